This is an optimization exercise on Yosys and OpenROAD, whose aim is small area, not a production implementation.
In this exercise RTL edits were held to simulation tests only and were not proved equivalent to the original.
The runs stand in the order in which they began. Some may have run side by side, so a run need not build on the results above it, and the first need not be the original design.
Some runs may be left out. An edit can pass the tests and still lose a function that they never use.
Power is estimated from default activity; no workload was simulated.

[flow/config.mk]
export PLATFORM = sky130hd
export DESIGN_NAME = axi_stream_insert_header
export DESIGN_NICKNAME = axi_stream_insert_header
export VERILOG_FILES = /design/flow/design.v
export SDC_FILE = /design/flow/constraint.sdc
export NUM_CORES = 4
export LEC_CHECK = 0
export CAP_MARGIN = 20
export CORE_MARGIN = 2
export CORE_UTILIZATION = 25
export SLEW_MARGIN = 20
[flow/constraint.sdc]
create_clock -name core_clock -period 5.0 [get_ports {clk}]
set_input_delay 1.0000 -clock core_clock [delete_from_list [all_inputs] [get_ports {clk}]]
set_output_delay 1.0000 -clock core_clock [all_outputs]
set_load 0.01 [all_outputs]
[flow/design.v]
`timescale 1ns/1ps
module axi_stream_insert_header #(
parameter DATA_WD = 256,
parameter DATA_BYTE_WD = DATA_WD / 8,
parameter BYTE_CNT_WD = $clog2(DATA_BYTE_WD)
) (
input clk,
input rst_n,
input valid_in,
input [DATA_WD-1 : 0] data_in,
input [DATA_BYTE_WD-1 : 0] keep_in,
input last_in,
output ready_in,
output valid_out,
output [DATA_WD-1 : 0] data_out,
output [DATA_BYTE_WD-1 : 0] keep_out,
output last_out,
input ready_out,
input valid_insert,
input [DATA_WD-1 : 0] data_insert,
input [DATA_BYTE_WD-1 : 0] keep_insert,
input [BYTE_CNT_WD-1 : 0] byte_insert_cnt,
output ready_insert
);
reg [BYTE_CNT_WD-1 : 0] byte_insert_cnt_r;
reg valid_in_r;
reg ready_in_r;
reg valid_s;
reg valid_s_r;
wire valid_s1;
reg [(DATA_WD << 1)-1:0] data_r;
reg [(DATA_BYTE_WD << 1)-1:0] keep_r;
reg valid_out_r;
reg [DATA_WD-1:0] data_out_r;
reg [DATA_BYTE_WD-1:0] keep_out_r;
reg last_out_r;
assign ready_in = ready_out;
assign ready_insert = ready_out;
always @(posedge clk, negedge rst_n) begin
    if(!rst_n)
    valid_in_r <= 1'b0;
	else 
	valid_in_r <= valid_in;
end
always @(posedge clk, negedge rst_n) begin
    if(!rst_n)
    ready_in_r <= 1'b0;
	else 
	ready_in_r <= ready_in;
end
always @(posedge clk, negedge rst_n) begin
    if(!rst_n)
	byte_insert_cnt_r <= {(BYTE_CNT_WD){1'b0}};
	else if(!valid_s & valid_insert & valid_in & ready_in & ready_insert)
	byte_insert_cnt_r <= byte_insert_cnt;
end
always @(posedge clk, negedge rst_n) begin
    if(!rst_n)
    valid_s <= 1'b0;
    else if(last_in & valid_in & ready_in)
    valid_s <= 1'b0;
    else if(valid_insert & valid_in & ready_insert & ready_in)
    valid_s <= 1'b1;
end
always @(posedge clk, negedge rst_n) begin
    if(!rst_n)
    valid_s_r <= 1'b0;
	else 
	valid_s_r <= valid_s;
end
assign valid_s1 = valid_s | valid_s_r;
always @(posedge clk, negedge rst_n) begin
    if(!rst_n)begin
        data_r <= {(DATA_WD << 1){1'b0}};
        keep_r <= {(DATA_BYTE_WD << 1){1'b0}};
    end
    else if(!valid_s & valid_insert & valid_in & ready_in & ready_insert)begin
        data_r <= {data_insert, data_in};
        keep_r <= {keep_insert, keep_in};
    end
    else if(valid_s & valid_in & ready_in)begin
        data_r <= {data_r[DATA_WD-1:0], data_in};
        keep_r <= {keep_r[DATA_BYTE_WD-1:0], keep_in};
    end
end
always @(posedge clk, negedge rst_n) begin
    if(!rst_n)
    last_out_r <= 1'b0;
    else if(last_in & valid_in & ready_in & !keep_r[byte_insert_cnt_r])
    last_out_r <= 1'b1;
	else if(!valid_s1 & keep_r[byte_insert_cnt_r] & ready_in_r)
	last_out_r <= 1'b1;
    else
    last_out_r <= 1'b0;
end
assign last_out = last_out_r;
always @(posedge clk, negedge rst_n) begin
	if(!rst_n)begin
		data_out_r <= {DATA_WD{1'b0}};
		keep_out_r <= {DATA_BYTE_WD{1'b0}};
   end
   else if(valid_s1 & valid_in_r & ready_in_r)begin
        data_out_r <= data_r >> ((byte_insert_cnt_r + 1) << 3);
        keep_out_r <= keep_r >> (byte_insert_cnt_r + 1);
   end
   else if(!valid_s1 & keep_r[byte_insert_cnt_r] & ready_in_r)begin
		data_out_r <= data_r << ((DATA_BYTE_WD-1-byte_insert_cnt_r) << 3);
		keep_out_r <= keep_r << (DATA_BYTE_WD-1-byte_insert_cnt_r);
	end
end
assign data_out = data_out_r;
assign keep_out = keep_out_r;
always @(posedge clk, negedge rst_n) begin
	if(!rst_n)
	valid_out_r <= 1'b0;
	else if(valid_s1 & valid_in_r & ready_in_r)
	valid_out_r <= 1'b1;
	else if(!valid_s1 & keep_r[byte_insert_cnt_r] & ready_in_r)
	valid_out_r <= 1'b1;
	else
	valid_out_r <= 1'b0;
end
assign valid_out = valid_out_r;
endmodule
[flow/run.sh]
#!/bin/bash
# synth_recipe.tcl (not shown) runs the flow's synth.tcl, then flattens the netlist and writes it again
# the make line also repeats each setting of config.mk as NAME=value (left out here)
make -C /OpenROAD-flow-scripts/flow DESIGN_CONFIG=/design/flow/config.mk WORK_HOME=/design/flow/orfs CLKGATE_MAP_FILE= SYNTH_SCRIPT=/design/flow/synth_recipe.tcl finish
==> results of run 1 <==
cell type report:
class / instances / share of cell area
clock inverter: 48 / 0.00609
antenna: 60 / 0.00163
tap: 3781 / 0.0514
inverter: 22 / 0.00117
multi-input combinational: 5218 / 0.514
clock buffer: 146 / 0.0334
timing repair buffer: 1476 / 0.154
sequential: 875 / 0.238
kinds of logic (layout without fill, tap and decap cells):
family,count (synthesis),count (layout),share of synthesized area
and+or+nand+nor,1158,1158,0.0775
DFF,875,875,0.302
buffers and inverters,770,1692,0.0488
muxes,2065,2065,0.386
other,0,60,0
AOI/OAI and AO/OA,1995,1995,0.186
state kept, by name, indices dropped and copies added (netlist names):
| signal | cells |
|---|---|
| data_r | 512 |
| data_out_r | 256 |
| keep_r | 64 |
| keep_out_r | 32 |
| byte_insert_cnt_r | 5 |
| last_out_r | 1 |
| ready_in_r | 1 |
| valid_in_r | 1 |
| valid_out_r | 1 |
| valid_s | 1 |
| valid_s_r | 1 |
power by group:
part / leakage [nW] / switching (mW) / internal [mW]
registers: 10.5 / 6.96 / 9.42
clock network: 1.77 / 3.61 / 4.74
logic: 23.2 / 22.2 / 14.3
total: 35.5 / 32.8 / 28.5
stage by stage:
step | power (mW) | setup WS, ns | cell area (um^2) | instances
detailed placement | 50.4 | 0.694 | 88300 | 11400
finish | 61.2 | 0.476 | 92100 | 11600
global route | 61.6 | 0.559 | 92000 | 11600
global placement | 50.3 | 0.449 | 88300 | 11400
CTS | 58.8 | 0.694 | 91900 | 11600
floorplan | 29.0 | 2.23 | 72500 | 6863
path summary, 6_finish.rpt:
check	slack (ns)	startpoint	cells past startpoint	to
max in group asynchronous	3.38	rst_n	2	byte_insert_cnt_r[4]
min in group core_clock	0.51	data_out_r[53]	1	data_out_r[53]
setup reg to reg	0.48	byte_insert_cnt_r[0]	8	data_out_r[233]
hold reg to reg	0.51	data_out_r[53]	1	data_out_r[53]
setup / recovery	0.48	byte_insert_cnt_r[0]	8	data_out_r[233]
hold / removal	0.06	rst_n	1	data_r[105]
synth_stat cells (13+ instances only):
library cell / count / area, um^2
and2_1: 28 / 175
nor2b_1: 299 / 1870
mux2_2: 881 / 9920
clkbuf_1: 426 / 1600
nor3_1: 75 / 375
o2bb2ai_1: 22 / 193
buf_2: 149 / 746
a221o_1: 16 / 160
mux4_2: 496 / 11200
a22o_1: 35 / 307
a21oi_1: 129 / 646
o211ai_1: 120 / 901
a222oi_1: 13 / 130
o22ai_1: 124 / 776
buf_6: 36 / 405
nand2_1: 342 / 1280
a2111oi_0: 16 / 140
inv_1: 18 / 67.6
dfrtp_1: 875 / 21900
buf_1: 86 / 323
nand3_1: 40 / 200
a211o_1: 31 / 272
nand2b_1: 22 / 138
or2_2: 23 / 144
a22oi_1: 395 / 2970
o221ai_1: 54 / 473
o21ai_0: 457 / 2290
buf_4: 51 / 383
a221oi_1: 50 / 438
o22a_1: 23 / 201
a211oi_1: 35 / 263
a31oi_1: 323 / 2020
nor2_1: 269 / 1010
a32oi_1: 18 / 158
mux2i_1: 678 / 6790
a2bb2oi_1: 38 / 333
routing by layer:
| layer | wire length (um) | vias to the layer above |
|---|---|---|
| li1 | - | 28900 |
| met3 | 84000 | 791 |
| met5 | 795 | - |
| met1 | 253000 | 39600 |
| met4 | 31400 | 52 |
| met2 | 215000 | 6011 |
layout by cell type (no fill, tap or decap), drive strengths merged, types with 29 or more instances in the layout:
cell type      Yosys  final
and2              32     32
a22oi            395    395
nor2b            299    299
mux4             496    496
buf              322    600
o221ai            54     54
a2bb2oi           38     38
o22ai            124    124
inv               22     29
nand2            342    342
dfrtp            875    875
a221oi            50     50
mux2             891    891
a22o              35     35
a31oi            323    323
nand3             40     40
o211ai           120    120
a21oi            129    129
o21ai            460    460
a211o             31     31
nor2             270    270
clkbuf           426    146
diode              0     60
mux2i            678    678
a211oi            35     35
nor3              76     76
clkdlybuf4s50      0    876
critical path, cell delays in order (launching register included):
cell     delay, ns
dfrtp_4       0.89
buf_12        0.47
mux4_2        0.63
mux2_2        0.33
o21ai_0       0.90
buf_4         0.26
o22ai_1       0.07
nor3_1        0.50
mux2i_1       0.16
==> summary.txt, run 1 <==
Syn Inst Count about 6900; status timing/DRC/antenna clean; pin count of the biggest net entering global routing 198; met1 Resource Use GR 0.539; Worst setup SP type register; Worst EP required approximately 5.7 ns; CP Max Fanout 63; routed via count 75300; first-pass GRT wire length 744 mm; met2 Resource Use GR 0.483; clock skew around 0.069 ns; final setup fails 0; area delta synth->final 27.0%; clock sinks 875; Total Wirelength about 600 mm; maximum vdd drop 371 uV; Die Ht 543 um; crit path DAT 5.21 ns; Routed Antenna Nets 0; f_max 221 MHz; FF+latch area 21900 um^2; Yosys warnings 1; number of synthesized flops with an enable pin 0; Post-DP HPWL around 470 mm; multi-input logic area 47400 um^2; initial cell density of the core 0.252; syn avg cell area 10.6 um^2; total gr overflow 0; # Post-CTS Setup Buffers 0; DR pass1 iterations 7; number of distinct library cells after synthesis 75; Final GP Congestion approximately 1.1; die width 543 um; CTS tree done; # DRC 0; Max-Cap Viols 0; synthesized area 72500 um^2; Slew headroom 0.101; Core ar. between 200000 and 300000 um^2; Final TNS setup 0 ns; initial antenna violation count 118; cts hold-fix bufs 0; clock transition at the registers of the reported paths 0.06 ns; grt peak-use layer met1; Top FF cell, synth dfrtp_1; sequential area share after synthesis 0.302; Final period util 0.905; asr flop ratio synth 1.00; final hold viol count 0; critical path class reg -> reg; cell row count about 200; Seq cells post-synth 875; Max clock buf depth 4; nets 8289; TritonCTS Buffers 109; WL/cell 50.2 um; initial drt markers 13200; clk root buf clkbuf_16; CTS H-tree depth 3; Slew Viols, Final 0; die area 295000 um^2; fillers between 20000 and 30000; leakage approximately 36 nW; worst hold slack approximately 0.06 ns; Syn Nets 7450; Tightest Pin Transition approximately 1.3 ns; Pwr per Cell Area 665 nW/um^2; hold crit path type in -> async; number of global-route vias before repair 69000; routing usage on met3 0.179; Crit. End Element register; layout cells sized above 1 0.288; CTS resizes 0; min cycle time layout 4.52 ns; final core utilization 0.319; top-level port count 879; unrepaired setup endpoints after global routing no; Skew-Pair Late Insertion Delay 0.90 ns; Vias/cell 6.48; All-Layer GR Usage 0.383; Port Buffers 878
==> run 2: changes to the inputs <==
==> flow/design.v (replaced) <==
`timescale 1ns/1ps
module axi_stream_insert_header #(
parameter DATA_WD = 256,
parameter DATA_BYTE_WD = DATA_WD / 8,
parameter BYTE_CNT_WD = $clog2(DATA_BYTE_WD)
) (
input clk,
input rst_n,
input valid_in,
input [DATA_WD-1 : 0] data_in,
input [DATA_BYTE_WD-1 : 0] keep_in,
input last_in,
output ready_in,
output valid_out,
output [DATA_WD-1 : 0] data_out,
output [DATA_BYTE_WD-1 : 0] keep_out,
output last_out,
input ready_out,
input valid_insert,
input [DATA_WD-1 : 0] data_insert,
input [DATA_BYTE_WD-1 : 0] keep_insert,
input [BYTE_CNT_WD-1 : 0] byte_insert_cnt,
output ready_insert
);
localparam LW = 9;
localparam NB = DATA_BYTE_WD;
assign ready_in = ready_out;
assign ready_insert = ready_out;
reg valid_s;        
reg valid_s_r;      
reg kflag;          
reg valid_out_r;
reg [BYTE_CNT_WD-1:0] cnt_r;
reg acc_r;          
reg rdy_r;          
reg last_out_r;
reg [NB*LW-1:0] hi_r;
reg [NB*LW-1:0] lo_r;
reg [NB*LW-1:0] out_r;
wire acc = valid_in & ready_out;
wire hdr = ~valid_s & valid_insert & acc;
wire en  = acc & (valid_s | valid_insert);
wire mode = valid_s | valid_s_r;
wire [NB*LW-1:0] in_l, ins_l;
genvar g;
generate for (g = 0; g < NB; g = g + 1) begin : pk
    assign in_l[g*LW +: LW]  = {keep_in[g], data_in[g*8 +: 8]};
    assign ins_l[g*LW +: LW] = {keep_insert[g], data_insert[g*8 +: 8]};
end endgenerate
wire [BYTE_CNT_WD-1:0] ksel = valid_s ? cnt_r : byte_insert_cnt;
always @(posedge clk, negedge rst_n) begin
    if (!rst_n) begin
        valid_s <= 1'b0;
        valid_s_r <= 1'b0;
        kflag <= 1'b0;
        valid_out_r <= 1'b0;
    end else begin
        if (last_in & acc)
            valid_s <= 1'b0;
        else if (valid_insert & acc)
            valid_s <= 1'b1;
        valid_s_r <= valid_s;
        if (en)
            kflag <= keep_in[ksel];
        valid_out_r <= rdy_r & (mode ? acc_r : kflag);
    end
end
always @(posedge clk) begin
    acc_r <= acc;
    rdy_r <= ready_out;
    if (hdr)
        cnt_r <= byte_insert_cnt;
    last_out_r <= (last_in & acc & ~kflag) | (~mode & kflag & rdy_r);
    if (en) begin
        hi_r <= valid_s ? lo_r : ins_l;
        lo_r <= in_l;
    end
end
wire [NB*LW-1:0] eh = mode ? hi_r : lo_r;
wire [NB*LW-1:0] el = mode ? lo_r : {NB*LW{1'b0}};
wire [2*NB*LW-1:0] e = {eh, el};
wire [(2*NB-1)*LW-1:0] s0 = e[2*NB*LW-1:LW];            
wire [(NB+15)*LW-1:0] s1 = cnt_r[4] ? s0[(NB+31)*LW-1:16*LW] : s0[(NB+15)*LW-1:0];
wire [(NB+7)*LW-1:0]  s2 = cnt_r[3] ? s1[(NB+15)*LW-1:8*LW]  : s1[(NB+7)*LW-1:0];
wire [(NB+3)*LW-1:0]  s3 = cnt_r[2] ? s2[(NB+7)*LW-1:4*LW]   : s2[(NB+3)*LW-1:0];
wire [(NB+1)*LW-1:0]  s4 = cnt_r[1] ? s3[(NB+3)*LW-1:2*LW]   : s3[(NB+1)*LW-1:0];
wire [NB*LW-1:0]      s5 = cnt_r[0] ? s4[(NB+1)*LW-1:1*LW]   : s4[NB*LW-1:0];
always @(posedge clk)
    out_r <= s5;
generate for (g = 0; g < NB; g = g + 1) begin : upk
    assign data_out[g*8 +: 8] = out_r[g*LW +: 8];
    assign keep_out[g] = out_r[g*LW + 8];
end endgenerate
assign valid_out = valid_out_r;
assign last_out = last_out_r;
endmodule
==> summary.txt, run 2 <==
CTS resizes 0 (unchanged); initial drt markers 7894 (was 13200); DR pass1 iterations 7 (unchanged); cts hold-fix bufs 0 (unchanged); status timing/DRC/antenna clean (unchanged); wire length on met3 41.8 mm (was 84.0 mm); Syn Inst Count 4520 (was 6863); nets 6023 (was 8289); CTS tree done (unchanged); synth cell count leaders 641 x mux2i_1, 581 x edfxtp_1, 432 x nand2_1 (was 881 x mux2_2, 875 x dfrtp_1, 678 x mux2i_1); # DRC 0 (unchanged); Logic pwr share 0.303 (was 0.596); Seq cells post-synth 876 (was 875); Final period util 0.936 (was 0.905); share of total power in sequential cells 0.367 (was 0.268); All-Layer GR Usage 0.333 (was 0.383); Total Wirelength 361 mm (was 584 mm); pin count of the biggest net entering global routing 126 (was 198); f_max 214 MHz (was 221 MHz); clock transition at the registers of the reported paths 0.07 ns (was 0.06 ns); unrepaired setup endpoints after global routing no (unchanged); routed via count 49100 (was 75300); cell row count 166 (was 197); maximum vdd drop 283 uV (was 371 uV); slowest CP cell o21ai_0 (unchanged); final setup fails 0 (unchanged); initial cell density of the core 0.251 (was 0.252); Slew Viols, Final 0 (unchanged); sequential area share after synthesis 0.456 (was 0.302); clock sinks 876 (was 875); first-pass GRT wire length 465 mm (was 744 mm); Yosys warnings 1 (unchanged); number of global-route vias before repair 46700 (was 69000); layout cells sized above 1 0.198 (was 0.288); CP Max Fanout 35 (was 63); Crit path largest cell delay 0.88 ns (was 0.90 ns); Max Used Layer met5 (unchanged); leakage 24.6 nW (was 35.5 nW); biggest regs hi_r: 288 flops, lo_r: 288 flops, out_r: 288 flops (was data_r: 512 flops, data_out_r: 256 flops, keep_r: 64 flops); Slew headroom 0.0516 (was 0.101); Area contributors post-synth edfxtp_1 34%, mux2i_1 13%, dfxtp_1 11% (was dfrtp_1 30%, mux4_2 15%, mux2_2 14%); design area 68100 um^2 (was 92100 um^2); Switching Power 8.91 mW (was 32.8 mW); hold crit path type reg -> reg (was in -> async); syn avg cell area 11.3 um^2 (was 10.6 um^2); Post-DP HPWL 293 mm (was 474 mm); CTS H-tree depth 3 (unchanged); area delta synth->final 33.0% (was 27.0%); number of distinct library cells after synthesis 61 (was 75); Skew-Pair Late Insertion Delay 0.82 ns (was 0.90 ns); Clk pwr share 0.329 (was 0.136); clock skew 0.0504 ns (was 0.0694 ns); met1 WL 145 mm (was 253 mm); Routed Antenna Nets 0 (unchanged); clk root buf clkbuf_16 (unchanged); total gr overflow 0 (unchanged); TritonCTS Buffers 105 (was 109); Top FF cell, synth edfxtp_1 (was dfrtp_1); Pwr per Cell Area 363 nW/um^2 (was 665 nW/um^2); fillers 20500 (was 29300); die area 209000 um^2 (was 295000 um^2); synthesized area 51200 um^2 (was 72500 um^2); Syn Nets 5107 (was 7450); Max clock buf depth 3 (was 4); Tightest Pin Transition 1.42 ns (was 1.34 ns); share of the synthesized area in the top cell type 0.341 (was 0.302); crit path DAT 5.30 ns (was 5.21 ns); sw frac 0.360 (was 0.535); r2r setup slk 0.32 ns (was 0.48 ns); Final TNS setup 0 ns (unchanged); asr flop ratio synth 0.00457 (was 1.00); most common cell after layout, fill and taps aside clkdlybuf4s50_1 (was mux2_2); min cycle time layout 4.68 ns (was 4.52 ns); Placement Cell Area 64500 um^2 (was 88300 um^2); initial antenna violation count 82 (was 118); top-level port count 879 (unchanged); Port Buffers 878 (unchanged); Top cell by count, worst path mux2i_1; number of synthesized flops with an enable pin 581 (was 0); Pint 15.8 mW (was 28.5 mW); final core utilization 0.334 (was 0.319); Core ar. 204000 um^2 (was 288000 um^2); Synth area leader edfxtp_1 (was dfrtp_1); final hold viol count 0 (unchanged); count leader, synth mux2i_1 (was mux2_2); Vias/cell 5.97 (was 6.48); Final GP Congestion 1.11 (was 1.09); Die Ht 457 um (was 543 um); WL/cell 43.9 um (was 50.2 um); crit-path cells nor2_4 > buf_4 > mux2i_4 > mux2i_1 > o21ai_0 > mux2i_1 > mux2i_1 (was buf_12 > mux4_2 > mux2_2 > o21ai_0 > buf_4 > o22ai_1 > nor3_1 > mux2i_1); total power draw 24.8 mW (was 61.2 mW); met2 wire length 149 mm (was 215 mm); critical path class reg -> reg (unchanged); Crit. End Element register (unchanged); die width 457 um (was 543 um); Worst EP required 5.62 ns (was 5.69 ns); # Post-CTS Setup Buffers 0 (unchanged); most frequent cells in the layout 878 x clkdlybuf4s50_1, 627 x mux2i_1, 581 x edfxtp_1 (was 881 x mux2_2, 876 x clkdlybuf4s50_1, 869 x dfrtp_1); Worst setup SP type register (unchanged); Max-Cap Viols 0 (unchanged)
[run 2: cell count changes in the layout (fill, tap and decap cells not counted), sizes merged, moves of 291 or more]
cell / before / now
dfrtp: 875 / 4
edfxtp: 0 / 581
mux2: 891 / 320
mux4: 496 / 174
a31oi: 323 / 18
dfxtp: 0 / 291
[run 2: layout make-up]
type | instances | area (um^2) | area share
multi-input combinational | 3229 | 26000 | 0.382
sequential | 876 | 23400 | 0.343
timing repair buffer | 1214 | 11700 | 0.172
tap | 2688 | 3360 | 0.0494
clock buffer | 132 | 2820 | 0.0414
clock inverter | 65 | 764 | 0.0112
inverter | 10 | 55.1 | 0.000808
antenna | 17 | 42.5 | 0.000625
[run 2: critical path: cells and delay by family (launching register included)]
family / cells / cell delay, ns
AO/OA/AOI/OAI: 1 / 0.88
AND/OR/NAND/NOR: 1 / 0.46
buffers and inverters: 1 / 0.64
flip-flops: 1 / 0.71
multiplexers: 4 / 1.74
[run 2: per-stage QoR]
step	setup WS (ns)	hold WS [ns]	instances
after floorplan	-0.872	0.424	4520
after detailed placement	0.633	0.531	8016
after global routing	0.407	0.522	8216
final	0.319	0.538	8231
after CTS	0.590	0.496	8213
after global placement	0.166	0.546	8014
[run 2: routing by layer]
metal / global-route usage / up-vias
met5: 0 / -
met3: 0.116 / 835
met1: 0.432 / 24800
met4: 0.193 / 60
met2: 0.477 / 3869
li1: - / 19500
[run 2: final timing paths]
path	startpoint	cells past startpoint	to
hold reg to reg	rdy_r	1	valid_out_r
setup reg to reg	valid_s	7	out_r[81]
hold / removal	rdy_r	1	valid_out_r
setup / recovery	valid_s	7	out_r[81]
min in group asynchronous	rst_n	1	valid_s
max in group asynchronous	rst_n	1	valid_s
[run 2: power by group through the flow]
stage | logic, mW | registers [mW] | clock network (mW)
finish | 7.51 | 9.09 | 8.15
global route | 7.53 | 9.11 | 8.50
CTS | 7.18 | 9.07 | 8.27
detailed placement | 7.16 | 9.23 | 0
global placement | 7.17 | 9.23 | 0
floorplan | 3.10 | 8.93 | 0
[run 2: logic make-up (layout without fill, tap and decap cells)]
| family | count (synthesis) | count (layout) | synth area share |
|---|---|---|---|
| AOI/OAI and AO/OA | 1226 | 1226 | 0.156 |
| buffers and inverters | 415 | 1421 | 0.0401 |
| DFF | 876 | 876 | 0.456 |
| muxes | 1153 | 1153 | 0.280 |
| other | 0 | 17 | 0 |
| and+or+nand+nor | 850 | 850 | 0.0685 |
==> run 3: changes to the inputs <==
==> flow/design.v (replaced) <==
`timescale 1ns/1ps
module axi_stream_insert_header #(
parameter DATA_WD = 256,
parameter DATA_BYTE_WD = DATA_WD / 8,
parameter BYTE_CNT_WD = $clog2(DATA_BYTE_WD)
) (
input clk,
input rst_n,
input valid_in,
input [DATA_WD-1 : 0] data_in,
input [DATA_BYTE_WD-1 : 0] keep_in,
input last_in,
output ready_in,
output valid_out,
output [DATA_WD-1 : 0] data_out,
output [DATA_BYTE_WD-1 : 0] keep_out,
output last_out,
input ready_out,
input valid_insert,
input [DATA_WD-1 : 0] data_insert,
input [DATA_BYTE_WD-1 : 0] keep_insert,
input [BYTE_CNT_WD-1 : 0] byte_insert_cnt,
output ready_insert
);
localparam LW = 9;
localparam NB = DATA_BYTE_WD;
localparam W  = NB * LW;
assign ready_in = ready_out;
assign ready_insert = ready_out;
reg valid_s;        
reg mode_r;         
reg kflag;          
reg valid_out_r;
reg [BYTE_CNT_WD-1:0] cnt_r;    
reg [BYTE_CNT_WD-1:0] cnt_n;    
reg acc_r;          
reg rdy_r;          
reg last_out_r;
reg [W-1:0] hi_n;   
reg [W-1:0] lo_n;   
reg [W-1:0] out_r;
wire acc = valid_in & ready_out;
wire hdr = ~valid_s & valid_insert & acc;       
wire en  = acc & (valid_s | valid_insert);      
wire vs_next = (last_in & acc) ? 1'b0 : (valid_insert & acc) ? 1'b1 : valid_s;
wire [W-1:0] in_l, ins_l;
genvar g;
generate for (g = 0; g < NB; g = g + 1) begin : pk
    assign in_l[g*LW +: LW]  = {keep_in[g], data_in[g*8 +: 8]};
    assign ins_l[g*LW +: LW] = {keep_insert[g], data_insert[g*8 +: 8]};
end endgenerate
wire ld      = en | (~valid_s & mode_r);    
wire ld_hold = ~ld;
wire hi_in   = hdr & last_in;               
wire hi_ins  = hdr & ~last_in;              
wire hi_lo   = ld & ~hdr;                   
wire lo_in   = ld & (valid_s | hi_ins);
wire [BYTE_CNT_WD-1:0] ksel = valid_s ? cnt_r : byte_insert_cnt;
always @(posedge clk, negedge rst_n) begin
    if (!rst_n) begin
        valid_s <= 1'b0;
        mode_r <= 1'b0;
        kflag <= 1'b0;
        valid_out_r <= 1'b0;
    end else begin
        valid_s <= vs_next;
        mode_r <= vs_next | valid_s;
        if (en)
            kflag <= keep_in[ksel];
        valid_out_r <= rdy_r & (mode_r ? acc_r : kflag);
    end
end
always @(posedge clk) begin
    acc_r <= acc;
    rdy_r <= ready_out;
    if (hdr) begin
        cnt_r <= byte_insert_cnt;
        cnt_n <= ~byte_insert_cnt;
    end
    last_out_r <= (last_in & acc & ~kflag) | (~mode_r & kflag & rdy_r);
    lo_n <= ~((~lo_n & {W{ld_hold}}) | (in_l & {W{lo_in}}));
    hi_n <= ~((in_l & {W{hi_in}}) | (ins_l & {W{hi_ins}}) |
              (~hi_n & {W{ld_hold}}) | (~lo_n & {W{hi_lo}}));
end
wire [(2*NB-1)*LW-1:0] st [0:BYTE_CNT_WD];
assign st[0] = {hi_n, lo_n[W-1:LW]};
genvar k;
generate for (k = BYTE_CNT_WD-1; k >= 0; k = k - 1) begin : sh
    localparam I = BYTE_CNT_WD-1-k;        
    localparam N = (NB + (1 << k) - 1) * LW;    
    assign st[I+1][N-1:0] = ~((st[I][N + (1 << k)*LW - 1 : (1 << k)*LW] | {N{cnt_n[k]}}) &
                              (st[I][N-1:0]                             | {N{cnt_r[k]}}));
    if (N < (2*NB-1)*LW) begin : pad
        assign st[I+1][(2*NB-1)*LW-1:N] = {((2*NB-1)*LW-N){1'b0}};
    end
end endgenerate
wire [W-1:0] win = (BYTE_CNT_WD % 2) ? st[BYTE_CNT_WD][W-1:0] : ~st[BYTE_CNT_WD][W-1:0];
always @(posedge clk)
    out_r <= win;
generate for (g = 0; g < NB; g = g + 1) begin : upk
    assign data_out[g*8 +: 8] = out_r[g*LW +: 8];
    assign keep_out[g] = out_r[g*LW + 8];
end endgenerate
assign valid_out = valid_out_r;
assign last_out = last_out_r;
endmodule
--- a/flow/config.mk
+++ b/flow/config.mk
@@ -8,4 +8,5 @@
 export CAP_MARGIN = 20
 export CORE_MARGIN = 2
 export CORE_UTILIZATION = 25
+export CTS_BUF_LIST = sky130_fd_sc_hd__clkbuf_4 sky130_fd_sc_hd__clkbuf_8
 export SLEW_MARGIN = 20
==> summary.txt, run 3 <==
number of global-route vias before repair 45000 (was 46700); f_max 249 MHz (was 214 MHz); maximum vdd drop 300 uV (was 283 uV); DP Cell Count 7726 (was 8016); initial drt markers 6625 (was 7894); number of synthesized flops with an enable pin 10 (was 581); top-level port count 879 (unchanged); TritonCTS Buffers 161 (was 105); biggest regs hi_n: 288 flops, lo_n: 288 flops, out_r: 288 flops (was hi_r: 288 flops, lo_r: 288 flops, out_r: 288 flops); Slew Viols, Final 0 (unchanged); Crit. End Element register (unchanged); FF-to-FF Start cnt_r[4] (was valid_s); nets 6287 (was 6023); Skew-Pair Late Insertion Delay 0.96 ns (was 0.82 ns); crit path DAT 4.80 ns (was 5.30 ns); worst hold slack 0.284 ns (was 0.538 ns); initial antenna violation count 41 (was 82); pin count of the biggest net entering global routing 213 (was 126); Syn Nets 5603 (was 5107); # DRC 0 (unchanged); Synth area leader dfxtp_1 (was edfxtp_1); count leader, synth o22ai_1 (was mux2i_1); Final TNS setup 0 ns (unchanged); Routed Antenna Nets 0 (unchanged); most frequent cells in the layout 1962 x o22ai_1, 891 x nor2_1, 877 x clkdlybuf4s50_1 (was 878 x clkdlybuf4s50_1, 627 x mux2i_1, 581 x edfxtp_1); Tightest Pin Transition 1.27 ns (was 1.42 ns); CTS resizes 0 (unchanged); # Post-CTS Setup Buffers 0 (unchanged); asr flop ratio synth 0.00454 (was 0.00457); design area 56200 um^2 (was 68100 um^2); clock sinks 881 (was 876); Placement Cell Area 52600 um^2 (was 64500 um^2); slowest CP cell o22ai_1 (was o21ai_0); Final period util 0.805 (was 0.936); FF-to-FF path depth 6 (was 7); final hold viol count 0 (unchanged); sequential area share after synthesis 0.428 (was 0.456); Die Ht 412 um (was 457 um); clock skew 0.0719 ns (was 0.0504 ns); Final GP Congestion 1.09 (was 1.11); number of distinct library cells after synthesis 40 (was 61); WL/cell 36.4 um (was 43.9 um); Top FF cell, synth dfxtp_1 (was edfxtp_1); share of the synthesized area in the top cell type 0.418 (was 0.341); Vias/cell 6.05 (was 5.97); Seq cells post-synth 881 (was 876); Worst EP required 5.78 ns (was 5.62 ns); Post-DP HPWL 235 mm (was 293 mm); syn avg cell area 8.28 um^2 (was 11.3 um^2); crit-path cells buf_12 > o22ai_1 > o22ai_1 > o22ai_1 > o22ai_1 > o22ai_1 (was nor2_4 > buf_4 > mux2i_4 > mux2i_1 > o21ai_0 > mux2i_1 > mux2i_1); most common cell after layout, fill and taps aside o22ai_1 (was clkdlybuf4s50_1); routed via count 48500 (was 49100); min cycle time layout 4.02 ns (was 4.68 ns); Yosys warnings 1 (unchanged); unrepaired setup endpoints after global routing no (unchanged); Crit path largest cell delay 0.98 ns (was 0.88 ns); Port Buffers 878 (unchanged); initial cell density of the core 0.252 (was 0.251); CTS tree done (unchanged); Max-Cap Viols 0 (unchanged); CP Max Fanout 85 (was 35); synthesized area 41500 um^2 (was 51200 um^2); Syn Inst Count 5016 (was 4520); final setup fails 0 (unchanged); Slew headroom 0.152 (was 0.0516); non-filler instance count after layout 8026 (was 8231); CTS H-tree depth 4 (was 3); Area contributors post-synth dfxtp_1 42%, o22ai_1 30%, nor2_1 8.1% (was edfxtp_1 34%, mux2i_1 13%, dfxtp_1 11%); layout cells sized above 1 0.0930 (was 0.198); clk root buf clkbuf_8 (was clkbuf_16); r2r setup slk 0.98 ns (was 0.32 ns); DR pass1 iterations 10 (was 7); cell row count 149 (was 166); die width 412 um (was 457 um); total gr overflow 0 (unchanged); cts hold-fix bufs 0 (unchanged); first-pass GRT wire length 382 mm (was 465 mm); synth cell count leaders 1965 x o22ai_1, 891 x nor2_1, 867 x dfxtp_1 (was 641 x mux2i_1, 581 x edfxtp_1, 432 x nand2_1); die area 169000 um^2 (was 209000 um^2); Core ar. 165000 um^2 (was 204000 um^2); Top cell by count, worst path o22ai_1 (was mux2i_1); status timing/DRC/antenna clean (unchanged); Pwr per Cell Area 488 nW/um^2 (was 363 nW/um^2); clock transition at the registers of the reported paths 0.06 ns (was 0.07 ns); critical path class reg -> reg (unchanged); area delta synth->final 35.2% (was 33.0%); reg2reg end out_r[244] (was out_r[81]); All-Layer GR Usage 0.328 (was 0.333); hold crit path type in -> async (was reg -> reg); Worst setup SP type register (unchanged); Max clock buf depth 3 (unchanged); Total Wirelength 292 mm (was 361 mm); leakage 20.3 nW (was 24.6 nW)
## run 3: how the worst max path moves through the flow
stage | startpoint | end | slack, ns | depth (start not counted)
floorplan | valid_in | cnt_n[0] | 2.48 | 8
global placement | ready_out | hi_n[5] | 1.27 | 8
CTS | cnt_r[4] | out_r[62] | 1.40 | 6
finish | cnt_r[4] | out_r[244] | 0.98 | 6
global route | cnt_r[4] | out_r[73] | 1.13 | 6
detailed placement | ready_out | hi_n[77] | 1.24 | 8
## run 3: layout make-up
| cell class | count | area (um^2) |
|---|---|---|
| Antenna cell | 20 | 50.0 |
| Clock buffer | 240 | 3000 |
| Clock inverter | 40 | 498 |
| Fill cell | 17300 | 109000 |
| Inverter | 12 | 45.0 |
| Multi-Input combinational cell | 3517 | 20900 |
| Sequential cell | 881 | 17800 |
| Tap cell | 2189 | 2740 |
| Timing Repair Buffer | 1127 | 11100 |
## run 3: logic make-up after synthesis
| family | count (synthesis) | share of synthesized area |
|---|---|---|
| AOI/OAI and AO/OA | 2302 | 0.347 |
| buffers and inverters | 618 | 0.0700 |
| DFF | 881 | 0.428 |
| muxes | 291 | 0.0703 |
| and+or+nand+nor | 924 | 0.0848 |
## run 3: layer usage
metal	wire, um	GRT usage	up-vias
met5	145	0.00848	-
met4	25700	0.242	22
met3	30300	0.107	747
met2	125000	0.496	3158
met1	111000	0.386	23500
li1	-	-	21100
## run 3: power breakdown
| part | internal [mW] | leakage (nW) | switching [mW] |
|---|---|---|---|
| Clock | 4.24 | 1.84 | 3.38 |
| Sequential | 8.75 | 7.39 | 1.70 |
| Combinational | 3.34 | 11.0 | 6.00 |
## run 3: worst max-delay path, delay by kind of cell (launching register included)
family	cells	cell delay [ns]
compound gates	5	2.53
flops	1	0.83
buf+inv	1	0.41
## run 3: through the flow
| step | utilization | setup WS [ns] | total power, mW |
|---|---|---|---|
| after floorplan | - | 2.48 | 14.1 |
| after global placement | 0.319 | 1.27 | 19.4 |
| after detailed placement | 0.319 | 1.24 | 19.5 |
| after CTS | 0.340 | 1.40 | 27.0 |
| after global routing | 0.340 | 1.13 | 28.1 |
| final | 0.340 | 0.977 | 27.4 |
==> run 4: changes to the inputs <==
--- a/flow/design.v
+++ b/flow/design.v
@@ -55,6 +55,11 @@
 wire hi_ins  = hdr & ~last_in;              
 wire hi_lo   = ld & ~hdr;                   
 wire lo_in   = ld & (valid_s | hi_ins);
+wire [W-1:0] hi_d, lo_d;
+axi_stream_insert_header_load #(.W(W)) u_load (
+    .hi_n(hi_n), .lo_n(lo_n), .in_l(in_l), .ins_l(ins_l),
+    .hold_n(ld), .hi_in(hi_in), .hi_ins(hi_ins), .hold(ld_hold), .hi_lo_n(~hi_lo), .lo_in(lo_in),
+    .hi_d(hi_d), .lo_d(lo_d));
 wire [BYTE_CNT_WD-1:0] ksel = valid_s ? cnt_r : byte_insert_cnt;
 always @(posedge clk, negedge rst_n) begin
     if (!rst_n) begin
@@ -78,9 +83,8 @@
         cnt_n <= ~byte_insert_cnt;
     end
     last_out_r <= (last_in & acc & ~kflag) | (~mode_r & kflag & rdy_r);
-    lo_n <= ~((~lo_n & {W{ld_hold}}) | (in_l & {W{lo_in}}));
-    hi_n <= ~((in_l & {W{hi_in}}) | (ins_l & {W{hi_ins}}) |
-              (~hi_n & {W{ld_hold}}) | (~lo_n & {W{hi_lo}}));
+    lo_n <= lo_d;
+    hi_n <= hi_d;
 end
 wire [(2*NB-1)*LW-1:0] st [0:BYTE_CNT_WD];
 assign st[0] = {hi_n, lo_n[W-1:LW]};
@@ -104,3 +108,36 @@
 assign valid_out = valid_out_r;
 assign last_out = last_out_r;
 endmodule
+module axi_stream_insert_header_load #(
+parameter W = 288
+) (
+input [W-1:0] hi_n,
+input [W-1:0] lo_n,
+input [W-1:0] in_l,
+input [W-1:0] ins_l,
+input hold,
+input hold_n,
+input hi_in,
+input hi_ins,
+input hi_lo_n,
+input lo_in,
+output [W-1:0] hi_d,
+output [W-1:0] lo_d
+);
+wire [W-1:0] keep_hi = ~((hi_n | {W{hold_n}}) & (lo_n | {W{hi_lo_n}}));
+axi_stream_insert_header_sel #(.W(W)) u_sel (
+    .in_l(in_l), .ins_l(ins_l), .hi_in(hi_in), .hi_ins(hi_ins), .keep_hi(keep_hi), .hi_d(hi_d));
+assign lo_d = ~((~lo_n & ~{W{hold_n}}) | (in_l & {W{lo_in}}));
+endmodule
+module axi_stream_insert_header_sel #(
+parameter W = 288
+) (
+input [W-1:0] in_l,
+input [W-1:0] ins_l,
+input hi_in,
+input hi_ins,
+input [W-1:0] keep_hi,
+output [W-1:0] hi_d
+);
+assign hi_d = ~((in_l & {W{hi_in}}) | (ins_l & {W{hi_ins}}) | keep_hi);
+endmodule
==> flow/flow/run.sh (new file) <==
#!/bin/bash
# The standard layout (standard.sh), with two changes to how the layout
# is made: the port buffers use the smallest buffer cell, and clock tree
# synthesis adds no dummy loads and builds the tree from clkbuf_4/clkbuf_8.
set -euo pipefail
bash standard.sh \
  "BUFFER_PORTS_ARGS=-buffer_cell sky130_fd_sc_hd__buf_1" \
  "CTS_ARGS=-sink_clustering_enable -repair_clock_nets -dont_use_dummy_load -buf_list {sky130_fd_sc_hd__clkbuf_4 sky130_fd_sc_hd__clkbuf_8}" \
  finish > standard_flow.log 2>&1
==> flow/standard.sh (new file) <==
#!/bin/bash
# synth_recipe.tcl (not shown) runs the flow's synth.tcl, then flattens the netlist and writes it again
# the make line also repeats each setting of config.mk as NAME=value (left out here)
make -C /OpenROAD-flow-scripts/flow DESIGN_CONFIG=/design/flow/config.mk WORK_HOME=/design/flow/orfs CLKGATE_MAP_FILE= SYNTH_SCRIPT=/design/flow/synth_recipe.tcl "${@:-finish}"
--- a/flow/config.mk
+++ b/flow/config.mk
@@ -7,6 +7,6 @@
 export LEC_CHECK = 0
 export CAP_MARGIN = 20
 export CORE_MARGIN = 2
-export CORE_UTILIZATION = 25
-export CTS_BUF_LIST = sky130_fd_sc_hd__clkbuf_4 sky130_fd_sc_hd__clkbuf_8
+export CORE_UTILIZATION = 45
 export SLEW_MARGIN = 20
+export SYNTH_HIERARCHICAL = 1
removed: flow/run.sh
==> summary.txt, run 4 <==
initial antenna violation count 47 (was 41); Worst EP required 5.68 ns (was 5.78 ns); critical path class reg -> reg (unchanged); biggest regs hi_n: 288 flops, lo_n: 288 flops, out_r: 288 flops (unchanged); All-Layer GR Usage 0.486 (was 0.328); Port Buffers 878 (unchanged); Syn Inst Count 4122 (was 5016); Switching Power 9.21 mW (was 11.1 mW); DR pass1 iterations 7 (was 10); most frequent cells in the layout 1965 x o22ai_1, 878 x buf_1, 867 x dfxtp_1 (was 1962 x o22ai_1, 891 x nor2_1, 877 x clkdlybuf4s50_1); nets 5303 (was 6287); Min-Delay Path Depth 2; cell row count 107 (was 149); syn avg cell area 9.47 um^2 (was 8.28 um^2); status timing/DRC/antenna clean (unchanged); FF-to-FF path depth 7 (was 6); Syn Nets 4709 (was 5603); Final GP Congestion 1.09 (about the same); Yosys warnings 7 (was 1); CTS tree done (unchanged); clk root buf clkbuf_8 (unchanged); WL/cell 39.1 um (was 36.4 um); Worst setup SP type register (unchanged); final hold viol count 0 (unchanged); number of global-route vias before repair 38900 (was 45000); f_max 247 MHz (was 249 MHz); Final period util 0.811 (was 0.805); Max clock buf depth 3 (unchanged); Pint 14.2 mW (was 16.3 mW); total gr overflow 0 (unchanged); first-pass GRT wire length 306 mm (was 382 mm); most common cell after layout, fill and taps aside o22ai_1 (unchanged); crit path DAT 4.73 ns (was 4.80 ns); # DRC 0 (unchanged); Routed Antenna Nets 0 (unchanged); die width 298 um (was 412 um); synthesized area 39000 um^2 (was 41500 um^2); Post-DP HPWL 180 mm (was 235 mm); area delta synth->final 13.8% (was 35.2%); Tightest Pin Transition 1.31 ns (was 1.27 ns); min cycle time layout 4.05 ns (was 4.02 ns); Final TNS setup 0 ns (unchanged); clock sinks 881 (unchanged); TritonCTS Buffers 147 (was 161); Die Ht 298 um (was 412 um); Total Wirelength 230 mm (was 292 mm); hold crit path type in -> reg (was in -> async); initial cell density of the core 0.456 (was 0.252); routed via count 44700 (was 48500); # Post-CTS Setup Buffers 0 (unchanged); die area 89100 um^2 (was 169000 um^2); Slew headroom 0.125 (was 0.152); total power draw 23.4 mW (was 27.4 mW); maximum vdd drop 365 uV (was 300 uV); Core ar. 85500 um^2 (was 165000 um^2); CTS resizes 0 (unchanged); unrepaired setup endpoints after global routing no (unchanged); leakage 14.7 nW (was 20.3 nW); share of total power in sequential cells 0.435 (was 0.381); pin count of the biggest net entering global routing 214 (was 213); top-level port count 879 (unchanged); CP Max Fanout 45 (was 85); Clk pwr share 0.226 (was 0.278); Pwr per Cell Area 527 nW/um^2 (was 488 nW/um^2); initial drt markers 7796 (was 6625); CTS H-tree depth 4 (unchanged); Crit. End Element register (unchanged); Max-Cap Viols 0 (unchanged); final setup fails 0 (unchanged); clock transition at the registers of the reported paths 0.06 ns (about the same); layout cells sized above 1 0.0679 (was 0.0930); Logic pwr share 0.339 (was 0.341); Slew Viols, Final 0 (unchanged); clock skew 0.104 ns (was 0.0719 ns); Vias/cell 7.59 (was 6.05); sw frac 0.394 (was 0.404); fillers 8331 (was 17300); Skew-Pair Late Insertion Delay 0.89 ns (was 0.96 ns)
run 4: cell count changes in the layout (fill, tap and decap cells not counted), sizes merged, moves of 288 or more:
| cell | delta |
|---|---|
| clkdlybuf4s50 | -877 |
| nor2 | -867 |
| buf | +768 |
| a2bb2oi | +289 |
| a221oi | +288 |
| mux2i | -288 |
run 4: layout make-up:
class,instances,area [um^2],share of cell area
multi-input cells,2655,18200,0.409
flip-flops and latches,881,17800,0.400
repair buffers,1019,4900,0.110
clock buffers,147,2020,0.0456
well taps,1144,1430,0.0322
diodes,30,75.1,0.00169
inverters,12,45.0,0.00101
run 4: timing repair:
item                                    4_1_cts  5_1_grt
endpoints found under the setup margin        0        0
endpoints found under the hold margin         4        0
hold buffers                                  1        0
run 4: power by group through the flow:
stage / clock network (mW) / registers, mW / logic (mW)
final: 5.29 / 10.2 / 7.92
after detailed placement: 0 / 10.2 / 7.42
after floorplan: 0 / 9.91 / 4.34
after global placement: 0 / 10.2 / 7.37
after global routing: 5.55 / 10.3 / 7.99
after CTS: 5.27 / 10.1 / 7.45
run 4: per-stage QoR:
stage | worst slack, ns | instance area (um^2) | instances | hold WS, ns | utilization
floorplan | 2.39 | 39000 | 4122 | 0.443 | -
global placement | 1.40 | 42300 | 5709 | 0.463 | 0.494
detailed placement | 1.31 | 42300 | 5709 | 0.466 | 0.494
CTS | 1.51 | 44300 | 5857 | 0.267 | 0.518
global route | 1.04 | 44400 | 5875 | 0.301 | 0.519
finish | 0.945 | 44400 | 5888 | 0.296 | 0.519
run 4: worst max-delay path, stage by stage (launching register included):
cell and delay [ns]:
edfxtp_1 0.90, buf_12 0.33, buf_4 0.26, o22ai_1 0.24
o22ai_1 1.06, o22ai_1 0.46, o22ai_1 0.45, o22ai_1 0.15
run 4: layer usage:
metal	share of wire	track usage	wire (um)	vias to the layer above
met5	0.0014	0.0101	322	-
met3	0.13	0.160	30300	711
met1	0.38	0.627	87400	21600
met2	0.41	0.680	93600	3647
li1	-	-	-	18700
met4	0.081	0.342	18700	34
run 4: path summary, 6_finish.rpt:
| path | start | endpoint | slack (ns) |
|---|---|---|---|
| worst max register to register | cnt_r[4] | out_r[54] | 0.95 |
| worst min register to register | lo_n[0] | lo_n[0] | 0.48 |
| max in group asynchronous | rst_n | valid_out_r | 4.21 |
| worst max-delay path | cnt_r[4] | out_r[54] | 0.95 |
| min in group asynchronous | rst_n | kflag | 0.54 |
| worst min-delay path | data_insert[39] | hi_n[43] | 0.30 |
==> run 5: changes to the inputs <==
==> flow/flow/run.sh (replaced) <==
#!/bin/bash
# The standard layout (standard.sh), with two changes to how the layout
# is made: the port buffers use the smallest buffer cell, and clock tree
# synthesis adds no dummy loads, clusters up to 16 registers per leaf buffer
# and builds the tree from clkbuf_4/clkbuf_8.
set -euo pipefail
bash standard.sh \
  "BUFFER_PORTS_ARGS=-buffer_cell sky130_fd_sc_hd__buf_1" \
  "CTS_ARGS=-sink_clustering_enable -repair_clock_nets -dont_use_dummy_load -sink_clustering_size 16 -sink_clustering_max_diameter 100 -buf_list {sky130_fd_sc_hd__clkbuf_4 sky130_fd_sc_hd__clkbuf_8}" \
  finish > standard_flow.log 2>&1
--- a/flow/config.mk
+++ b/flow/config.mk
@@ -5,8 +5,8 @@
 export SDC_FILE = /design/flow/constraint.sdc
 export NUM_CORES = 4
 export LEC_CHECK = 0
-export CAP_MARGIN = 20
+export CAP_MARGIN = 35
 export CORE_MARGIN = 2
 export CORE_UTILIZATION = 45
-export SLEW_MARGIN = 20
+export SLEW_MARGIN = 25
 export SYNTH_HIERARCHICAL = 1
==> summary.txt, run 5 <==
number of global-route vias before repair 38200 (was 38900); cell row count 107 (unchanged); slowest CP cell edfxtp_1 (was o22ai_1); Crit path largest cell delay 0.91 ns (was 1.06 ns); maximum vdd drop 285 uV (was 365 uV); Worst EP required 5.53 ns (was 5.68 ns); Total Wirelength 230 mm (about the same); leakage 14.2 nW (was 14.7 nW); most common cell after layout, fill and taps aside o22ai_1 (unchanged); Max Used Layer met5 (unchanged); CTS tree done (unchanged); first-pass GRT wire length 305 mm (was 306 mm); Final GP Congestion 1.09 (unchanged); Final TNS setup 0 ns (unchanged); Slew headroom 0.252 (was 0.125); Post-DP HPWL 180 mm (about the same); r2r setup slk 1.14 ns (was 0.95 ns); total power draw 21.7 mW (was 23.4 mW); total gr overflow 0 (unchanged); status timing/DRC/antenna clean (unchanged); Top cell by count, worst path o22ai_1 (unchanged); design area 43400 um^2 (was 44400 um^2); Slew Viols, Final 0 (unchanged); clock transition at the registers of the reported paths 0.11 ns (was 0.06 ns); Vias/cell 7.67 (was 7.59); FF-to-FF Start cnt_r[4] (unchanged); Routed Antenna Nets 0 (unchanged); Setup crit end out_r[127] (was out_r[54]); CP Max Fanout 45 (unchanged); clk root buf clkbuf_8 (unchanged); WL/cell 39.6 um (was 39.1 um); final hold viol count 0 (unchanged); Final period util 0.772 (was 0.811); Syn Inst Count 4122 (unchanged); fillers 8324 (was 8331); top-level port count 879 (unchanged); Worst setup SP type register (unchanged); Die Ht 298 um (unchanged); met1 WL 88.4 mm (was 87.4 mm); crit path DAT 4.39 ns (was 4.73 ns); met2 wire length 94.7 mm (was 93.6 mm); synthesized area 39000 um^2 (unchanged); CTS H-tree depth 3 (was 4); Critical Path Source cnt_r[4] (unchanged); syn avg cell area 9.47 um^2 (unchanged); reg2reg end out_r[127] (was out_r[54]); cts hold-fix bufs 0 (was 1); Port Buffers 878 (unchanged); # Post-CTS Setup Buffers 0 (unchanged); Skew-Pair Late Insertion Delay 0.76 ns (was 0.89 ns); most frequent cells in the layout 1964 x o22ai_1, 878 x buf_1, 867 x dfxtp_1 (was 1965 x o22ai_1, 878 x buf_1, 867 x dfxtp_1); min cycle time layout 3.86 ns (was 4.05 ns); Yosys warnings 7 (unchanged); Pwr per Cell Area 500 nW/um^2 (was 527 nW/um^2); initial cell density of the core 0.456 (unchanged); critical path class reg -> reg (unchanged); All-Layer GR Usage 0.483 (was 0.486); initial antenna violation count 47 (unchanged); area delta synth->final 11.2% (was 13.8%); die area 89100 um^2 (unchanged); hold crit path type in -> async (was in -> reg); pin count of the biggest net entering global routing 214 (unchanged); nets 5231 (was 5303); final setup fails 0 (unchanged); FF-to-FF path depth 7 (unchanged); Placement Cell Area 42300 um^2 (about the same); initial drt markers 7559 (was 7796); post-route setup slack 1.14 ns (was 0.945 ns); Syn Nets 4709 (unchanged); Core ar. 85500 um^2 (unchanged); f_max 259 MHz (was 247 MHz); DR pass1 iterations 7 (unchanged); clock sinks 881 (unchanged); Tightest Pin Transition 1.12 ns (was 1.31 ns); TritonCTS Buffers 66 (was 147); unrepaired setup endpoints after global routing no (unchanged); clock skew 0.0876 ns (was 0.104 ns); layout cells sized above 1 0.0539 (was 0.0679); Max clock buf depth 3 (unchanged); wire length on met3 28.9 mm (was 30.3 mm); Max-Cap Viols 0 (unchanged); Crit. End Element register (unchanged); CTS resizes 0 (unchanged); die width 298 um (unchanged); # DRC 0 (unchanged); biggest regs hi_n: 288 flops, lo_n: 288 flops, out_r: 288 flops (unchanged); crit-path cells buf_12 > buf_4 > o22ai_1 > o22ai_1 > o22ai_1 > o22ai_1 > o22ai_1 (unchanged); pre-CTS setup slack 1.32 ns (was 1.31 ns); routed via count 44600 (was 44700)
-- run 5: worst min path at each step --
stage             endpoint  slack [ns]  depth (start not counted)
6_report       valid_out_r        0.08                          1
5_1_grt        valid_out_r        0.08                          1
2_1_floorplan  valid_out_r        0.44                          1
3_5_place_dp       lo_n[0]        0.47                          1
4_1_cts        valid_out_r        0.05                          1
3_3_place_gp       lo_n[8]        0.46                          1
-- run 5: area by class of cell --
cell class | instances | area [um^2] | share of cell area
Tap cell | 1144 | 1430 | 0.0330
Antenna cell | 26 | 65.1 | 0.00150
Inverter | 12 | 45.0 | 0.00104
Clock buffer | 66 | 908 | 0.0209
Timing Repair Buffer | 1028 | 4990 | 0.115
Multi-Input combinational cell | 2655 | 18200 | 0.419
Sequential cell | 881 | 17800 | 0.409
-- run 5: routing by layer --
| layer | global-route usage | up-vias |
|---|---|---|
| li1 | - | 18500 |
| met5 | 0 | - |
| met4 | 0.300 | 26 |
| met1 | 0.634 | 21800 |
| met3 | 0.146 | 611 |
| met2 | 0.691 | 3698 |
-- run 5: metrics by stage --
step	utilization	instances	hold slack, ns
after floorplan	-	4122	0.443
after global placement	0.494	5709	0.463
after detailed placement	0.495	5714	0.466
after CTS	0.505	5780	0.0543
after global routing	0.506	5794	0.0845
final	0.507	5812	0.0835
-- run 5: worst max-delay path: cells and delay by family (launching register included) --
| family | cells | cell delay (ns) |
|---|---|---|
| AOI/OAI and AO/OA | 5 | 2.14 |
| DFF | 1 | 0.91 |
| buffers and inverters | 2 | 0.59 |
-- run 5: power breakdown --
group / switching (mW) / internal (mW)
sequential: 1.40 / 8.76
combinational: 5.12 / 2.84
clock: 2.37 / 1.19
==> run 6: changes to the inputs <==
==> flow/flow/run.sh (replaced) <==
#!/bin/bash
# The standard layout (standard.sh), with two changes to how the layout
# is made: the port buffers use the smallest buffer cell, and clock tree
# synthesis adds no dummy loads, clusters up to 12 registers per leaf buffer
# and builds the tree from clkbuf_4/clkbuf_8.
set -euo pipefail
bash standard.sh \
  "BUFFER_PORTS_ARGS=-buffer_cell sky130_fd_sc_hd__buf_1" \
  "CTS_ARGS=-sink_clustering_enable -repair_clock_nets -dont_use_dummy_load -sink_clustering_size 12 -sink_clustering_max_diameter 80 -buf_list {sky130_fd_sc_hd__clkbuf_4 sky130_fd_sc_hd__clkbuf_8}" \
  finish > standard_flow.log 2>&1
--- a/flow/config.mk
+++ b/flow/config.mk
@@ -5,7 +5,7 @@
 export SDC_FILE = /design/flow/constraint.sdc
 export NUM_CORES = 4
 export LEC_CHECK = 0
-export CAP_MARGIN = 35
+export CAP_MARGIN = 30
 export CORE_MARGIN = 2
 export CORE_UTILIZATION = 45
 export SLEW_MARGIN = 25
==> summary.txt, run 6 <==
Worst setup SP type register (unchanged); Slew headroom 0.166 (was 0.252); clk root buf clkbuf_8 (unchanged); met1 Resource Use GR 0.623 (was 0.634); non-filler instance count after layout 5832 (was 5812); post-route setup slack 1.08 ns (was 1.14 ns); die area 89100 um^2 (unchanged); Skew-Pair Late Insertion Delay 0.78 ns (was 0.76 ns); Max clock buf depth 3 (unchanged); CP Max Fanout 45 (unchanged); synthesized area 39000 um^2 (unchanged); Pwr per Cell Area 506 nW/um^2 (was 500 nW/um^2); most common cell after layout, fill and taps aside o22ai_1 (unchanged); maximum vdd drop 264 uV (was 285 uV); critical path class reg -> reg (unchanged); worst hold slack 0.113 ns (was 0.0835 ns); Top cell by count, worst path o22ai_1 (unchanged); Port Buffers 878 (unchanged); grt peak-use layer met2 (unchanged); Die Ht 298 um (unchanged); CTS tree done (unchanged); unrepaired setup endpoints after global routing no (unchanged); Total Wirelength 230 mm (about the same); top-level port count 879 (unchanged); die width 298 um (unchanged); Worst EP required 5.55 ns (was 5.53 ns); All-Layer GR Usage 0.484 (was 0.483); Slew Viols, Final 0 (unchanged); min cycle time layout 3.92 ns (was 3.86 ns); pre-CTS setup slack 1.31 ns (was 1.32 ns); total gr overflow 0 (unchanged); initial cell density of the core 0.456 (unchanged); pin count of the biggest net entering global routing 214 (unchanged); crit path DAT 4.47 ns (was 4.39 ns); # DRC 0 (unchanged); area delta synth->final 11.9% (was 11.2%); Syn Inst Count 4122 (unchanged); Vias/cell 7.68 (was 7.67); CTS H-tree depth 3 (unchanged); # Post-CTS Setup Buffers 0 (unchanged); first-pass GRT wire length 305 mm (about the same); cell row count 107 (unchanged); DP Cell Count 5711 (was 5714); f_max 255 MHz (was 259 MHz); FF-to-FF path depth 7 (unchanged); hold crit path type in -> async (unchanged); Final period util 0.784 (was 0.772); Tightest Pin Transition 1.25 ns (was 1.12 ns); TritonCTS Buffers 86 (was 66); Yosys warnings 7 (unchanged); met2 Resource Use GR 0.686 (was 0.691); Syn Nets 4709 (unchanged); nets 5247 (was 5231); syn avg cell area 9.47 um^2 (unchanged); status timing/DRC/antenna clean (unchanged); most frequent cells in the layout 1961 x o22ai_1, 878 x buf_1, 867 x dfxtp_1 (was 1964 x o22ai_1, 878 x buf_1, 867 x dfxtp_1); clock skew 0.0993 ns (was 0.0876 ns); slowest CP cell o22ai_1 (was edfxtp_1); final setup fails 0 (unchanged); Final TNS setup 0 ns (unchanged); DR pass1 iterations 6 (was 7); Max-Cap Viols 0 (unchanged); WL/cell 39.5 um (was 39.6 um); clock sinks 881 (unchanged); leakage 14.3 nW (was 14.2 nW); layout cells sized above 1 0.0578 (was 0.0539); clock transition at the registers of the reported paths 0.09 ns (was 0.11 ns); routing usage on met3 0.161 (was 0.146); Crit path largest cell delay 1.02 ns (was 0.91 ns); Post-DP HPWL 180 mm (about the same); FF-to-FF Start cnt_r[4] (unchanged); crit-path cells buf_12 > buf_4 > o22ai_1 > o22ai_1 > o22ai_1 > o22ai_1 > o22ai_1 (unchanged); initial antenna violation count 56 (was 47); routed via count 44800 (was 44600); cts hold-fix bufs 0 (unchanged); Final GP Congestion 1.09 (unchanged); Crit. End Element register (unchanged); CTS resizes 0 (unchanged); initial drt markers 7611 (was 7559); Critical Path Source cnt_r[4] (unchanged); Core ar. 85500 um^2 (unchanged); number of global-route vias before repair 38400 (was 38200); biggest regs hi_n: 288 flops, lo_n: 288 flops, out_r: 288 flops (unchanged); final hold viol count 0 (unchanged); Routed Antenna Nets 0 (unchanged)
## run 6: path summary, 6_finish.rpt
| kind | slack [ns] | end |
|---|---|---|
| setup / recovery | 1.08 | out_r[127] |
| hold / removal | 0.11 | valid_out_r |
| max in group asynchronous | 4.64 | mode_r |
| min in group core_clock | 0.41 | hi_n[160] |
| setup reg to reg | 1.08 | out_r[127] |
| hold reg to reg | 0.48 | lo_n[6] |
## run 6: metrics by stage
step	total power, mW	util	cell area [um^2]
final	22.1	0.510	43600
after global routing	22.5	0.510	43600
after CTS	21.5	0.508	43500
after detailed placement	17.7	0.495	42300
after global placement	17.6	0.494	42300
after floorplan	14.2	-	39000
## run 6: layout make-up
type | count | area (um^2)
clock buffer | 86 | 1180
fill | 8306 | 41900
inverter | 12 | 45.0
sequential | 881 | 17800
timing repair buffer | 1024 | 4960
antenna | 30 | 75.1
multi-input combinational | 2655 | 18200
tap | 1144 | 1430
## run 6: power by group
group          internal (mW)  leakage, nW  switching [mW]  total, mW
Clock                   1.53        0.619            2.45       3.98
Combinational           2.84         6.31            5.14       7.97
Sequential              8.76         7.39            1.39       10.2
Total                   13.1         14.3            8.98       22.1
## run 6: per-layer routing
| metal | vias up | share of wire |
|---|---|---|
| met5 | - | 0.0010 |
| met2 | 3780 | 0.41 |
| met3 | 689 | 0.14 |
| met1 | 21700 | 0.38 |
| li1 | 18600 | - |
| met4 | 36 | 0.081 |
## run 6: worst max-delay path, delay by kind of cell (launching register included)
kind | cells | cell delay, ns
AOI/OAI and AO/OA | 5 | 2.23
buffers and inverters | 2 | 0.59
DFF | 1 | 0.88
==> run 7: changes to the inputs <==
==> flow/run.sh (new file) <==
#!/bin/bash
# synth_recipe.tcl (not shown) runs the flow's synth.tcl, then flattens the netlist and writes it again
# the make line also repeats each setting of config.mk as NAME=value (left out here)
make -C /OpenROAD-flow-scripts/flow DESIGN_CONFIG=/design/flow/config.mk WORK_HOME=/design/flow/orfs CLKGATE_MAP_FILE= SYNTH_SCRIPT=/design/flow/synth_recipe.tcl finish
--- a/flow/config.mk
+++ b/flow/config.mk
@@ -8,5 +8,8 @@
 export CAP_MARGIN = 30
 export CORE_MARGIN = 2
 export CORE_UTILIZATION = 45
+export CTS_BUF_LIST = sky130_fd_sc_hd__clkbuf_4 sky130_fd_sc_hd__clkbuf_8
+export CTS_CLUSTER_DIAMETER = 80
+export CTS_CLUSTER_SIZE = 12
 export SLEW_MARGIN = 25
 export SYNTH_HIERARCHICAL = 1
removed: flow/flow/run.sh
removed: flow/standard.sh
==> summary.txt, run 7 <==
status timing/DRC/antenna clean (unchanged); Routed Antenna Nets 0 (unchanged); total gr overflow 0 (unchanged); initial antenna violation count 38 (was 56); die area 89100 um^2 (unchanged); crit-path cells buf_12 > o22ai_1 > o22ai_1 > o22ai_1 > o22ai_1 > o22ai_1 (was buf_12 > buf_4 > o22ai_1 > o22ai_1 > o22ai_1 > o22ai_1 > o22ai_1); DR pass1 iterations 10 (was 6); total power draw 23.1 mW (was 22.1 mW); Final GP Congestion 1.11 (was 1.09); # DRC 0 (unchanged); die width 298 um (unchanged); Slew Viols, Final 0 (unchanged); top-level port count 879 (unchanged); post-route setup slack 1.01 ns (was 1.08 ns); Syn Nets 4709 (unchanged); worst hold slack 0.440 ns (was 0.113 ns); unrepaired setup endpoints after global routing no (unchanged); CTS H-tree depth 3 (unchanged); final setup fails 0 (unchanged); CP Max Fanout 118 (was 45); CTS resizes 0 (unchanged); TritonCTS Buffers 84 (was 86); initial cell density of the core 0.456 (unchanged); design area 49200 um^2 (was 43600 um^2); number of global-route vias before repair 39800 (was 38400); crit path DAT 4.51 ns (was 4.47 ns); maximum vdd drop 243 uV (was 264 uV); hold crit path type in -> async (unchanged); synthesized area 39000 um^2 (unchanged); clock sinks 881 (unchanged); family with the most delay on the worst path compound AO/OA/AOI/OAI gates (unchanged); Final period util 0.798 (was 0.784); routed via count 45100 (was 44800); Crit path largest cell delay 1.04 ns (was 1.02 ns); cell row count 107 (unchanged); min cycle time layout 3.99 ns (was 3.92 ns); clock skew 0.0562 ns (was 0.0993 ns); Critical Path Source cnt_n[4] (was cnt_r[4]); Placement Cell Area 47700 um^2 (was 42300 um^2); cts hold-fix bufs 0 (unchanged); WL/cell 39.8 um (was 39.5 um); first-pass GRT wire length 312 mm (was 305 mm); Port Buffers 878 (unchanged); area delta synth->final 26.0% (was 11.9%); syn avg cell area 9.47 um^2 (unchanged); Top cell by count, worst path o22ai_1 (unchanged); nets 5244 (was 5247); clock transition at the registers of the reported paths 0.10 ns (was 0.09 ns); Die Ht 298 um (unchanged); Core ar. 85500 um^2 (unchanged); Post-DP HPWL 181 mm (was 180 mm); most frequent cells in the layout 1962 x o22ai_1, 878 x clkdlybuf4s50_1, 867 x dfxtp_1 (was 1961 x o22ai_1, 878 x buf_1, 867 x dfxtp_1); Skew-Pair Late Insertion Delay 0.77 ns (was 0.78 ns); CP Buf/Inv Count 1 (was 2); pin count of the biggest net entering global routing 257 (was 214); Syn Inst Count 4122 (unchanged); Final TNS setup 0 ns (unchanged); layout cells sized above 1 0.0600 (was 0.0578); initial drt markers 8753 (was 7611); leakage 16.7 nW (was 14.3 nW); Vias/cell 7.72 (was 7.68); Pwr per Cell Area 469 nW/um^2 (was 506 nW/um^2); Max clock buf depth 3 (unchanged); f_max 251 MHz (was 255 MHz); All-Layer GR Usage 0.493 (was 0.484); critical path class reg -> reg (unchanged); Worst EP required 5.52 ns (was 5.55 ns); biggest regs hi_n: 288 flops, lo_n: 288 flops, out_r: 288 flops (unchanged); # Post-CTS Setup Buffers 0 (unchanged); Tightest Pin Transition 1.18 ns (was 1.25 ns); FF-to-FF Start cnt_n[4] (was cnt_r[4]); pre-CTS setup slack 0.973 ns (was 1.31 ns); slowest CP cell edfxtp_1 (was o22ai_1); Max-Cap Viols 0 (unchanged); Yosys warnings 7 (unchanged); Slew headroom 0.215 (was 0.166); r2r setup slk 1.01 ns (was 1.08 ns); CTS tree done (unchanged); final hold viol count 0 (unchanged); Worst setup SP type register (unchanged); clk root buf clkbuf_8 (unchanged); Crit. End Element register (unchanged); Total Wirelength 233 mm (was 230 mm); most common cell after layout, fill and taps aside o22ai_1 (unchanged)
## run 7: final timing paths
path | endpoint | cells after the start
worst max-delay path | out_r[225] | 6
worst min-delay path | mode_r | 1
worst max register to register | out_r[225] | 6
worst min register to register | lo_n[5] | 1
max in group asynchronous | kflag | 1
min in group core_clock | lo_n[5] | 1
## run 7: where the power goes
part / leakage, nW / total (mW) / internal (mW) / switching [mW]
logic: 8.63 / 8.75 / 3.51 / 5.24
clock network: 0.681 / 4.16 / 1.64 / 2.53
registers: 7.39 / 10.2 / 8.76 / 1.41
## run 7: layout make-up
type	instances	area, um^2
repair buffers	1023	10400
diodes	30	75.1
well taps	1144	1430
inverters	12	45.0
fillers	7552	36400
clock buffers	90	1200
clock inverters	9	115
flip-flops and latches	881	17800
multi-input cells	2655	18200
## run 7: routing by layer
layer / vias up / wire [um] / GRT usage
met5: - / 92 / 0
met4: 14 / 20500 / 0.347
met3: 840 / 32100 / 0.160
met2: 4116 / 94600 / 0.701
met1: 21600 / 85400 / 0.629
li1: 18500 / - / -
## run 7: stage by stage
step / std cells / utilization
floorplan: 4122 / -
global placement: 5712 / 0.558
detailed placement: 5712 / 0.558
CTS: 5811 / 0.573
global route: 5820 / 0.574
finish: 5844 / 0.575
## run 7: worst register-to-register path, stage by stage (launching register included)
cell and delay, ns:
edfxtp_1 1.04, buf_12 0.47, o22ai_1 0.33, o22ai_1 0.84, o22ai_1 0.34, o22ai_1 0.46, o22ai_1 0.26
==> run 8: changes to the inputs <==
==> flow/design.v (replaced) <==
`timescale 1ns/1ps
module axi_stream_insert_header #(
parameter DATA_WD = 256,
parameter DATA_BYTE_WD = DATA_WD / 8,
parameter BYTE_CNT_WD = $clog2(DATA_BYTE_WD)
) (
input clk,
input rst_n,
input valid_in,
input [DATA_WD-1 : 0] data_in,
input [DATA_BYTE_WD-1 : 0] keep_in,
input last_in,
output ready_in,
output valid_out,
output [DATA_WD-1 : 0] data_out,
output [DATA_BYTE_WD-1 : 0] keep_out,
output last_out,
input ready_out,
input valid_insert,
input [DATA_WD-1 : 0] data_insert,
input [DATA_BYTE_WD-1 : 0] keep_insert,
input [BYTE_CNT_WD-1 : 0] byte_insert_cnt,
output ready_insert
);
localparam LW = 9;
localparam NB = DATA_BYTE_WD;
localparam W  = NB * LW;
assign ready_in = ready_out;
assign ready_insert = ready_out;
reg valid_s;        
reg mode_r;         
reg kflag;          
reg valid_out_r;
reg [BYTE_CNT_WD-1:0] cnt_r;    
reg [BYTE_CNT_WD-1:0] cnt_n;    
reg acc_r;          
reg rdy_r;          
reg last_out_r;
reg [W-1:0] m_n;    
reg [W-1:0] l_n;    
reg [W-1:0] out_r;
wire acc = valid_in & ready_out;
wire hdr = ~valid_s & valid_insert & acc;       
wire en  = acc & (valid_s | valid_insert);      
wire vs_next = (last_in & acc) ? 1'b0 : (valid_insert & acc) ? 1'b1 : valid_s;
wire [W-1:0] in_l, ins_l;
genvar g;
generate for (g = 0; g < NB; g = g + 1) begin : pk
    assign in_l[g*LW +: LW]  = {keep_in[g], data_in[g*8 +: 8]};
    assign ins_l[g*LW +: LW] = {keep_insert[g], data_insert[g*8 +: 8]};
end endgenerate
wire shift  = valid_s & acc;                    
wire hdr_mb = hdr & ~last_in;                   
wire hdr_1b = hdr & last_in;                    
wire ended  = ~valid_s & mode_r & ~hdr;         
wire m_ld   = shift | hdr | ended;
wire [BYTE_CNT_WD-1:0] cnt_ld = hdr ? byte_insert_cnt : cnt_r;
wire [NB-1:0] sel_l_n, sel_ins, sel_in;
generate for (g = 0; g < NB; g = g + 1) begin : ls
    wire low = (g <= cnt_ld);
    assign sel_l_n[g] = ~(low & (shift | ended));
    assign sel_ins[g] = low & hdr_mb;
    assign sel_in[g]  = low ? hdr_1b : (shift | hdr_mb);
end endgenerate
wire [W-1:0] m_d, l_d;
axi_stream_insert_header_load #(.NB(NB), .LW(LW)) u_load (
    .m_n(m_n), .l_n(l_n), .in_l(in_l), .ins_l(ins_l),
    .m_ld(m_ld), .l_ld(en), .l_hold_n(en),
    .sel_l_n(sel_l_n), .sel_ins(sel_ins), .sel_in(sel_in),
    .m_d(m_d), .l_d(l_d));
wire [BYTE_CNT_WD-1:0] ksel = valid_s ? cnt_r : byte_insert_cnt;
always @(posedge clk, negedge rst_n) begin
    if (!rst_n) begin
        valid_s <= 1'b0;
        mode_r <= 1'b0;
        kflag <= 1'b0;
        valid_out_r <= 1'b0;
    end else begin
        valid_s <= vs_next;
        mode_r <= vs_next | valid_s;
        if (en)
            kflag <= keep_in[ksel];
        valid_out_r <= rdy_r & (mode_r ? acc_r : kflag);
    end
end
always @(posedge clk) begin
    acc_r <= acc;
    rdy_r <= ready_out;
    if (hdr) begin
        cnt_r <= byte_insert_cnt;
        cnt_n <= ~byte_insert_cnt;
    end
    last_out_r <= (last_in & acc & ~kflag) | (~mode_r & kflag & rdy_r);
    m_n <= m_d;
    l_n <= l_d;
end
wire [W-1:0] st [0:BYTE_CNT_WD];
assign st[0] = {m_n[LW-1:0], m_n[W-1:LW]};
genvar k;
generate for (k = BYTE_CNT_WD-1; k >= 0; k = k - 1) begin : rot
    localparam I = BYTE_CNT_WD-1-k;
    localparam S = (1 << k) * LW;
    wire [W-1:0] r = {st[I][S-1:0], st[I][W-1:S]};
    assign st[I+1] = ~((r | {W{cnt_n[k]}}) & (st[I] | {W{cnt_r[k]}}));
end endgenerate
wire [W-1:0] win = (BYTE_CNT_WD % 2) ? st[BYTE_CNT_WD] : ~st[BYTE_CNT_WD];
always @(posedge clk)
    out_r <= win;
generate for (g = 0; g < NB; g = g + 1) begin : upk
    assign data_out[g*8 +: 8] = out_r[g*LW +: 8];
    assign keep_out[g] = out_r[g*LW + 8];
end endgenerate
assign valid_out = valid_out_r;
assign last_out = last_out_r;
endmodule
module axi_stream_insert_header_load #(
parameter NB = 32,
parameter LW = 9
) (
input [NB*LW-1:0] m_n,
input [NB*LW-1:0] l_n,
input [NB*LW-1:0] in_l,
input [NB*LW-1:0] ins_l,
input m_ld,
input l_ld,
input l_hold_n,
input [NB-1:0] sel_l_n,
input [NB-1:0] sel_ins,
input [NB-1:0] sel_in,
output [NB*LW-1:0] m_d,
output [NB*LW-1:0] l_d
);
localparam W = NB * LW;
wire [W-1:0] sel_l_n_w;
genvar g;
generate for (g = 0; g < NB; g = g + 1) begin : lx
    assign sel_l_n_w[g*LW +: LW] = {LW{sel_l_n[g]}};
end endgenerate
wire [W-1:0] keep_m = ~((m_n | {W{m_ld}}) & (l_n | sel_l_n_w));
axi_stream_insert_header_sel #(.NB(NB), .LW(LW)) u_sel (
    .a(in_l), .sa(sel_in), .b(ins_l), .sb(sel_ins), .c(keep_m), .y(m_d));
assign l_d = ~((~l_n & ~{W{l_hold_n}}) | (in_l & {W{l_ld}}));
endmodule
module axi_stream_insert_header_sel #(
parameter NB = 32,
parameter LW = 9
) (
input [NB*LW-1:0] a,
input [NB-1:0] sa,
input [NB*LW-1:0] b,
input [NB-1:0] sb,
input [NB*LW-1:0] c,
output [NB*LW-1:0] y
);
genvar g;
generate for (g = 0; g < NB; g = g + 1) begin : ln
    assign y[g*LW +: LW] = ~((a[g*LW +: LW] & {LW{sa[g]}}) | (b[g*LW +: LW] & {LW{sb[g]}}) | c[g*LW +: LW]);
end endgenerate
endmodule
==> flow/flow/run.sh (new file) <==
#!/bin/bash
# The standard layout (standard.sh), with two changes to how the layout
# is made: the port buffers use the smallest buffer cell, and clock tree
# synthesis adds no dummy loads, clusters up to 16 registers per leaf buffer
# and builds the tree from clkbuf_4/clkbuf_8.
set -euo pipefail
bash standard.sh \
  "BUFFER_PORTS_ARGS=-buffer_cell sky130_fd_sc_hd__buf_1" \
  "CTS_ARGS=-sink_clustering_enable -repair_clock_nets -dont_use_dummy_load -sink_clustering_size 16 -sink_clustering_max_diameter 100 -buf_list {sky130_fd_sc_hd__clkbuf_4 sky130_fd_sc_hd__clkbuf_8}" \
  finish > standard_flow.log 2>&1
==> flow/standard.sh (new file) <==
#!/bin/bash
# synth_recipe.tcl (not shown) runs the flow's synth.tcl, then flattens the netlist and writes it again
# the make line also repeats each setting of config.mk as NAME=value (left out here)
make -C /OpenROAD-flow-scripts/flow DESIGN_CONFIG=/design/flow/config.mk WORK_HOME=/design/flow/orfs CLKGATE_MAP_FILE= SYNTH_SCRIPT=/design/flow/synth_recipe.tcl "${@:-finish}"
==> flow/config.mk (replaced) <==
export PLATFORM = sky130hd
export DESIGN_NAME = axi_stream_insert_header
export DESIGN_NICKNAME = axi_stream_insert_header
export VERILOG_FILES = /design/flow/design.v
export SDC_FILE = /design/flow/constraint.sdc
export NUM_CORES = 4
export LEC_CHECK = 0
export CAP_MARGIN = 35
export CORE_MARGIN = 2
export CORE_UTILIZATION = 45
export SLEW_MARGIN = 25
export SYNTH_HIERARCHICAL = 1
removed: flow/run.sh
==> summary.txt, run 8 <==
status timing/DRC/antenna clean (unchanged); final setup fails 0 (unchanged); number of global-route vias before repair 37000 (was 39800); CTS tree done (unchanged); pre-CTS setup slack 0.742 ns (was 0.973 ns); share of the synthesized area in the top cell type 0.458; Final GP Congestion 1.15 (was 1.11); CTS H-tree depth 3 (unchanged); asr flop ratio synth 0.00454; die width 295 um (was 298 um); CP Max Fanout 86 (was 118); Core ar. 83700 um^2 (was 85500 um^2); cell row count 106 (was 107); clock transition at the registers of the reported paths 0.11 ns (was 0.10 ns); Pwr per Cell Area 701 nW/um^2 (was 469 nW/um^2); # Post-CTS Setup Buffers 0 (unchanged); All-Layer GR Usage 0.472 (was 0.493); clock sinks 881 (unchanged); sequential area share after synthesis 0.465; crit path DAT 4.20 ns (was 4.51 ns); initial cell density of the core 0.455 (was 0.456); clock skew 0.101 ns (was 0.0562 ns); biggest regs l_n: 288 flops, m_n: 288 flops, out_r: 288 flops (was hi_n: 288 flops, lo_n: 288 flops, out_r: 288 flops); syn avg cell area 9.49 um^2 (was 9.47 um^2); min cycle time layout 3.67 ns (was 3.99 ns); top-level port count 879 (unchanged); Area contributors post-synth dfxtp_1 46%, o22ai_1 29%, a221oi_1 6.6%; Slew headroom 0.296 (was 0.215); clk root buf clkbuf_8 (unchanged); Final TNS setup 0 ns (unchanged); Yosys warnings 7 (unchanged); TritonCTS Buffers 66 (was 84); Crit path largest cell delay 0.72 ns (was 1.04 ns); Final period util 0.734 (was 0.798); synthesized area 38100 um^2 (was 39000 um^2); Tightest Pin Transition 1.06 ns (was 1.18 ns); final hold viol count 0 (unchanged); Synth area leader dfxtp_1; routed via count 42300 (was 45100); area delta synth->final 10.7% (was 26.0%); first-pass GRT wire length 288 mm (was 312 mm); pin count of the biggest net entering global routing 266 (was 257); Total Wirelength 217 mm (was 233 mm); most frequent cells in the layout 1735 x o22ai_1, 878 x buf_1, 867 x dfxtp_1 (was 1962 x o22ai_1, 878 x clkdlybuf4s50_1, 867 x dfxtp_1); f_max 273 MHz (was 251 MHz); initial antenna violation count 29 (was 38); # DRC 0 (unchanged); nets 5118 (was 5244); hold crit path type in -> async (unchanged); Seq cells post-synth ~880; Max-Cap Viols 0 (unchanged); post-route setup slack 1.33 ns (was 1.01 ns); maximum vdd drop 337 uV (was 243 uV); slowest CP cell edfxtp_1 (unchanged); die area 87000 um^2 (was 89100 um^2); Crit. End Element register (unchanged); crit-path cells buf_12 > o22ai_1 > o22ai_1 > o22ai_1 > o22ai_1 > o22ai_1 (unchanged); Vias/cell 7.45 (was 7.72); Top cell by count, worst path o22ai_1 (unchanged); Post-DP HPWL 175 mm (was 181 mm); synth cell count leaders 1735 x o22ai_1, 872 x dfxtp_1, 289 x a221oi_1; Syn Inst Count 4013 (was 4122); Port Buffers 878 (unchanged); count leader, synth o22ai_1; Skew-Pair Late Insertion Delay 0.76 ns (was 0.77 ns); Worst setup SP type register (unchanged); Worst EP required 5.53 ns (was 5.52 ns); Routed Antenna Nets 0 (unchanged); number of distinct library cells after synthesis 49; Top FF cell, synth dfxtp_1; number of synthesized flops with an enable pin 5; critical path class reg -> reg (unchanged); cts hold-fix bufs 0 (unchanged); total gr overflow 0 (unchanged); leakage 14.1 nW (was 16.7 nW); Max clock buf depth 3 (unchanged); unrepaired setup endpoints after global routing no (unchanged); Syn Nets 4600 (was 4709); Die Ht 295 um (was 298 um); initial drt markers 7281 (was 8753); layout cells sized above 1 0.0468 (was 0.0600); WL/cell 38.3 um (was 39.8 um); most common cell after layout, fill and taps aside o22ai_1 (unchanged); CTS resizes 0 (unchanged); Slew Viols, Final 0 (unchanged); DR pass1 iterations 9 (was 10)
-- run 8: stage by stage --
| step | hold slack (ns) | power, mW | utilization | cells | area, um^2 |
|---|---|---|---|---|---|
| after floorplan | 0.443 | 18.5 | - | 4013 | 38100 |
| after global placement | 0.463 | 25.0 | 0.490 | 5578 | 41000 |
| after detailed placement | 0.456 | 25.1 | 0.491 | 5586 | 41100 |
| after CTS | 0.139 | 28.5 | 0.501 | 5652 | 42000 |
| after global routing | 0.146 | 30.0 | 0.503 | 5670 | 42100 |
| final | 0.128 | 29.5 | 0.504 | 5678 | 42100 |
-- run 8: report_power, final --
part | switching, mW | internal [mW] | total (mW) | leakage (nW)
Clock | 2.26 | 1.19 | 3.45 | 0.475
Combinational | 9.80 | 4.28 | 14.1 | 6.20
Sequential | 2.48 | 9.53 | 12.0 | 7.41
-- run 8: critical path: cells and delay by family, from the launching register on --
| kind | cells | cell delay, ns |
|---|---|---|
| flops | 1 | 0.72 |
| buf+inv | 1 | 0.37 |
| compound gates | 5 | 2.35 |
-- run 8: cell families (layout without fill, tap and decap cells) --
logic type             after synthesis  after routing  synth area share
AO/OA/AOI/OAI                     2392           2392             0.430
AND/OR/NAND/NOR                    153            153            0.0186
buffers and inverters              564           1080            0.0783
multiplexers                        23             23           0.00789
flip-flops                         881            881             0.465
other                                0             15                 0
-- run 8: cell type report --
| class | count | area (um^2) |
|---|---|---|
| Sequential cell | 881 | 17700 |
| Tap cell | 1134 | 1420 |
| Multi-Input combinational cell | 2568 | 17400 |
| Clock buffer | 66 | 908 |
| Inverter | 26 | 100 |
| Fill cell | 8075 | 41500 |
| Antenna cell | 15 | 37.5 |
| Timing Repair Buffer | 988 | 4520 |
-- run 8: layer usage --
metal  up-vias  GRT usage  share of wire
met5         -          0        0.00078
met4        24      0.280          0.072
met3       678      0.139           0.13
met2      3489      0.706           0.42
met1     20300      0.602           0.38
li1      17800          -              -
-- run 8: final timing paths --
check                            startpoint           to  slack [ns]  cells after the start
setup / recovery                   cnt_n[4]   out_r[162]        1.33                      6
hold / removal                        rst_n        kflag        0.13                      1
setup reg to reg                   cnt_n[4]   out_r[162]        1.33                      6
hold reg to reg                       rdy_r  valid_out_r        0.47                      1
max in group asynchronous             rst_n       mode_r        4.64                      1
min in group core_clock    data_insert[169]     m_n[190]        0.40                      2
==> run 9: changes to the inputs <==
==> flow/flow/run.sh (replaced) <==
#!/bin/bash
# The standard layout (standard.sh), with two changes to how the layout
# is made: the port buffers use the smallest buffer cell, and clock tree
# synthesis adds no dummy loads, clusters up to 12 registers per leaf buffer
# and builds the tree from clkbuf_4/clkbuf_8.
set -euo pipefail
bash standard.sh \
  "BUFFER_PORTS_ARGS=-buffer_cell sky130_fd_sc_hd__buf_1" \
  "CTS_ARGS=-sink_clustering_enable -repair_clock_nets -dont_use_dummy_load -sink_clustering_size 12 -sink_clustering_max_diameter 80 -buf_list {sky130_fd_sc_hd__clkbuf_4 sky130_fd_sc_hd__clkbuf_8}" \
  finish > standard_flow.log 2>&1
--- a/flow/config.mk
+++ b/flow/config.mk
@@ -5,7 +5,7 @@
 export SDC_FILE = /design/flow/constraint.sdc
 export NUM_CORES = 4
 export LEC_CHECK = 0
-export CAP_MARGIN = 35
+export CAP_MARGIN = 30
 export CORE_MARGIN = 2
 export CORE_UTILIZATION = 45
 export SLEW_MARGIN = 25
==> summary.txt, run 9 <==
Slew headroom 0.252 (was 0.296); Top FF cell, synth dfxtp_1 (unchanged); synthesized area 38100 um^2 (unchanged); Adder-Cell Fraction of Synth Area 0 (unchanged); CP Buf/Inv Count 1 (unchanged); All-Layer GR Usage 0.474 (was 0.472); min cycle time layout 3.83 ns (was 3.67 ns); Post-Synth Simple-Gate Area 0.0186 (unchanged); family with the most delay on the worst path compound AO/OA/AOI/OAI gates (unchanged); Worst setup SP type register (unchanged); routed via count 42300 (about the same); Final TNS setup 0 ns (unchanged); Compound-Gate Fraction of Synth Area 0.430 (unchanged); initial cell density of the core 0.455 (unchanged); TritonCTS Buffers 84 (was 66); initial drt markers 7363 (was 7281); Total Wirelength 218 mm (was 217 mm); Routed Antenna Nets 0 (unchanged); CTS H-tree depth 3 (unchanged); maximum vdd drop 331 uV (was 337 uV); most frequent cells in the layout 1735 x o22ai_1, 878 x buf_1, 867 x dfxtp_1 (unchanged); Crit path largest cell delay 0.94 ns (was 0.72 ns); Seq cells post-synth 881 (unchanged); Post-Synth XOR/XNOR Area 0 (unchanged); layout cells sized above 1 0.0485 (was 0.0468); multiplexer share of the synthesized area 0.00789 (unchanged); number of distinct library cells after synthesis 49 (unchanged); Final period util 0.767 (was 0.734); unrepaired setup endpoints after global routing no (unchanged); number of cells on the critical path 6 (unchanged); final setup fails 0 (unchanged); first-pass GRT wire length 289 mm (was 288 mm); Pint 15.3 mW (was 15.0 mW); WL/cell 38.4 um (was 38.3 um); crit-path cells buf_4 > o22ai_1 > o22ai_1 > o22ai_1 > o22ai_1 > o22ai_1 (was buf_12 > o22ai_1 > o22ai_1 > o22ai_1 > o22ai_1 > o22ai_1); clock transition at the registers of the reported paths 0.09 ns (was 0.11 ns); most common cell after layout, fill and taps aside o22ai_1 (unchanged); Tightest Pin Transition 1.12 ns (was 1.06 ns); hold crit path type in -> async (unchanged); total gr overflow 0 (unchanged); Slew Viols, Final 0 (unchanged); Clk pwr share 0.129 (was 0.117); f_max 261 MHz (was 273 MHz); final core utilization 0.505 (was 0.504); Crit. End Element register (unchanged); crit path DAT 4.35 ns (was 4.20 ns); share of the synthesized area in the top cell type 0.458 (unchanged); Logic pwr share 0.470 (was 0.477); area delta synth->final 11.0% (was 10.7%); asr flop ratio synth 0.00454 (unchanged); cts hold-fix bufs 0 (unchanged); DR pass1 iterations 6 (was 9); number of global-route vias before repair 37100 (was 37000); pin count of the biggest net entering global routing 266 (unchanged); sw frac 0.489 (was 0.492); Top cell by count, worst path o22ai_1 (unchanged); # DRC 0 (unchanged); Max clock buf depth 3 (unchanged); FF-to-FF Start cnt_r[4] (was cnt_n[4]); clk root buf clkbuf_8 (unchanged); number of synthesized flops with an enable pin 5 (unchanged); Max-Cap Viols 0 (unchanged); biggest regs l_n: 288 flops, m_n: 288 flops, out_r: 288 flops (unchanged); synth cell count leaders 1735 x o22ai_1, 872 x dfxtp_1, 289 x a221oi_1 (unchanged); FF-to-FF path depth 6 (unchanged); Yosys warnings 7 (unchanged); Area contributors post-synth dfxtp_1 46%, o22ai_1 29%, a221oi_1 6.6% (unchanged); Port Buffers 878 (unchanged); Die Ht 295 um (unchanged); final hold viol count 0 (unchanged); slowest CP cell dfxtp_4 (was edfxtp_1); share of total power in sequential cells 0.402 (was 0.406); r2r setup slk 1.17 ns (was 1.33 ns); CTS resizes 0 (unchanged); Final GP Congestion 1.15 (unchanged); largest family of logic cells by synthesized area compound AO/OA/AOI/OAI gates (unchanged); Worst EP required 5.52 ns (was 5.53 ns); critical path class reg -> reg (unchanged); DP Cell Count 5581 (was 5586); CTS tree done (unchanged); count leader, synth o22ai_1 (unchanged); Syn Nets 4600 (unchanged); Critical Path Source cnt_r[4] (was cnt_n[4]); Core ar. 83700 um^2 (unchanged); cell row count 106 (unchanged); Pwr per Cell Area 707 nW/um^2 (was 701 nW/um^2); Skew-Pair Late Insertion Delay 0.76 ns (about the same); clock skew 0.105 ns (was 0.101 ns); syn avg cell area 9.49 um^2 (unchanged); top-level port count 879 (unchanged); die area 87000 um^2 (unchanged); non-filler instance count after layout 5683 (was 5678); Switching Power 14.6 mW (was 14.5 mW); Synth area leader dfxtp_1 (unchanged); reg2reg end out_r[266] (was out_r[162]); Post-DP HPWL 175 mm (about the same); CP Max Fanout 78 (was 86); total power draw 29.9 mW (was 29.5 mW); nets 5125 (was 5118); leakage 14.1 nW (about the same); Setup crit end out_r[266] (was out_r[162]); # Post-CTS Setup Buffers 0 (unchanged); sequential area share after synthesis 0.465 (unchanged); die width 295 um (unchanged); status timing/DRC/antenna clean (unchanged); Vias/cell 7.45 (about the same); initial antenna violation count 23 (was 29); Syn Inst Count 4013 (unchanged); clock sinks 881 (unchanged)
## run 9: cell counts after synthesis
No cell type changed its count.
## run 9: layout make-up
cell class                      count  area [um^2]
Multi-Input combinational cell   2568        17400
Sequential cell                   881        17700
Inverter                           26          100
Antenna cell                       13         32.5
Timing Repair Buffer              977         4410
Clock buffer                       84         1160
Fill cell                        8133        41400
Tap cell                         1134         1420
## run 9: layer usage
metal  global-route usage  share of wire
met5                    0        0.00065
met4                0.283          0.072
met3                0.138           0.13
met2                0.709           0.42
met1                0.606           0.38
## run 9: cell families after synthesis
family,after synthesis
buf+inv,564
simple gates,153
flops,881
compound gates,2392
mux,23
## run 9: power groups by stage
stage / clock, mW / combinational [mW] / sequential (mW)
6_report: 3.84 / 14.0 / 12.0
5_1_grt: 4.08 / 14.2 / 12.1
4_1_cts: 3.86 / 13.1 / 11.9
3_5_place_dp: 0 / 13.1 / 12.0
3_3_place_gp: 0 / 13.0 / 12.0
2_1_floorplan: 0 / 7.30 / 11.2
## run 9: worst min path at each step
stage / startpoint / to / cells past startpoint
after floorplan: rdy_r / valid_out_r / 1
after global placement: l_n[188] / l_n[188] / 1
after detailed placement: rdy_r / valid_out_r / 1
after CTS: rst_n / kflag / 1
after global routing: rst_n / kflag / 1
final: rst_n / kflag / 1
## run 9: per-stage QoR
step / hold slack [ns] / setup WS [ns] / cell area (um^2)
detailed placement: 0.452 / 0.693 / 41000
CTS: 0.0473 / 1.44 / 42200
finish: 0.0701 / 1.17 / 42300
global placement: 0.463 / 0.620 / 41000
floorplan: 0.443 / 2.23 / 38100
global route: 0.0946 / 1.23 / 42300
==> run 10: changes to the inputs <==
==> flow/run.sh (new file) <==
#!/bin/bash
# synth_recipe.tcl (not shown) runs the flow's synth.tcl, then flattens the netlist and writes it again
# the make line also repeats each setting of config.mk as NAME=value (left out here)
make -C /OpenROAD-flow-scripts/flow DESIGN_CONFIG=/design/flow/config.mk WORK_HOME=/design/flow/orfs CLKGATE_MAP_FILE= SYNTH_SCRIPT=/design/flow/synth_recipe.tcl finish
--- a/flow/config.mk
+++ b/flow/config.mk
@@ -8,5 +8,8 @@
 export CAP_MARGIN = 30
 export CORE_MARGIN = 2
 export CORE_UTILIZATION = 45
+export CTS_BUF_LIST = sky130_fd_sc_hd__clkbuf_4 sky130_fd_sc_hd__clkbuf_8
+export CTS_CLUSTER_DIAMETER = 80
+export CTS_CLUSTER_SIZE = 12
 export SLEW_MARGIN = 25
 export SYNTH_HIERARCHICAL = 1
removed: flow/flow/run.sh
removed: flow/standard.sh
==> summary.txt, run 10 <==
Area contributors post-synth dfxtp_1 46%, o22ai_1 29%, a221oi_1 6.6% (unchanged); Core ar. 83700 um^2 (unchanged); Slew headroom 0.247 (was 0.252); area delta synth->final 25.8% (was 11.0%); leakage 16.6 nW (was 14.1 nW); clock skew 0.0385 ns (was 0.105 ns); TritonCTS Buffers 85 (was 84); Max-Cap Viols 0 (unchanged); die area 87000 um^2 (unchanged); crit path DAT 4.85 ns (was 4.35 ns); initial antenna violation count 20 (was 23); FF-to-FF Start cnt_r[4] (unchanged); Critical Path Source ready_out (was cnt_r[4]); syn avg cell area 9.49 um^2 (unchanged); cts hold-fix bufs 0 (unchanged); Final GP Congestion 1.10 (was 1.15); count leader, synth o22ai_1 (unchanged); Skew-Pair Late Insertion Delay 0.77 ns (was 0.76 ns); number of synthesized flops with an enable pin 5 (unchanged); Worst Hold Launch l_n[80]; Syn Inst Count 4013 (unchanged); CP Max Fanout 10 (was 78); number of distinct library cells after synthesis 49 (unchanged); Post-DP HPWL 177 mm (was 175 mm); met1 WL 78.3 mm (was 81.9 mm); final core utilization 0.572 (was 0.505); Logic pwr share 0.496 (was 0.470); Vias/cell 7.49 (was 7.45); Final TNS setup 0 ns (unchanged); met2 wire length 93.4 mm (was 92.6 mm); Port Buffers 878 (unchanged); biggest regs l_n: 288 flops, m_n: 288 flops, out_r: 288 flops (unchanged); WL/cell 38.6 um (was 38.4 um); min cycle time layout 4.23 ns (was 3.83 ns); # Post-CTS Setup Buffers 0 (unchanged); unrepaired setup endpoints after global routing no (unchanged); clock sinks 881 (unchanged); Die Ht 295 um (unchanged); most common cell after layout, fill and taps aside o22ai_1 (unchanged); number of global-route vias before repair 38500 (was 37100); clk root buf clkbuf_8 (unchanged); Pwr per Cell Area 668 nW/um^2 (was 707 nW/um^2); All-Layer GR Usage 0.482 (was 0.474); share of total power in sequential cells 0.375 (was 0.402); layout cells sized above 1 0.0522 (was 0.0485); Seq cells post-synth 881 (unchanged); Worst EP required 5.62 ns (was 5.52 ns); CTS resizes 0 (unchanged); Synth area leader dfxtp_1 (unchanged); Routed Antenna Nets 0 (unchanged); CTS H-tree depth 3 (unchanged); nets 5131 (was 5125); routed via count 42700 (was 42300); wire length on met3 30.5 mm (was 27.7 mm); Syn Nets 4600 (unchanged); f_max 236 MHz (was 261 MHz); Pint 17.1 mW (was 15.3 mW); hold endpoint l_n[80]; # DRC 0 (unchanged); r2r setup slk 0.96 ns (was 1.17 ns); critical path class in -> reg (was reg -> reg); hold crit path type reg -> reg (was in -> async); Slew Viols, Final 0 (unchanged); initial drt markers 7716 (was 7363); Tightest Pin Transition 1.13 ns (was 1.12 ns); Max Used Layer met5 (unchanged); Clk pwr share 0.129 (about the same); FF-to-FF path depth 8 (was 6); final hold viol count 0 (unchanged); die width 295 um (unchanged); Worst setup SP type input pin (was register); reg2reg end m_n[272] (was out_r[266]); DR pass1 iterations 9 (was 6); sequential area share after synthesis 0.465 (unchanged); Max clock buf depth 3 (unchanged); fillers 7411 (was 8133); synthesized area 38100 um^2 (unchanged); pin count of the biggest net entering global routing 259 (was 266); cell row count 106 (unchanged); Switching Power 14.8 mW (was 14.6 mW); Top FF cell, synth dfxtp_1 (unchanged); total gr overflow 0 (unchanged); Total Wirelength 220 mm (was 218 mm); top-level port count 879 (unchanged); Final period util 0.846 (was 0.767); Yosys warnings 7 (unchanged); maximum vdd drop 300 uV (was 331 uV); most frequent cells in the layout 1735 x o22ai_1, 878 x clkdlybuf4s50_1, 867 x dfxtp_1 (was 1735 x o22ai_1, 878 x buf_1, 867 x dfxtp_1); asr flop ratio synth 0.00454 (unchanged); Crit. End Element register (unchanged); status timing/DRC/antenna clean (unchanged); initial cell density of the core 0.455 (unchanged); first-pass GRT wire length 295 mm (was 289 mm); Min-Delay Path Depth 1; synth cell count leaders 1735 x o22ai_1, 872 x dfxtp_1, 289 x a221oi_1 (unchanged); share of the synthesized area in the top cell type 0.458 (unchanged); CTS tree done (unchanged); sw frac 0.464 (was 0.489); final setup fails 0 (unchanged); clock transition at the registers of the reported paths 0.08 ns (was 0.09 ns)
## run 10: cell counts after synthesis
No cell type changed its count.
## run 10: worst max-delay path by stage
stage,end,slack [ns],cells past startpoint
finish,m_n[272],0.77,11
global route,m_n[277],0.71,11
CTS,m_n[270],0.97,11
detailed placement,m_n[277],0.20,11
global placement,m_n[271],0.37,11
floorplan,m_n[89],2.23,10
## run 10: through the flow
step,power [mW],cell area [um^2],hold WS [ns],worst slack [ns],cells
finish,32.0,47900,0.476,0.768,5703
global route,32.4,47900,0.486,0.709,5695
detailed placement,26.9,46500,0.466,0.204,5589
floorplan,18.5,38100,0.443,2.23,4013
global placement,26.7,46500,0.463,0.370,5589
CTS,30.9,47900,0.477,0.971,5689
## run 10: layer usage
layer  track usage  vias to the layer above
met4         0.302                       28
met3         0.170                      812
li1              -                    17800
met5             0                        -
met2         0.721                     3581
met1         0.589                    20500
## run 10: cells by family (layout without fill, tap and decap cells)
group / after synthesis / in the layout / share of synthesized area
and+or+nand+nor: 153 / 153 / 0.0186
other: 0 / 12 / 0
muxes: 23 / 23 / 0.00789
AOI/OAI and AO/OA: 2392 / 2392 / 0.430
buffers and inverters: 564 / 1108 / 0.0783
DFF: 881 / 881 / 0.465
## run 10: power groups by stage
stage / clock [mW] / sequential, mW / combinational [mW]
final: 4.13 / 12.0 / 15.9
after global routing: 4.38 / 12.1 / 15.9
after CTS: 4.13 / 11.8 / 15.0
after detailed placement: 0 / 11.9 / 14.9
after global placement: 0 / 11.9 / 14.8
after floorplan: 0 / 11.2 / 7.30
## run 10: layout make-up
cell class,count,area [um^2],share of cell area
Clock buffer,88,1190,0.0249
Multi-Input combinational cell,2568,17400,0.364
Tap cell,1134,1420,0.0296
Inverter,26,100,0.00209
Clock inverter,12,153,0.00319
Antenna cell,12,30.0,0.000627
Sequential cell,881,17700,0.370
Timing Repair Buffer,982,9860,0.206
## run 10: critical path, cell delays in order
cell	delay (ns)
clkdlybuf4s50_1	0.62
and2_1	0.36
nand2_1	0.11
o21ai_2	0.09
inv_1	0.07
nor2_1	0.48
inv_1	0.35
nor2_1	0.73
nand2_1	0.57
o22ai_1	0.35
a221oi_1	0.08
==> run 11: changes to the inputs <==
--- a/flow/design.v
+++ b/flow/design.v
@@ -52,20 +52,18 @@
 wire shift  = valid_s & acc;                    
 wire hdr_mb = hdr & ~last_in;                   
 wire hdr_1b = hdr & last_in;                    
-wire ended  = ~valid_s & mode_r & ~hdr;         
-wire m_ld   = shift | hdr | ended;
 wire [BYTE_CNT_WD-1:0] cnt_ld = hdr ? byte_insert_cnt : cnt_r;
 wire [NB-1:0] sel_l_n, sel_ins, sel_in;
 generate for (g = 0; g < NB; g = g + 1) begin : ls
     wire low = (g <= cnt_ld);
-    assign sel_l_n[g] = ~(low & (shift | ended));
+    assign sel_l_n[g] = ~(low & ~hdr);
     assign sel_ins[g] = low & hdr_mb;
     assign sel_in[g]  = low ? hdr_1b : (shift | hdr_mb);
 end endgenerate
 wire [W-1:0] m_d, l_d;
 axi_stream_insert_header_load #(.NB(NB), .LW(LW)) u_load (
-    .m_n(m_n), .l_n(l_n), .in_l(in_l), .ins_l(ins_l),
-    .m_ld(m_ld), .l_ld(en), .l_hold_n(en),
+    .l_n(l_n), .in_l(in_l), .ins_l(ins_l),
+    .l_ld(en), .l_hold_n(en),
     .sel_l_n(sel_l_n), .sel_ins(sel_ins), .sel_in(sel_in),
     .m_d(m_d), .l_d(l_d));
 wire [BYTE_CNT_WD-1:0] ksel = valid_s ? cnt_r : byte_insert_cnt;
@@ -117,11 +115,9 @@
 parameter NB = 32,
 parameter LW = 9
 ) (
-input [NB*LW-1:0] m_n,
 input [NB*LW-1:0] l_n,
 input [NB*LW-1:0] in_l,
 input [NB*LW-1:0] ins_l,
-input m_ld,
 input l_ld,
 input l_hold_n,
 input [NB-1:0] sel_l_n,
@@ -136,9 +132,9 @@
 generate for (g = 0; g < NB; g = g + 1) begin : lx
     assign sel_l_n_w[g*LW +: LW] = {LW{sel_l_n[g]}};
 end endgenerate
-wire [W-1:0] keep_m = ~((m_n | {W{m_ld}}) & (l_n | sel_l_n_w));
+wire [W-1:0] from_l = ~(l_n | sel_l_n_w);
 axi_stream_insert_header_sel #(.NB(NB), .LW(LW)) u_sel (
-    .a(in_l), .sa(sel_in), .b(ins_l), .sb(sel_ins), .c(keep_m), .y(m_d));
+    .a(in_l), .sa(sel_in), .b(ins_l), .sb(sel_ins), .c(from_l), .y(m_d));
 assign l_d = ~((~l_n & ~{W{l_hold_n}}) | (in_l & {W{l_ld}}));
 endmodule
 module axi_stream_insert_header_sel #(
==> flow/flow/run.sh (new file) <==
#!/bin/bash
# The standard layout (standard.sh), with two changes to how the layout
# is made: the port buffers use the smallest buffer cell, and clock tree
# synthesis adds no dummy loads, clusters up to 12 registers per leaf buffer
# and builds the tree from clkbuf_4/clkbuf_8.
set -euo pipefail
bash standard.sh \
  "BUFFER_PORTS_ARGS=-buffer_cell sky130_fd_sc_hd__buf_1" \
  "CTS_ARGS=-sink_clustering_enable -repair_clock_nets -dont_use_dummy_load -sink_clustering_size 12 -sink_clustering_max_diameter 80 -buf_list {sky130_fd_sc_hd__clkbuf_4 sky130_fd_sc_hd__clkbuf_8}" \
  finish > standard_flow.log 2>&1
==> flow/standard.sh (new file) <==
#!/bin/bash
# synth_recipe.tcl (not shown) runs the flow's synth.tcl, then flattens the netlist and writes it again
# the make line also repeats each setting of config.mk as NAME=value (left out here)
make -C /OpenROAD-flow-scripts/flow DESIGN_CONFIG=/design/flow/config.mk WORK_HOME=/design/flow/orfs CLKGATE_MAP_FILE= SYNTH_SCRIPT=/design/flow/synth_recipe.tcl "${@:-finish}"
--- a/flow/config.mk
+++ b/flow/config.mk
@@ -8,8 +8,5 @@
 export CAP_MARGIN = 30
 export CORE_MARGIN = 2
 export CORE_UTILIZATION = 45
-export CTS_BUF_LIST = sky130_fd_sc_hd__clkbuf_4 sky130_fd_sc_hd__clkbuf_8
-export CTS_CLUSTER_DIAMETER = 80
-export CTS_CLUSTER_SIZE = 12
 export SLEW_MARGIN = 25
 export SYNTH_HIERARCHICAL = 1
removed: flow/run.sh
==> summary.txt, run 11 <==
cts hold-fix bufs 0 (unchanged); Crit. End Element register (unchanged); Worst setup SP type register (was input pin); cell row count 105 (was 106); die area 85100 um^2 (was 87000 um^2); Slew Viols, Final 0 (unchanged); Placement Cell Area 40300 um^2 (was 46500 um^2); Post-DP HPWL 172 mm (was 177 mm); pin count of the biggest net entering global routing 287 (was 259); number of synthesized flops with an enable pin 5 (unchanged); All-Layer GR Usage 0.469 (was 0.482); syn avg cell area 9.32 um^2 (was 9.49 um^2); Worst EP required 5.51 ns (was 5.62 ns); Tightest Pin Transition 1.21 ns (was 1.13 ns); # DRC 0 (unchanged); maximum vdd drop 246 uV (was 300 uV); Final TNS setup 0 ns (unchanged); leakage 14.4 nW (was 16.6 nW); initial cell density of the core 0.455 (about the same); synth cell count leaders 1445 x o22ai_1, 872 x dfxtp_1, 340 x nor2_1 (was 1735 x o22ai_1, 872 x dfxtp_1, 289 x a221oi_1); number of global-route vias before repair 35400 (was 38500); Syn Inst Count 4001 (was 4013); first-pass GRT wire length 280 mm (was 295 mm); nets 5152 (was 5131); clock transition at the registers of the reported paths 0.09 ns (was 0.08 ns); Syn Nets 4588 (was 4600); hold crit path type in -> async (was reg -> reg); CP Max Fanout 84 (was 10); Total Wirelength 211 mm (was 220 mm); final hold viol count 0 (unchanged); CTS tree done (unchanged); Die Ht 292 um (was 295 um); critical path class reg -> reg (was in -> reg); layout cells sized above 1 0.0491 (was 0.0522); clk root buf clkbuf_8 (unchanged); unrepaired setup endpoints after global routing no (unchanged); initial drt markers 7512 (was 7716); most common cell after layout, fill and taps aside o22ai_1 (unchanged); clock skew 0.0862 ns (was 0.0385 ns); Area contributors post-synth dfxtp_1 47%, o22ai_1 24%, a221oi_1 6.8% (was dfxtp_1 46%, o22ai_1 29%, a221oi_1 6.6%); f_max 268 MHz (was 236 MHz); Slew headroom 0.191 (was 0.247); DR pass1 iterations 7 (was 9); final core utilization 0.508 (was 0.572); Seq cells post-synth 881 (unchanged); CTS resizes 0 (unchanged); # Post-CTS Setup Buffers 0 (unchanged); die width 292 um (was 295 um); Synth area leader dfxtp_1 (unchanged); Core ar. 82000 um^2 (was 83700 um^2); count leader, synth o22ai_1 (unchanged); Final period util 0.745 (was 0.846); Final GP Congestion 1.19 (was 1.10); top-level port count 879 (unchanged); fillers 7988 (was 7411); sequential area share after synthesis 0.475 (was 0.465); area delta synth->final 11.7% (was 25.8%); min cycle time layout 3.73 ns (was 4.23 ns); Max clock buf depth 3 (unchanged); total gr overflow 0 (unchanged); number of distinct library cells after synthesis 49 (unchanged); Skew-Pair Late Insertion Delay 0.74 ns (was 0.77 ns); design area 41600 um^2 (was 47900 um^2); Yosys warnings 7 (unchanged); synthesized area 37300 um^2 (was 38100 um^2); WL/cell 37.4 um (was 38.6 um); Pwr per Cell Area 567 nW/um^2 (was 668 nW/um^2); asr flop ratio synth 0.00454 (unchanged); Max-Cap Viols 0 (unchanged); crit path DAT 4.24 ns (was 4.85 ns); Vias/cell 7.19 (was 7.49); Port Buffers 878 (unchanged); status timing/DRC/antenna clean (unchanged); routed via count 40600 (was 42700); biggest regs l_n: 288 flops, m_n: 288 flops, out_r: 288 flops (unchanged); final setup fails 0 (unchanged); clock sinks 881 (unchanged); most frequent cells in the layout 1441 x o22ai_1, 878 x buf_1, 867 x dfxtp_1 (was 1735 x o22ai_1, 878 x clkdlybuf4s50_1, 867 x dfxtp_1); Top FF cell, synth dfxtp_1 (unchanged); initial antenna violation count 12 (was 20); share of the synthesized area in the top cell type 0.468 (was 0.458); TritonCTS Buffers 83 (was 85); CTS H-tree depth 3 (unchanged); Routed Antenna Nets 0 (unchanged)
[run 11: changes by cell type after synthesis, sizes merged, moves of 4 or more]
cell,before,now
buf,305,248
a21oi,30,26
nand3,9,5
clkbuf,233,261
o21ai,26,32
nand2b,9,25
mux2i,21,25
nor2,57,342
a22oi,1,14
o31a,0,4
o32ai,4,0
o22ai,1735,1445
[run 11: through the flow]
step	power (mW)	worst slack (ns)	cells	hold slack [ns]
after floorplan	14.8	2.34	4001	0.443
after global placement	19.2	0.572	5537	0.463
after detailed placement	19.2	0.776	5541	0.467
after CTS	22.9	1.51	5624	0.113
after global routing	24.0	1.27	5636	0.132
final	23.6	1.27	5642	0.123
[run 11: worst paths after layout]
path	startpoint	to	slack (ns)	depth (start not counted)
min in group core_clock	data_insert[8]	m_n[9]	0.43	2
worst max register to register	cnt_r[4]	out_r[200]	1.27	6
worst max-delay path	cnt_r[4]	out_r[200]	1.27	6
worst min register to register	l_n[129]	m_n[129]	0.46	2
worst min-delay path	rst_n	valid_out_r	0.12	1
max in group asynchronous	rst_n	valid_s	4.66	1
[run 11: cells by family after synthesis]
| kind of cell | synth area share |
|---|---|
| AOI/OAI and AO/OA | 0.393 |
| DFF | 0.475 |
| buffers and inverters | 0.0749 |
| muxes | 0.00739 |
| and+or+nand+nor | 0.0497 |
[run 11: cell type report]
class / count / area (um^2) / share of cell area
Multi-Input combinational cell: 2586 / 16800 / 0.404
Timing Repair Buffer: 988 / 4480 / 0.108
Sequential cell: 881 / 17700 / 0.426
Antenna cell: 9 / 22.5 / 0.000541
Tap cell: 1070 / 1340 / 0.0322
Clock buffer: 83 / 1140 / 0.0274
Inverter: 25 / 93.8 / 0.00225
[run 11: report_power, final]
group          switching, mW  internal [mW]  leakage [nW]  total, mW
sequential              1.42           8.82          7.41       10.2
combinational           6.67           2.88          6.44       9.55
clock                   2.33           1.48         0.597       3.81
[run 11: layer usage]
layer / GRT usage / part of all wire / wire length [um]
met1: 0.599 / 0.38 / 80100
met2: 0.707 / 0.43 / 90300
met3: 0.127 / 0.12 / 25400
met4: 0.280 / 0.072 / 15300
met5: 0 / 0.00032 / 67
[run 11: worst max-delay path, cell delays in order (launching register included)]
cell and delay, ns:
dfxtp_4 0.95, buf_4 0.38, o22ai_1 0.17, o22ai_1 0.76, o22ai_1 0.27, o22ai_1 0.73, o22ai_1 0.24

[static timing again, ports no longer ideal]
How much do the figures lean on ideal ports? The routed layouts below were timed once more, with nothing changed but the port constraints.
Step 1: set_driving_cell puts a clkbuf_16 on clk and a buf_2 on each other input, an assumption about the parent block.
Step 2 moves the port delays by t, midway between the first and last clock arrival at a register: inputs arrive t later, outputs are due t later. That takes back most of the time a late clock gives input paths.
Slacks: ideal ports / drivers / drivers and shift; pairs: ideal ports / drivers.
run | t, ns | setup slack, ns | hold WS [ns] | worst setup path at the end | cell pins on the clock port's net
run 1 | 0.967 | 0.476 / 0.476 / 0.476 | 0.060 / 0.008 / 0.506 | register to register | 1
run 2 | 0.889 | 0.319 / 0.319 / 0.319 | 0.538 / 0.517 / 0.538 | register to register | 1
run 3 | 1.022 | 0.977 / 0.977 / 0.977 | 0.284 / 0.231 / 0.469 | register to register | 1
run 4 | 0.912 | 0.945 / 0.945 / 0.945 | 0.296 / 0.249 / 0.477 | register to register | 1
run 5 | 0.791 | 1.142 / 1.142 / 1.142 | 0.084 / 0.029 / 0.484 | register to register | 1
run 6 | 0.809 | 1.082 / 1.082 / 1.082 | 0.113 / 0.065 / 0.480 | register to register | 1
run 7 | 0.813 | 1.009 / 1.009 / 0.728 | 0.440 / 0.399 / 0.479 | input to register | 1
run 8 | 0.790 | 1.332 / 1.332 / 0.619 | 0.128 / 0.129 / 0.474 | input to register | 1
run 9 | 0.783 | 1.167 / 1.167 / 0.531 | 0.070 / 0.072 / 0.474 | input to register | 1
run 10 | 0.820 | 0.768 / 0.779 / -0.041 | 0.476 / 0.476 / 0.476 | input to register | 1
run 11 | 0.775 | 1.275 / 1.275 / 0.632 | 0.123 / 0.071 / 0.459 | input to register | 1
With both steps, setup timing fails in run 10, where it was met with ideal ports. For run 10, which loses most, drivers alone change the setup slack by +0.011 ns; drivers and shift together by -0.809 ns.
